From an optimization exercise on the open Yosys and OpenROAD flow, aimed at small area, a short achievable clock period and few clock cycles; shortcuts taken in it are not production practice.
Only simulation tests tie the RTL to the original design; equivalence was not proved.
Runs are listed by start time; runs that overlapped did not see each other's results, and the first one shown may already differ from the original design.
Some runs may be left out. An edit can pass the tests and still lose a function that they never use.
No activity file was given, so power comes from the tool's default toggle rates.

[design/flow/constraint.sdc]
create_clock -name core_clock -period 10.0 [get_ports {clk}]
set_input_delay 2.0000 -clock core_clock [delete_from_list [all_inputs] [get_ports {clk}]]
set_output_delay 2.0000 -clock core_clock [all_outputs]
set_load 0.01 [all_outputs]
[design/flow/config.mk]
export PLATFORM = sky130hd
export DESIGN_NAME = femtorv_core
export DESIGN_NICKNAME = femtorv_core
export VERILOG_FILES = /design/flow/design.v
export SDC_FILE = /design/flow/constraint.sdc
export NUM_CORES = 4
export LEC_CHECK = 0
export CAP_MARGIN = 20
export CORE_MARGIN = 2
export CORE_UTILIZATION = 30
export SLEW_MARGIN = 20
[design/flow/design.v]
module dffr #(
    parameter int DATA_WIDTH = 1
) (
    input  logic                  clk_i,
    input  logic                  rst_n_i,
    input  logic [DATA_WIDTH-1:0] dat_i,
    output logic [DATA_WIDTH-1:0] dat_o
);
  always_ff @(posedge clk_i) begin
    if (!rst_n_i) dat_o <= '0;
    else dat_o <= dat_i;
  end
endmodule
module dffer #(
    parameter int DATA_WIDTH = 1
) (
    input  logic                  clk_i,
    input  logic                  rst_n_i,
    input  logic                  en_i,
    input  logic [DATA_WIDTH-1:0] dat_i,
    output logic [DATA_WIDTH-1:0] dat_o
);
  always_ff @(posedge clk_i) begin
    if (!rst_n_i) dat_o <= '0;
    else if (en_i) dat_o <= dat_i;
  end
endmodule
module edge_det_sync_re #(
    parameter int DATA_WIDTH = 1
) (
    input  logic                  clk_i,
    input  logic                  rst_n_i,
    input  logic [DATA_WIDTH-1:0] dat_i,
    output logic [DATA_WIDTH-1:0] re_o
);
  logic [DATA_WIDTH-1:0] s_dat_q;
  dffr #(DATA_WIDTH) u_dffr (
      clk_i,
      rst_n_i,
      dat_i,
      s_dat_q
  );
  assign re_o = dat_i & ~s_dat_q;
endmodule
module FemtoRV32(
   input          clk,
   output [31:0] mem_addr,   
   output [31:0] mem_wdata,  
   output [3:0]  mem_wmask,  
   input  [31:0] mem_rdata,  
   output        mem_rstrb,  
   input         mem_rbusy,  
   input         mem_wbusy,  
   input         reset       
);
   parameter RESET_ADDR       = 32'h00000000;
   parameter ADDR_WIDTH       = 24;
   localparam FETCH_INSTR_bit     = 0;
   localparam WAIT_INSTR_bit      = 1;
   localparam EXECUTE1_bit        = 2;
   localparam EXECUTE2_bit        = 3;
   localparam WAIT_ALU_OR_MEM_bit = 4;
   localparam NB_STATES           = 5;
   localparam FETCH_INSTR     = 1 << FETCH_INSTR_bit;
   localparam WAIT_INSTR      = 1 << WAIT_INSTR_bit;
   localparam EXECUTE1        = 1 << EXECUTE1_bit;
   localparam EXECUTE2        = 1 << EXECUTE2_bit;
   localparam WAIT_ALU_OR_MEM = 1 << WAIT_ALU_OR_MEM_bit;
   reg  [31:2] instr;         
   wire writeBack;
   wire [31:0] writeBackData;
   (* onehot *)
   reg [NB_STATES-1:0] state;
   reg [31:0]  cycles;
   wire [31:0] LOAD_data;
   wire  [7:0] LOAD_byte;
   wire [15:0] LOAD_halfword;
 wire [4:0] rdId = instr[11:7];
 (* onehot *)
 wire [7:0] funct3Is = 8'b00000001 << instr[14:12];
 wire [31:0] Uimm = {    instr[31],   instr[30:12], {12{1'b0}}};
 wire [31:0] Iimm = {{21{instr[31]}}, instr[30:20]};
 /*verilator lint_off UNUSED*/  
 wire [31:0] Simm = {{21{instr[31]}}, instr[30:25],instr[11:7]};
 wire [31:0] Bimm = {{20{instr[31]}}, instr[7],instr[30:25],instr[11:8],1'b0};
 wire [31:0] Jimm = {{12{instr[31]}}, instr[19:12],instr[20],instr[30:21],1'b0};
 /*verilator lint_on UNUSED*/
   wire isLoad    =  (instr[6:2] == 5'b00000);  
   wire isALUimm  =  (instr[6:2] == 5'b00100);  
   wire isAUIPC   =  (instr[6:2] == 5'b00101);  
   wire isStore   =  (instr[6:2] == 5'b01000);  
   wire isALUreg  =  (instr[6:2] == 5'b01100);  
   wire isLUI     =  (instr[6:2] == 5'b01101);  
   wire isBranch  =  (instr[6:2] == 5'b11000);  
   wire isJALR    =  (instr[6:2] == 5'b11001);  
   wire isJAL     =  (instr[6:2] == 5'b11011);  
   wire isSYSTEM  =  (instr[6:2] == 5'b11100);  
   wire isALU = isALUimm | isALUreg;
   reg [31:0] rs1;
   reg [31:0] rs2;
   reg [31:0] registerFile [31:0];
   always @(posedge clk) begin
      if (!reset) begin
         integer i;
         for(i = 0; i < 32; ++i) registerFile[i] <= 32'd0;
      end
     else if (writeBack)
       if (rdId != 0)
         registerFile[rdId] <= writeBackData;
   end
   wire [31:0] aluIn1 = rs1;
   wire [31:0] aluIn2 = isALUreg | isBranch ? rs2 : Iimm;
   reg  [31:0] aluReg;        
   reg  [4:0]  aluShamt;      
   wire aluBusy = |aluShamt;  
   wire aluWr;                
   wire [31:0] aluPlus = aluIn1 + aluIn2;
   wire [32:0] aluMinus = {1'b1, ~aluIn2} + {1'b0,aluIn1} + 33'b1;
   wire        LT  = (aluIn1[31] ^ aluIn2[31]) ? aluIn1[31] : aluMinus[32];
   wire        LTU = aluMinus[32];
   wire        EQ  = (aluMinus[31:0] == 0);
   wire [31:0] aluOut = aluReg;
   wire funct3IsShift = funct3Is[1] | funct3Is[5];
   always @(posedge clk) begin
      if(!reset) begin
         aluShamt <= 5'd0;
         aluReg <= 32'd0;
      end
      else begin
      if(aluWr) begin
	 aluShamt <= funct3IsShift ? aluIn2[4:0] : 5'b0;
	 aluReg <=
	 (funct3IsShift ? aluIn1 : 32'b0                                        ) |
	 (funct3Is[0]  ? instr[30] & instr[5] ? aluMinus[31:0] : aluPlus : 32'b0) |
	 (funct3Is[2]  ? {31'b0, LT}                                     : 32'b0) |
         (funct3Is[3]  ? {31'b0, LTU}                                    : 32'b0) |
         (funct3Is[4]  ? aluIn1 ^ aluIn2                                 : 32'b0) |
         (funct3Is[6]  ? aluIn1 | aluIn2                                 : 32'b0) |
	 (funct3Is[7]  ? aluIn1 & aluIn2                                 : 32'b0) ;
      end
      if (|aluShamt) begin
         aluShamt <= aluShamt - 1;
	 aluReg <= funct3Is[1] ? aluReg << 1 :               
		   {instr[30] & aluReg[31], aluReg[31:1]};   
      end
   end
   end
   wire predicate_ =
        funct3Is[0] &  EQ  |  
        funct3Is[1] & !EQ  |  
        funct3Is[4] &  LT  |  
        funct3Is[5] & !LT  |  
        funct3Is[6] &  LTU |  
        funct3Is[7] & !LTU ;  
   reg 	predicate;
   reg  [ADDR_WIDTH-1:0] PC;  
   wire [ADDR_WIDTH-1:0] PCplus4 = PC + 4;
   reg [ADDR_WIDTH-1:0]  PCplusImm;
   reg [ADDR_WIDTH-1:0]  loadstore_addr;
   /*verilator lint_off WIDTH*/
   assign mem_addr = state[WAIT_INSTR_bit] | state[FETCH_INSTR_bit] ?
		     PC : loadstore_addr ;
   assign writeBackData  =
      (isSYSTEM            ? cycles    : 32'b0) |   
      (isLUI               ? Uimm      : 32'b0) |   
      (isALU               ? aluOut    : 32'b0) |   
      (isAUIPC             ? PCplusImm : 32'b0) |   
      (isJALR   | isJAL    ? PCplus4   : 32'b0) |   
      (isLoad              ? LOAD_data : 32'b0) ;   
   /*verilator lint_on WIDTH*/
   wire mem_byteAccess     = instr[13:12] == 2'b00;  
   wire mem_halfwordAccess = instr[13:12] == 2'b01;  
   wire LOAD_sign =
	!instr[14] & (mem_byteAccess ? LOAD_byte[7] : LOAD_halfword[15]);
   assign LOAD_data =
         mem_byteAccess ? {{24{LOAD_sign}},     LOAD_byte} :
     mem_halfwordAccess ? {{16{LOAD_sign}}, LOAD_halfword} :
                          mem_rdata ;
   assign LOAD_halfword =
	       loadstore_addr[1] ? mem_rdata[31:16] : mem_rdata[15:0];
   assign LOAD_byte =
	       loadstore_addr[0] ? LOAD_halfword[15:8] : LOAD_halfword[7:0];
   assign mem_wdata[ 7: 0] = rs2[7:0];
   assign mem_wdata[15: 8] = loadstore_addr[0] ? rs2[7:0]  : rs2[15: 8];
   assign mem_wdata[23:16] = loadstore_addr[1] ? rs2[7:0]  : rs2[23:16];
   assign mem_wdata[31:24] = loadstore_addr[0] ? rs2[7:0]  :
			     loadstore_addr[1] ? rs2[15:8] : rs2[31:24];
   wire [3:0] STORE_wmask =
	      mem_byteAccess      ?
	            (loadstore_addr[1] ?
		          (loadstore_addr[0] ? 4'b1000 : 4'b0100) :
		          (loadstore_addr[0] ? 4'b0010 : 4'b0001)
                    ) :
	      mem_halfwordAccess ?
	            (loadstore_addr[1] ? 4'b1100 : 4'b0011) :
              4'b1111;
   assign writeBack = ~(isBranch | isStore ) &
	            (state[EXECUTE2_bit] | state[WAIT_ALU_OR_MEM_bit]);
   assign mem_rstrb = state[EXECUTE2_bit] & isLoad | state[FETCH_INSTR_bit];
   assign mem_wmask = {4{state[EXECUTE2_bit] & isStore}} & STORE_wmask;
   assign aluWr = state[EXECUTE1_bit] & isALU;
   wire jumpToPCplusImm = isJAL | (isBranch & predicate);
   wire needToWait = isLoad | isStore | aluBusy;
   always @(posedge clk) begin
      if(!reset) begin
         state      <= WAIT_ALU_OR_MEM;  
         PC         <= RESET_ADDR[ADDR_WIDTH-1:0];
      end else
      case(1'b1)
        state[WAIT_INSTR_bit]: begin
           if(!mem_rbusy) begin  
              rs1 <= registerFile[mem_rdata[19:15]];
              rs2 <= registerFile[mem_rdata[24:20]];
              instr <= mem_rdata[31:2];  
              state <= EXECUTE1;         
           end
        end
        state[EXECUTE1_bit]: begin
	   PCplusImm <= PC + ( instr[3] ? Jimm[ADDR_WIDTH-1:0] :
			       instr[4] ? Uimm[ADDR_WIDTH-1:0] :
			                  Bimm[ADDR_WIDTH-1:0] );
	   loadstore_addr <= rs1[ADDR_WIDTH-1:0] +
 		     (instr[5] ? Simm[ADDR_WIDTH-1:0] : Iimm[ADDR_WIDTH-1:0]);
	   predicate <= predicate_;
	   state <= EXECUTE2;
	end
        state[EXECUTE2_bit]: begin
           PC <= isJALR          ? {aluPlus[ADDR_WIDTH-1:1],1'b0} :
                 jumpToPCplusImm ? PCplusImm :
                 PCplus4;
	   state <= needToWait ? WAIT_ALU_OR_MEM : FETCH_INSTR;
        end
        state[WAIT_ALU_OR_MEM_bit]: begin
           if(!aluBusy & !mem_rbusy & !mem_wbusy) state <= FETCH_INSTR;
        end
        default: begin  
          state <= WAIT_INSTR;
        end
      endcase
   end
   always @(posedge clk) begin
      if(~reset) cycles <= 32'd0;
      else cycles <= cycles + 1;
   end
endmodule
module femtorv_core (
    input  logic        clk,
    input  logic        resetn,
    output logic        mem_valid,
    input  logic        mem_ready,
    output logic [ 3:0] mem_wstrb,
    output logic [31:0] mem_addr,
    output logic [31:0] mem_wdata,
    input  logic [31:0] mem_rdata
);
  logic s_mem_rstrb;
  logic s_mem_rstrb_re, s_mem_wmask_re;
  logic [31:0] s_mem_addr;
  logic [3:0] s_mem_wmask_d, s_mem_wmask_q;
  logic [3:0] s_mem_wmask;
  logic [31:0] s_mem_rdata_d, s_mem_rdata_q;
  logic [1:0] s_mem_req_d, s_mem_req_q;
  assign mem_valid = |s_mem_req_q;
  assign mem_addr  = {s_mem_addr[31:2], 2'b00};
  always_comb begin
    mem_wstrb = '0;
    if (s_mem_wmask_re) mem_wstrb = s_mem_wmask;
    else if (s_mem_req_q == 2'd2) mem_wstrb = s_mem_wmask_q;
  end
  edge_det_sync_re #(1) u_mem_rstrb_edge_det_sync_re (
      clk,
      resetn,
      s_mem_rstrb,
      s_mem_rstrb_re
  );
  edge_det_sync_re #(1) u_mem_wmask_edge_det_sync_re (
      clk,
      resetn,
      |s_mem_wmask,
      s_mem_wmask_re
  );
  always_comb begin
    s_mem_req_d = s_mem_req_q;
    if (s_mem_rstrb_re) s_mem_req_d = 2'd1;
    else if (s_mem_wmask_re) s_mem_req_d = 2'd2;
    else if ((|s_mem_req_q) && mem_ready) s_mem_req_d = 2'd0;
  end
  dffr #(2) u_mem_req_dffr (
      clk,
      resetn,
      s_mem_req_d,
      s_mem_req_q
  );
  assign s_mem_rdata_d = mem_rdata;
  dffer #(32) u_mem_rdata_dffer (
      clk,
      resetn,
      s_mem_req_q == 2'd1 && mem_ready,
      s_mem_rdata_d,
      s_mem_rdata_q
  );
  assign s_mem_wmask_d = s_mem_wmask;
  dffer #(4) u_mem_mask_dffer (
      clk,
      resetn,
      s_mem_wmask_re,
      s_mem_wmask_d,
      s_mem_wmask_q
  );
  FemtoRV32 #(
      .RESET_ADDR(32'h0000_0000),
      .ADDR_WIDTH(32)
  ) u_FemtoRV32 (
      .clk      (clk),
      .reset    (resetn),
      .mem_addr (s_mem_addr),
      .mem_wdata(mem_wdata),
      .mem_wmask(s_mem_wmask),
      .mem_rdata(s_mem_rdata_q),
      .mem_rstrb(s_mem_rstrb),
      .mem_rbusy(mem_valid),
      .mem_wbusy(mem_valid)
  );
endmodule
[design/flow/run.sh]
#!/bin/bash
# synth_recipe.tcl (not shown) runs the flow's synth.tcl, then flattens the netlist and writes it again
# the make line also repeats each setting of config.mk as NAME=value (left out here)
make -C /OpenROAD-flow-scripts/flow DESIGN_CONFIG=/design/flow/config.mk WORK_HOME=/design/flow/orfs CLKGATE_MAP_FILE= SYNTH_SCRIPT=/design/flow/synth_recipe.tcl finish
==> notes.md, run 1 <==
* Post-route ant nets at 0
* Kind of critical path: flip-flop to flip-flop
* Final WL at 277700 um
* Post-Syn Instances at 5962
* Synth Warn # at 6
* Nets@finish at 6052
* Cell Rows at 183
* DP Wirelength at 181700 um
* Crit-path max FO at 33
* DRT Pass-1 Iters at 9
* Hold path depth at 2
* Largest net degree at the start of global routing at 127
* Status: no timing/DRC/antenna violations
* Post-Syn Area at 0.07478 mm2
* #FFs+latches synth at between 1000 and 1500
* Count of different cell masters after synthesis at 100
* Worst setup SP type: flip-flop
* Main synth FF type: edfxtp_1
* Via density at 5.815
* RSZ-0062 raised after global routing: false
* DR top layer: met5
* FF-to-FF path depth at 20
* Tot GR Track Use at 21.49%
* Pwr/cell area at 188.6 mW/mm2
* Layout Skew at about 72 ps
* # port buffers at 101
* Worst setup EP type: flip-flop
* # hold bufs at CTS at 0
* Fin crit period at between 6000 and 7000 ps
* Final Hold Viols at 0
* Die Ht at 503.3 um
* Clk pin slew, worst setup/hold paths at about 70 ps
* Fmax at 162.0 MHz
* Max Slew Vio Count at 0
* Total die area at 0.2533 mm2
* Finished Cell Area at ~0.084 mm2
* Max IR drop VDD at 0.1432 mV
* Clock Tree Buf Depth at 3
* Top Ports at 104
* Core box area at 0.2482 mm2
* Number of global-route vias before repair at 52960
* Resize count post-CTS at 0
* Final setup fails at 0
* Clk root buf: clkbuf_16
* Setup Fix Bufs, Post-CTS at 0
* Post-DP Area at between 0.07 and 0.08 mm2
* Starting Density at 30.13%
* DRC viols at 0
* Total stage count of the critical path at 20
* WL met2 at 128300 um
* Slew HR at approximately a quarter
* Vias at 54080
* Clock sink count at 1329
* Largest delay share family, worst path: simple AND/OR/NAND/NOR gates
* Worst slew pin tran at 1124 ps
* Leakage at ~27 nW
* Setup TNS at 0 ps
* Crit-path max cell delay at 690 ps
* Detailed Route Iter0 Violations at just under 8000
* Routed len/inst at 29.86 um
* H-tree level count at 4
* Worst EP required at about 11000 ps
* CP Cell Sequence: nor2_1 -> nand2_1 -> nor2_4 -> buf_4 -> nor2b_1 -> buf_4 -> a21o_1 -> inv_1 -> ha_1 -> inv_1 -> nor2_1 -> a22oi_1 -> nand4_1 -> nor4b_1 -> nand4b_1 -> or4_1 -> nor4_1 -> and4_1 -> a31oi_1 -> nand3b_1
* Met3 routed wirelength at 30370 um
* Fillers at 24330
* Post-synth EDFFs at 1183
* Sequential-to-total area share from yosys stat at 51.42%
* Grt ovf at 0
* Num CTS Buffers at 139
* Crit path buf inv count at 4
* Maxcap violations at 0
* Avg Cell Area, Syn at 12.54 um2
* Clock latency on the worst-skew pair at 840 ps
* Antenna violations before repair at 29
* Global-route wire length before repair at 389900 um
* Die W at 503.3 um
* Ratio of cells with drive above 1 in the final layout at 21.34%
* Layout area overhead at 12.59%
* TritonCTS clock tree: yes
* Final period utilization at 61.74%
* Critical-path top delay cell: edfxtp_1
* M1 WL at 107700 um
* Routability cong. at 0.9547
* Arrival time worst endpoint at between 6000 and 7000 ps
* Worst hold-check path type: flip-flop to flip-flop
* Asr flop ratio synth at 0%
-- layout make-up --
| class | instances | area (um2) | area share [%] |
|---|---|---|---|
| diodes | 2 | 5.005 | 0.005945 |
| clock buffers | 175 | 3665 | 4.353 |
| clock inverters | 83 | 938.4 | 1.115 |
| inverters | 130 | 498.0 | 0.5915 |
| multi-input cells | 4003 | 34270 | 40.71 |
| flip-flops and latches | 1329 | 38480 | 45.70 |
| well taps | 3330 | 4167 | 4.949 |
| repair buffers | 249 | 2167 | 2.574 |
-- sequential cells by signal, summed over array words and instances (netlist names) --
signal	cells
u_FemtoRV32.registerFile	1024
u_FemtoRV32.PC	32
u_FemtoRV32.PCplusImm	32
u_FemtoRV32.aluReg	32
u_FemtoRV32.cycles	32
u_FemtoRV32.loadstore_addr	32
u_FemtoRV32.rs1	32
u_FemtoRV32.rs2	32
u_mem_rdata_dffer.dat_o	32
u_FemtoRV32.instr	30
u_FemtoRV32.aluShamt	5
u_FemtoRV32.state	5
u_mem_mask_dffer.dat_o	4
u_mem_req_dffr.dat_o	2
u_FemtoRV32.predicate	1
u_mem_rstrb_edge_det_sync_re.u_dffr.dat_o	1
u_mem_wmask_edge_det_sync_re.u_dffr.dat_o	1
-- power by group --
group          leakage (nW)  switching [mW]  internal [mW]  total [mW]
clock network          2.21            2.43           2.91        5.34
logic                  12.1            2.26           1.42        3.69
registers              13.2           0.425           6.43        6.85
total                  27.5            5.11           10.8        15.9
-- through the flow --
stage	instances	utilization (%)	setup WS, ps	total power, mW	hold slack (ps)
final	9301	33.92	3826	15.88	458.1
after global routing	9301	33.92	3576	16.35	476.2
after CTS	9299	33.92	3912	15.84	458.4
after detailed placement	9041	32.06	3715	10.56	449.7
after global placement	9041	32.06	3726	10.52	443.5
after floorplan	5995	-	2317	9.081	406.4
-- metal layers --
layer  GRT usage, %  vias up
met1          29.10    27810
li1               -    22260
met2          33.85     3397
met5              0        -
met4          8.032        6
met3          4.522      605
-- kinds of logic (layout without fill, tap and decap cells) --
| logic type | count (synthesis) | after routing | share of synthesized area (%) |
|---|---|---|---|
| compound gates | 812 | 812 | 7.317 |
| xor+xnor | 164 | 164 | 1.921 |
| fa+ha+maj | 165 | 165 | 2.801 |
| buf+inv | 663 | 637 | 3.402 |
| flops | 1329 | 1329 | 51.42 |
| mux | 829 | 829 | 22.04 |
| other cells | 1 | 36 | 0.005015 |
| simple gates | 1999 | 1999 | 11.09 |
-- cell usage after synthesis (29+ instances only) --
cell type  number  area (um2)
xnor2_1       107       937.2
nor2_1       1242        4662
buf_1          78       292.8
clkbuf_1      438        1644
o21ai_0       161       805.8
mux4_2        641       14440
a21oi_1       226        1131
mux2i_1        56       560.5
nor3_1         60       300.3
nor2b_1        29       181.4
nand3_1        72       360.4
and3_1         34       212.7
inv_1         125       469.2
a31oi_1        30       187.7
a222oi_1       36       360.4
xor2_1         57       499.2
mux2_2        132        1486
a21o_1         74       555.5
nand2_1       414        1554
nand2b_1       31       193.9
a211oi_1       49       367.9
edfxtp_1     1183       35520
dfxtp_1       146        2923
ha_1          161        2014
-- cells in the final DEF (no fill, tap or decap), drive strengths merged, types with 107 or more instances in the layout --
| cell | synthesis | routed |
|---|---|---|
| clkbuf | 438 | 175 |
| ha | 161 | 161 |
| dfxtp | 146 | 146 |
| buf | 95 | 149 |
| a21oi | 227 | 227 |
| edfxtp | 1183 | 1183 |
| nor2 | 1242 | 1242 |
| xnor2 | 107 | 107 |
| o21ai | 168 | 168 |
| mux4 | 641 | 641 |
| nand2 | 414 | 414 |
| mux2 | 132 | 132 |
| inv | 127 | 132 |
-- worst paths after layout --
check	start	endpoint	slack (ps)
setup / recovery	u_FemtoRV32.instr[3]$_DFFE_PP_	u_FemtoRV32.predicate$_DFFE_PP_	3830
hold / removal	u_mem_mask_dffer.dat_o[0]$_SDFFE_PN0P_	u_mem_mask_dffer.dat_o[0]$_SDFFE_PN0P_	460
setup reg to reg	u_FemtoRV32.instr[3]$_DFFE_PP_	u_FemtoRV32.predicate$_DFFE_PP_	3830
hold reg to reg	u_mem_mask_dffer.dat_o[0]$_SDFFE_PN0P_	u_mem_mask_dffer.dat_o[0]$_SDFFE_PN0P_	460
-- tightest hold or removal path, cell delays in order (launching register included) --
cell and delay (ps):
dfxtp_1 310, nand2_1 50, a21oi_1 50
Testbench counts, summed over its fixed seeds: cycles 235,629.
==> run 2: changes to the inputs <==
==> design/flow/design.v (replaced) <==
module femtorv_core (
    input  logic        clk,
    input  logic        resetn,
    output logic        mem_valid,
    input  logic        mem_ready,
    output logic [ 3:0] mem_wstrb,
    output logic [31:0] mem_addr,
    output logic [31:0] mem_wdata,
    input  logic [31:0] mem_rdata
);
  logic        valid_q;
  logic [31:2] addr_q;      
  logic [ 3:0] wstrb_q;
  logic [31:0] wdata_q;
  logic        is_data;     
  logic        iv;          
  logic [31:2] pc;          
  logic [31:2] instr;
  logic [ 2:0] ld_f3;
  logic [ 1:0] ld_off;
  logic [ 4:0] ld_rd_q;
  logic        ld_en_q;
  assign mem_valid = valid_q;
  assign mem_addr  = {addr_q, 2'b00};
  assign mem_wstrb = wstrb_q;
  assign mem_wdata = wdata_q;
  wire [4:0] opc = instr[6:2];
  wire isBr    =  opc[4] & ~opc[0];
  wire isJal   =  opc[4] &  opc[1];
  wire isJalr  =  opc[4] &  opc[0] & ~opc[1];
  wire isMem   = ~opc[4] & ~opc[2];
  wire isStore =  isMem  &  opc[3];
  wire isLoad  =  isMem  & ~opc[3];
  wire isALU   = ~opc[4] &  opc[2] & ~opc[0];
  wire isOp    =  isALU  &  opc[3];
  wire isU     = ~opc[4] &  opc[2] &  opc[0];
  wire isLui   =  isU    &  opc[3];
  wire isAuipc =  isU    & ~opc[3];
  wire [2:0] f3 = instr[14:12];
  wire [4:0] rd = instr[11:7];
  wire [31:0] Iimm = {{21{instr[31]}}, instr[30:20]};
  wire [31:0] Simm = {{21{instr[31]}}, instr[30:25], instr[11:7]};
  wire [31:0] Uimm = {instr[31:12], 12'b0};
  wire [31:0] Bimm = {{20{instr[31]}}, instr[7], instr[30:25], instr[11:8], 1'b0};
  wire [31:0] Jimm = {{12{instr[31]}}, instr[19:12], instr[20], instr[30:21], 1'b0};
  logic [31:1][31:0] rf;
  wire [4:0] ra1 = instr[19:15];
  wire [4:0] ra2 = instr[24:20];
  wire [31:0] r1 = (ra1 == 5'd0) ? 32'd0 : rf[ra1];
  wire [31:0] r2 = (ra2 == 5'd0) ? 32'd0 : rf[ra2];
  logic [31:0] a_q, bx_q;
  logic        sub_q, sra_q;
  logic        r_add, r_slt, r_sltu, r_xor, r_or, r_and, r_sll, r_sr, r_link;
  logic        br_q, jal_q, jalr_q, ld_q, st_q;
  logic [ 2:0] f3_q;
  logic [31:1] wbe_q;
  wire        aluF = isALU;
  wire        sub  = isBr | (isALU & (f3 == 3'b010 | f3 == 3'b011)) |
                     (isOp & f3 == 3'b000 & instr[30]);
  wire [31:0] b    = (isOp | isBr) ? r2 : isStore ? Simm : isU ? Uimm : Iimm;
  wire        writesRd = ~(isBr | isMem);
  wire [4:0]  widx = is_data ? ld_rd_q : rd;
  wire        wen  = is_data ? ld_en_q : (iv & writesRd);
  always_ff @(posedge clk) begin
    a_q    <= isAuipc ? {pc, 2'b00} : isLui ? 32'd0 : r1;
    bx_q   <= b ^ {32{sub}};
    sub_q  <= sub;
    sra_q  <= instr[30];
    r_add  <= aluF ? (f3 == 3'b000) : ~(isJal | isJalr);
    r_slt  <= aluF & (f3 == 3'b010);
    r_sltu <= aluF & (f3 == 3'b011);
    r_xor  <= aluF & (f3 == 3'b100);
    r_or   <= aluF & (f3 == 3'b110);
    r_and  <= aluF & (f3 == 3'b111);
    r_sll  <= aluF & (f3 == 3'b001);
    r_sr   <= aluF & (f3 == 3'b101);
    r_link <= isJal | isJalr;
    br_q   <= isBr;
    jal_q  <= isJal;
    jalr_q <= isJalr;
    ld_q   <= isLoad;
    st_q   <= isStore;
    f3_q   <= f3;
    for (int i = 1; i < 32; i++) wbe_q[i] <= wen & (widx == i[4:0]);
  end
  wire [32:0] sum33 = {1'b0, a_q} + {1'b0, bx_q} + {32'd0, sub_q};
  wire [31:0] sum   = sum33[31:0];
  wire        ltu   = ~sum33[32];
  wire        lt    = (a_q[31] ^ ~bx_q[31]) ? a_q[31] : ltu;
  wire        eq    = &(a_q ^ bx_q);     
  wire [31:0] sh_in;
  wire [31:0] sh_out;
  for (genvar k = 0; k < 32; k++) begin : g_rev
    assign sh_in[k]  = r_sll ? a_q[31-k] : a_q[k];
  end
  wire        sh_fill = sra_q & ~r_sll & a_q[31];
  wire [31:0] sh_s1 = bx_q[0] ? {{ 1{sh_fill}}, sh_in[31: 1]} : sh_in;
  wire [31:0] sh_s2 = bx_q[1] ? {{ 2{sh_fill}}, sh_s1[31: 2]} : sh_s1;
  wire [31:0] sh_s3 = bx_q[2] ? {{ 4{sh_fill}}, sh_s2[31: 4]} : sh_s2;
  wire [31:0] sh_s4 = bx_q[3] ? {{ 8{sh_fill}}, sh_s3[31: 8]} : sh_s3;
  wire [31:0] sh_res = bx_q[4] ? {{16{sh_fill}}, sh_s4[31:16]} : sh_s4;
  for (genvar k = 0; k < 32; k++) begin : g_rev2
    assign sh_out[k] = r_sll ? sh_res[31-k] : sh_res[k];
  end
  wire [31:0] res = ({32{r_add }} & sum) |
                    ({32{r_slt }} & {31'd0, lt}) |
                    ({32{r_sltu}} & {31'd0, ltu}) |
                    ({32{r_xor }} & (a_q ^ bx_q)) |
                    ({32{r_or  }} & (a_q | bx_q)) |
                    ({32{r_and }} & (a_q & bx_q)) |
                    ({32{r_sll | r_sr}} & sh_out) |
                    ({32{r_link}} & {addr_q, 2'b00});
  wire cond  = (f3_q[2] ? (f3_q[1] ? ltu : lt) : eq) ^ f3_q[0];
  wire taken = jal_q | jalr_q | (br_q & cond);
  wire [31:2] pcimm  = pc + (isJal ? Jimm[31:2] : Bimm[31:2]);
  wire [31:2] target = jalr_q ? sum[31:2] : pcimm;
  wire        exec   = iv & ~is_data;
  wire [15:0] ld_half = ld_off[1] ? mem_rdata[31:16] : mem_rdata[15:0];
  wire [ 7:0] ld_byte = ld_off[0] ? ld_half[15:8] : ld_half[7:0];
  wire        ld_sign = ~ld_f3[2] & (ld_f3[0] ? ld_half[15] : ld_byte[7]);
  wire [31:0] ldata   = ld_f3[1] ? mem_rdata :
                        ld_f3[0] ? {{16{ld_sign}}, ld_half} : {{24{ld_sign}}, ld_byte};
  wire [31:0] wb = is_data ? ldata : res;
  always_ff @(posedge clk)
    for (int i = 1; i < 32; i++)
      if (mem_ready & wbe_q[i]) rf[i] <= wb;
  wire [3:0] smask = f3_q[1] ? 4'b1111 :
                     f3_q[0] ? (sum[1] ? 4'b1100 : 4'b0011) :
                     (4'b0001 << sum[1:0]);
  always_ff @(posedge clk) begin
    if (!is_data)
      wdata_q <= f3[1] ? r2 : f3[0] ? {2{r2[15:0]}} : {4{r2[7:0]}};
    if (mem_ready & ~is_data) begin
      instr <= mem_rdata[31:2];
      pc    <= addr_q;
    end
    if (mem_ready & ~is_data & exec & (ld_q | st_q)) begin
      ld_rd_q <= rd;
      ld_en_q <= ld_q & (rd != 5'd0);
      ld_f3   <= f3_q;
      ld_off  <= sum[1:0];
    end
    if (!resetn) begin
      valid_q <= 1'b0;
      addr_q  <= 30'd0;
      wstrb_q <= 4'd0;
      is_data <= 1'b0;
      iv      <= 1'b0;
    end else begin
      valid_q <= 1'b1;
      if (mem_ready) begin
        if (is_data) begin
          is_data <= 1'b0;
          addr_q  <= pc + 30'd1;
          wstrb_q <= 4'd0;
        end else if (exec & (ld_q | st_q)) begin
          is_data <= 1'b1;
          addr_q  <= sum[31:2];
          wstrb_q <= st_q ? smask : 4'd0;
          iv      <= 1'b1;
        end else if (exec & taken) begin
          addr_q  <= target;
          iv      <= 1'b0;
        end else begin
          addr_q  <= addr_q + 30'd1;
          iv      <= 1'b1;
        end
      end
    end
  end
endmodule
==> run 2 against run 1 <==
Against the previous run: sequential share of layout area grew 2.3 points; via count down 12%; fmax up 17%; highest routed layer unchanged; global-route usage is 0.90 points higher; clock power increased by 1%; non-clock buffer count unchanged; worst setup slack better by 890 ps; total power grew 1.6%; cell count fell by 15%; sequential power fell by 2.9%; area after synthesis shrank 13%; largest power group unchanged; first-iteration DRC count decreased by 7.7%; critical endpoint is now rf[638]$_DFFE_PP_.
==> notes.md, run 2 <==
* Status: no timing/DRC/antenna violations
* Ranking of synthesized cells by area: edfxtp_1, mux4_2, dfxtp_1, nand2_1, a21oi_1
* Complex-gate fraction of the synthesized area at 10.73%
* Post-Synth XOR/XNOR Area at 2.054%
* CP startpoint: a_q[0]$_SDFF_PP0_
* Multi-input gate area at roughly 0.028 mm2
* Resize count post-CTS at 0
* #FFs+latches synth at 1246
* Clk pin slew, worst setup/hold paths at 60 ps
* Antenna violations before repair at 13
* Post-Synth Adder-Cell Area at 1.991%
* Num CTS Buffers at 140
* Grt ovf at 0
* Detailed Route Iter0 Violations at 7274
* Post-Syn Area at 0.06524 mm2
* Max Slew Vio Count at 0
* DP Wirelength at between 150000 and 200000 um
* Post-Synth Simple-Gate Area at 8.425%
* Min-delay src: instr[3]$_DFFE_PP_
* Clock sink count at around 1200
* Worst slew pin tran at 1242 ps
* Final period utilization at 52.82%
* Most frequent cells in the layout: edfxtp_1, nand2_1, mux4_2, nor2_1, a21oi_1
* Core box area at 0.2167 mm2
* Final setup fails at 0
* Cell Rows at about 170
* Post-synthesis mux area share at between 10% and 20%
* Crit-path max FO at 31
* Pwr/cell area at 215.6 mW/mm2
* Routability cong. at 1.032
* Worst setup EP type: flip-flop
* Vias at 47790
* Total die area at 0.2212 mm2
* Kind of critical path: flip-flop to flip-flop
* Starting Density at 30.10%
* RSZ-0062 raised after global routing: false
* Post-Syn Instances at 4922
* Post-synth EDFFs at 1095
* Via density at ~6
* Die W at 470.3 um
* Largest family of logic cells by synthesized area: multiplexers
* Main synth FF type: edfxtp_1
* Largest register FFs at 992
* Max IR drop VDD at ~0.13 mV
* Top Ports at around 100
* Nets@finish at 5066
* Setup Fix Bufs, Post-CTS at 0
* DRT Pass-1 Iters at 6
* Arrival time worst endpoint at 5690 ps
* Count leader, synth: edfxtp_1
* DRC viols at 0
* Sequential-to-total area share from yosys stat at 55.03%
* Fmax at 189.3 MHz
* Fin crit period at around 5300 ps
* Post-synth top area share at 50.40%
* Maxcap violations at 0
* Number of global-route vias before repair at 46040
* Worst hold-check path type: flip-flop to flip-flop
* FF+latch area at 0.03591 mm2
* Layout area overhead at 14.65%
* Clock Tree Buf Depth at 3
* Global-route wire length before repair at 355100 um
* TritonCTS clock tree: yes
* Die Ht at about 470 um
* # port buffers at 101
* Worst setup SP type: flip-flop
* Layout Skew at 59.22 ps
* Reg with most FFs: rf
* Finished Cell Area at around 0.075 mm2
* Routed len/inst at around 32 um
* Worst R2R Setup Slack at 4720 ps
* Most common cell after layout, fill and taps aside: edfxtp_1
* Final Hold Viols at 0
* Avg Cell Area, Syn at 13.26 um2
* H-tree level count at 4
* Synth Warn # at 1
* Clk root buf: clkbuf_16
* Slew HR at 17.19%
* Final WL at ~260000 um
* Fillers at 20810
* Post-DP Area at approximately 0.07 mm2
* Clock latency on the worst-skew pair at 820 ps
* Worst EP required at about 10000 ps
* Ratio of cells with drive above 1 in the final layout at about a fifth
* Largest net degree at the start of global routing at 123
* Post-route ant nets at 0
* Asr flop ratio synth at 0%
* Tot GR Track Use at between 20 and 25%
* Setup TNS at 0 ps
* Most frequent cells after synthesis: edfxtp_1, nand2_1, mux4_2
* FF-to-FF Start: a_q[0]$_SDFF_PP0_
* # hold bufs at CTS at 0
* Count of different cell masters after synthesis at 84
* Leading area contributor after synthesis: edfxtp_1
* Leakage at 24.73 nW
[run 2: kinds of logic after synthesis]
group                      Yosys count
adders and majority gates          102
buffers and inverters              498
DFF                               1246
xor gates and xnor gates           153
other                                1
AOI/OAI and AO/OA                 1051
and+or+nand+nor                   1258
muxes                              613
[run 2: worst paths after layout]
path / to / cells after the start
setup reg to reg: rf[638]$_DFFE_PP_ / 13
setup / recovery: rf[638]$_DFFE_PP_ / 13
hold reg to reg: jalr_q$_DFF_P_ / 1
hold / removal: jalr_q$_DFF_P_ / 1
[run 2: area by class of cell]
cell class	count	share of cell area, %
clock buffers	195	5.336
inverters	113	0.5671
clock inverters	60	1.089
well taps	2854	4.774
flip-flops and latches	1246	48.01
repair buffers	249	2.984
multi-input cells	3179	37.24
diodes	1	0.003345
[run 2: power by group]
group / switching, mW / internal, mW / total, mW
clock network: 2.20 / 3.22 / 5.42
logic: 2.80 / 1.25 / 4.05
registers: 0.229 / 6.42 / 6.65
total: 5.24 / 10.9 / 16.1
[run 2: metrics by stage]
step	power, mW	util (%)	setup slack, ps	hold slack [ps]	instances
global route	16.57	34.51	4559	493.1	7896
finish	16.13	34.51	4718	480.4	7897
floorplan	8.951	-	4719	346.2	4923
detailed placement	10.66	32.28	4662	469.6	7641
CTS	16.05	34.50	4683	477.9	7896
global placement	10.61	32.24	4675	447.7	7640
[run 2: routing by layer]
| metal | vias to the layer above | GRT usage (%) | part of all wire (%) | wire length (um) |
|---|---|---|---|---|
| li1 | 19370 | - | - | - |
| met1 | 24710 | 28.62 | 38 | 96000 |
| met2 | 2989 | 34.83 | 45 | 115700 |
| met3 | 700 | 5.627 | 11 | 27660 |
| met4 | 18 | 12.17 | 6.2 | 15720 |
| met5 | - | 0 | 0.046 | 118 |
[run 2: critical path, cell delays in order (launching register included)]
cell	delay, ps
dfxtp_1	890
fa_1	360
inv_1	70
fa_1	440
nand2b_1	200
a21oi_1	290
o21ai_0	170
o211a_1	280
o31a_1	350
o21ai_1	250
a21o_1	200
xnor2_1	230
a221oi_1	220
nor2_2	920
Testbench counts for the RTL of run 2, summed over its fixed seeds: cycles 83,774.
==> run 3: changes to the inputs <==
--- a/design/flow/design.v
+++ b/design/flow/design.v
@@ -17,8 +17,13 @@
   logic [31:2] pc;          
   logic [31:2] instr;
+  logic        pred_q;      
   logic [ 2:0] ld_f3;
   logic [ 1:0] ld_off;
   logic [ 4:0] ld_rd_q;
   logic        ld_en_q;
+  logic [31:0] res_q;
+  logic        wb_en_q;
+  logic        wb_ld_q;
+  logic [ 4:0] wb_idx_q;
   assign mem_valid = valid_q;
   assign mem_addr  = {addr_q, 2'b00};
@@ -42,11 +47,34 @@
   wire [31:0] Simm = {{21{instr[31]}}, instr[30:25], instr[11:7]};
   wire [31:0] Uimm = {instr[31:12], 12'b0};
-  wire [31:0] Bimm = {{20{instr[31]}}, instr[7], instr[30:25], instr[11:8], 1'b0};
-  wire [31:0] Jimm = {{12{instr[31]}}, instr[19:12], instr[20], instr[30:21], 1'b0};
+  wire [31:0] rdi = mem_rdata;
+  wire         t_s    = rdi[31];
+  wire         smallB = (rdi[7] == t_s) & (rdi[30] == t_s);
+  wire         smallJ = (rdi[19:12] == {8{t_s}}) & (rdi[20] == t_s) & (rdi[30] == t_s);
+  wire         p_new  = rdi[6] & (rdi[3] ? smallJ : (~rdi[2] & smallB));   
+  wire [9:2]   t_off  = {rdi[29:25], rdi[3] ? rdi[24:22] : rdi[11:9]};
+  wire [10:2]  t_lo   = {1'b0, addr_q[9:2]} + {1'b0, t_off};
+  wire [31:10] a_hp1  = addr_q[31:10] + 22'd1;
+  wire [31:10] a_hm1  = addr_q[31:10] - 22'd1;
+  wire [31:10] t_hi   = (t_lo[10] == t_s) ? addr_q[31:10] : t_lo[10] ? a_hp1 : a_hm1;
+  wire [31:2]  t_new  = {t_hi, t_lo[9:2]};
+  wire [31:2]  Bimm   = {{20{instr[31]}}, instr[7], instr[30:25], instr[11:9]};
+  wire [31:2]  Jimm   = {{12{instr[31]}}, instr[19:12], instr[20], instr[30:22]};
+  wire [15:0] ld_half = ld_off[1] ? res_q[31:16] : res_q[15:0];
+  wire [ 7:0] ld_byte = ld_off[0] ? ld_half[15:8] : ld_half[7:0];
+  wire        ld_sign = ~ld_f3[2] & (ld_f3[0] ? ld_half[15] : ld_byte[7]);
+  wire [31:0] wbdata  = ~wb_ld_q | ld_f3[1] ? res_q :
+                        ld_f3[0] ? {{16{ld_sign}}, ld_half} : {{24{ld_sign}}, ld_byte};
   logic [31:1][31:0] rf;
-  wire [4:0] ra1 = instr[19:15];
-  wire [4:0] ra2 = instr[24:20];
-  wire [31:0] r1 = (ra1 == 5'd0) ? 32'd0 : rf[ra1];
-  wire [31:0] r2 = (ra2 == 5'd0) ? 32'd0 : rf[ra2];
+  always_ff @(posedge clk)
+    for (int i = 1; i < 32; i++)
+      if (wb_en_q & (wb_idx_q == i[4:0])) rf[i] <= wbdata;
+  logic        is_a_q;      
+  logic [31:0] r2_q;
+  wire  [4:0]  ra1 = instr[19:15];
+  wire  [4:0]  ra2 = instr[24:20];
+  wire  [4:0]  pa  = is_a_q ? ra1 : mem_rdata[24:20];
+  wire  [31:0] pr  = (pa == 5'd0) ? 32'd0 : rf[pa];
+  wire  [31:0] r1  = (wb_en_q & (wb_idx_q == ra1)) ? wbdata : pr;
+  wire  [31:0] r2  = (wb_en_q & (wb_idx_q == ra2)) ? wbdata : r2_q;
   logic [31:0] a_q, bx_q;
   logic        sub_q, sra_q;
@@ -54,14 +82,12 @@
   logic        br_q, jal_q, jalr_q, ld_q, st_q;
   logic [ 2:0] f3_q;
-  logic [31:1] wbe_q;
   wire        aluF = isALU;
   wire        sub  = isBr | (isALU & (f3 == 3'b010 | f3 == 3'b011)) |
                      (isOp & f3 == 3'b000 & instr[30]);
   wire [31:0] b    = (isOp | isBr) ? r2 : isStore ? Simm : isU ? Uimm : Iimm;
-  wire        writesRd = ~(isBr | isMem);
-  wire [4:0]  widx = is_data ? ld_rd_q : rd;
-  wire        wen  = is_data ? ld_en_q : (iv & writesRd);
   always_ff @(posedge clk) begin
-    a_q    <= isAuipc ? {pc, 2'b00} : isLui ? 32'd0 : r1;
+    is_a_q <= mem_ready;
+    r2_q   <= (mem_ready & ~is_data) ? pr : r2;
+    if (is_a_q) a_q <= isAuipc ? {pc, 2'b00} : isLui ? 32'd0 : r1;
     bx_q   <= b ^ {32{sub}};
     sub_q  <= sub;
@@ -82,5 +108,4 @@
     st_q   <= isStore;
     f3_q   <= f3;
-    for (int i = 1; i < 32; i++) wbe_q[i] <= wen & (widx == i[4:0]);
   end
   wire [32:0] sum33 = {1'b0, a_q} + {1'b0, bx_q} + {32'd0, sub_q};
@@ -110,19 +135,12 @@
                     ({32{r_and }} & (a_q & bx_q)) |
                     ({32{r_sll | r_sr}} & sh_out) |
-                    ({32{r_link}} & {addr_q, 2'b00});
+                    ({32{r_link}} & {pc1, 2'b00});
   wire cond  = (f3_q[2] ? (f3_q[1] ? ltu : lt) : eq) ^ f3_q[0];
-  wire taken = jal_q | jalr_q | (br_q & cond);
-  wire [31:2] pcimm  = pc + (isJal ? Jimm[31:2] : Bimm[31:2]);
-  wire [31:2] target = jalr_q ? sum[31:2] : pcimm;
+  wire [31:2] pc1      = pc + 30'd1;
+  wire [31:2] pcimm    = pc + (jal_q ? Jimm : Bimm);
+  wire        redirect = jalr_q | ((jal_q | (br_q & cond)) ^ pred_q);
+  wire [31:2] target   = jalr_q ? sum[31:2] : pred_q ? pc1 : pcimm;
   wire        exec   = iv & ~is_data;
-  wire [15:0] ld_half = ld_off[1] ? mem_rdata[31:16] : mem_rdata[15:0];
-  wire [ 7:0] ld_byte = ld_off[0] ? ld_half[15:8] : ld_half[7:0];
-  wire        ld_sign = ~ld_f3[2] & (ld_f3[0] ? ld_half[15] : ld_byte[7]);
-  wire [31:0] ldata   = ld_f3[1] ? mem_rdata :
-                        ld_f3[0] ? {{16{ld_sign}}, ld_half} : {{24{ld_sign}}, ld_byte};
-  wire [31:0] wb = is_data ? ldata : res;
-  always_ff @(posedge clk)
-    for (int i = 1; i < 32; i++)
-      if (mem_ready & wbe_q[i]) rf[i] <= wb;
+  wire        writesRd = ~(br_q | ld_q | st_q);
   wire [3:0] smask = f3_q[1] ? 4'b1111 :
                      f3_q[0] ? (sum[1] ? 4'b1100 : 4'b0011) :
@@ -131,7 +149,13 @@
     if (!is_data)
       wdata_q <= f3[1] ? r2 : f3[0] ? {2{r2[15:0]}} : {4{r2[7:0]}};
+    if (mem_ready) begin
+      res_q    <= is_data ? mem_rdata : res;
+      wb_ld_q  <= is_data;
+      wb_idx_q <= is_data ? ld_rd_q : rd;
+    end
     if (mem_ready & ~is_data) begin
-      instr <= mem_rdata[31:2];
-      pc    <= addr_q;
+      instr  <= mem_rdata[31:2];
+      pc     <= addr_q;
+      pred_q <= p_new;
     end
     if (mem_ready & ~is_data & exec & (ld_q | st_q)) begin
@@ -147,10 +171,12 @@
       is_data <= 1'b0;
       iv      <= 1'b0;
+      wb_en_q <= 1'b0;
     end else begin
       valid_q <= 1'b1;
+      wb_en_q <= mem_ready & (is_data ? ld_en_q : exec & writesRd & (rd != 5'd0));
       if (mem_ready) begin
         if (is_data) begin
           is_data <= 1'b0;
-          addr_q  <= pc + 30'd1;
+          addr_q  <= pred_q ? pcimm : pc1;
           wstrb_q <= 4'd0;
         end else if (exec & (ld_q | st_q)) begin
@@ -159,9 +185,9 @@
           wstrb_q <= st_q ? smask : 4'd0;
           iv      <= 1'b1;
-        end else if (exec & taken) begin
+        end else if (exec & redirect) begin
           addr_q  <= target;
           iv      <= 1'b0;
         end else begin
-          addr_q  <= addr_q + 30'd1;
+          addr_q  <= p_new ? t_new : addr_q + 30'd1;
           iv      <= 1'b1;
         end
--- a/design/flow/config.mk
+++ b/design/flow/config.mk
@@ -8,4 +8,5 @@
 export CAP_MARGIN = 20
 export CORE_MARGIN = 2
-export CORE_UTILIZATION = 30
+export CORE_UTILIZATION = 50
+export SETUP_SLACK_MARGIN = 5
 export SLEW_MARGIN = 20
==> run 3 against run 2 <==
Against the previous run: still clean; die area shrank 43%; global-route usage grew 12 points; area after synthesis is 5.2% lower; register-to-register slack better by 290 ps; combinational power is 3% higher; critical path depth grew 9; total power down 1.7%; synthesized cell count shrank 4.4%; sequential cell count rose by 42; via count shrank 10%; largest cell class unchanged; largest power group unchanged.
==> notes.md, run 3 <==
* Status: no timing/DRC/antenna violations
* Worst setup SP type: input pin
* DP Wirelength at 139500 um
* FF+latch area at 0.03746 mm2
* Die W at 355.6 um
* Main synth FF type: edfxtp_1
* Synth Warn # at 1
* Critical-path top delay cell: or3_4
* P_int at roughly 11 mW
* Fin cells at 6567
* # port buffers at 101
* Layout Skew at 44.94 ps
* Die Ht at 355.6 um
* Clock sink count at 1288
* Core box area at between 0.1 and 0.15 mm2
* Clk root buf: clkbuf_16
* Leading area contributor after synthesis: edfxtp_1
* Clock Tree Buf Depth at 3
* Grt ovf at 0
* Maxcap violations at 0
* Worst R2R Setup Slack at approximately 5000 ps
* RSZ-0062 raised after global routing: true
* Kind of critical path: input pin to flip-flop
* DR top layer: met5
* Most frequent cells after synthesis: edfxtp_1, nand2_1, a21oi_1
* Max Slew Vio Count at 0
* Tot GR Track Use at 34.41%
* Fin crit period at around 5500 ps
* Reg with most FFs: rf
* Most common cell after layout, fill and taps aside: edfxtp_1
* Comb pwr share at 26.4%
* Crit-path max FO at 6
* Nets@finish at 4983
* Crit-path max cell delay at 420 ps
* Asr flop ratio synth at 0%
* Arrival time worst endpoint at 6140 ps
* Final Hold Viols at 0
* Switching Fraction at 33.10%
* Sequential power share at approximately two fifths
* Worst EP required at 10680 ps
* Num CTS Buffers at 134
* Largest net degree at the start of global routing at 90
* Ratio of cells with drive above 1 in the final layout at 17.13%
* Count leader, synth: edfxtp_1
* Via density at about 6.5
* Pwr/cell area at 223.6 mW/mm2
* TritonCTS clock tree: yes
* Post-Syn Instances at around 4700
* Worst hold-check path type: flip-flop to flip-flop
* Worst slew pin tran at around 1200 ps
* Final WL at 219500 um
* Total die area at 0.1265 mm2
* Placed insts at 6252
* Count of different cell masters after synthesis at 87
* Max IR drop VDD at ~0.19 mV
* DRT Pass-1 Iters at 6
* Post-synth top area share at 56.63%
* Sequential-to-total area share from yosys stat at between 60% and 70%
* Most frequent cells in the layout: edfxtp_1, nand2_1, a21oi_1, mux4_2, nor2_1
* Post-Syn Area at 0.06182 mm2
* Clock latency on the worst-skew pair at 790 ps
* Worst setup EP type: flip-flop
* Fillers at 9889
* Clk pin slew, worst setup/hold paths at 60 ps
* Met3 routed wirelength at ~19000 um
* Routed len/inst at ~33 um
* Slew HR at 19.50%
* Antenna violations before repair at 8
* DRC viols at 0
* CP Cell Sequence: buf_12 -> nand2_4 -> o21ai_2 -> ha_2 -> fa_2 -> a21o_1 -> a21oi_2 -> o21ai_2 -> o41a_1 -> clkinvlp_4 -> buf_12 -> ha_4 -> a211oi_4 -> o21bai_1 -> or3_1 -> or3_4 -> a31o_4 -> a21oi_2 -> xnor2_1 -> o211ai_1 -> a21o_1 -> a31oi_1
* Setup TNS at 0 ps
* Layout area overhead at 14.71%
* # hold bufs at CTS at 0
* M1 WL at 81840 um
* H-tree level count at 4
* Final period utilization at 54.56%
* Number of global-route vias before repair at 40980
* Multi-input gate area at 0.02357 mm2
* Final setup fails at 0
* Vias at 43010
* Cell Rows at 129
* Global-route wire length before repair at 307700 um
* Clock power frac at 31.6%
* Routability cong. at roughly 1.0
* WL met2 at 102300 um
* #FFs+latches synth at 1288
* Top Ports at 104
* P_sw at ~5.2 mW
* Post-synth EDFFs at 1166
* Leakage at 24.45 nW
* Post-route ant nets at 0
* Detailed Route Iter0 Violations at 5619
* Ranking of synthesized cells by area: edfxtp_1, mux4_2, dfxtp_1, nand2_1, a21oi_1
* Starting Density at 50.20%
* Fmax at about 180 MHz
* Largest register FFs at approximately 990
* Avg Cell Area, Syn at 13.15 um2
-- run 3: per-stage QoR --
| step | util [%] | hold WS [ps] | power (mW) | instance area (um2) | setup WS, ps |
|---|---|---|---|---|---|
| finish | 57.59 | 464.0 | 15.86 | 70920 | 4544 |
| global route | 57.58 | 486.9 | 16.33 | 70910 | 4382 |
| detailed placement | 52.94 | 450.4 | 10.58 | 65190 | 2232 |
| CTS | 57.24 | 458.7 | 15.71 | 70490 | 4608 |
| global placement | 52.93 | 453.7 | 10.58 | 65190 | 2288 |
| floorplan | - | 346.2 | 8.994 | 62350 | 3717 |
-- run 3: final timing paths --
| path | from | endpoint | cells past startpoint |
|---|---|---|---|
| max | mem_rdata[3] | addr_q[28]$_SDFFE_PN0P_ | 22 |
| min reg2reg | wstrb_q[1]$_SDFFE_PN0P_ | wstrb_q[1]$_SDFFE_PN0P_ | 2 |
| min | wstrb_q[1]$_SDFFE_PN0P_ | wstrb_q[1]$_SDFFE_PN0P_ | 2 |
| max reg2reg | bx_q[4]$_DFF_P_ | addr_q[10]$_SDFFE_PN0P_ | 14 |
-- run 3: worst max-delay path: cells and delay by family --
family | cells | cell delay [ps]
AOI/OAI and AO/OA | 12 | 2040
buffers and inverters | 3 | 390
xor gates and xnor gates | 1 | 150
adders and majority gates | 3 | 760
and+or+nand+nor | 3 | 790
-- run 3: what timing repair did --
item	CTS	global route
gates resized for setup	115	55
gates cloned	7	4
setup endpoints to repair	93	41
buffers inserted	44	10
pin swaps	41	21
-- run 3: power by group through the flow --
stage               registers, mW  logic, mW  clock network, mW
detailed placement           6.77       3.82                  0
floorplan                    6.63       2.36                  0
global placement             6.76       3.81                  0
finish                       6.66       4.18               5.02
global route                 6.66       4.39               5.29
CTS                          6.64       4.00               5.07
-- run 3: area by class of cell --
class | count | area share, %
inverters | 155 | 0.8874
flip-flops and latches | 1288 | 52.82
clock inverters | 82 | 1.329
well taps | 1637 | 2.888
clock buffers | 164 | 4.915
repair inverters | 3 | 0.03529
repair buffers | 277 | 3.880
multi-input cells | 2959 | 33.23
diodes | 2 | 0.007057
-- run 3: routing by layer --
metal	vias to the layer above	global-route usage (%)
met2	2211	54.22
met3	612	6.643
li1	18370	-
met5	-	0
met4	6	21.71
met1	21810	44.00
-- run 3: cells by family (layout without fill, tap and decap cells) --
kind of cell	after synthesis	after routing	share of synthesized area, %
buf+inv	458	681	2.969
other cells	1	4	0.006066
xor+xnor	178	179	2.534
compound gates	1159	1159	12.22
flops	1288	1288	60.58
simple gates	1125	1125	7.939
mux	364	364	11.06
fa+ha+maj	130	130	2.692
Testbench counts for the RTL of run 3, summed over its fixed seeds: cycles 79,072.
==> run 4: changes to the inputs <==
--- a/design/flow/design.v
+++ b/design/flow/design.v
@@ -48,16 +48,12 @@
   wire [31:0] Uimm = {instr[31:12], 12'b0};
   wire [31:0] rdi = mem_rdata;
-  wire         t_s    = rdi[31];
-  wire         smallB = (rdi[7] == t_s) & (rdi[30] == t_s);
-  wire         smallJ = (rdi[19:12] == {8{t_s}}) & (rdi[20] == t_s) & (rdi[30] == t_s);
-  wire         p_new  = rdi[6] & (rdi[3] ? smallJ : (~rdi[2] & smallB));   
+  wire         p_new  = rdi[6] & (rdi[3] | ~rdi[2]);           
   wire [9:2]   t_off  = {rdi[29:25], rdi[3] ? rdi[24:22] : rdi[11:9]};
-  wire [10:2]  t_lo   = {1'b0, addr_q[9:2]} + {1'b0, t_off};
-  wire [31:10] a_hp1  = addr_q[31:10] + 22'd1;
-  wire [31:10] a_hm1  = addr_q[31:10] - 22'd1;
-  wire [31:10] t_hi   = (t_lo[10] == t_s) ? addr_q[31:10] : t_lo[10] ? a_hp1 : a_hm1;
-  wire [31:2]  t_new  = {t_hi, t_lo[9:2]};
+  wire [9:2]   t_lo   = addr_q[9:2] + t_off;
+  wire [31:2]  a_inc  = addr_q + 30'd1;
+  wire [31:2]  t_next = ({30{p_new}} & {addr_q[31:10], t_lo}) | ({30{~p_new}} & a_inc);
   wire [31:2]  Bimm   = {{20{instr[31]}}, instr[7], instr[30:25], instr[11:9]};
   wire [31:2]  Jimm   = {{12{instr[31]}}, instr[19:12], instr[20], instr[30:22]};
+  wire [31:2]  pcimm  = pc + (isJal ? Jimm : Bimm);
   wire [15:0] ld_half = ld_off[1] ? res_q[31:16] : res_q[15:0];
   wire [ 7:0] ld_byte = ld_off[0] ? ld_half[15:8] : ld_half[7:0];
@@ -69,10 +65,10 @@
     for (int i = 1; i < 32; i++)
       if (wb_en_q & (wb_idx_q == i[4:0])) rf[i] <= wbdata;
-  logic        is_a_q;      
   logic [31:0] r2_q;
   wire  [4:0]  ra1 = instr[19:15];
   wire  [4:0]  ra2 = instr[24:20];
-  wire  [4:0]  pa  = is_a_q ? ra1 : mem_rdata[24:20];
-  wire  [31:0] pr  = (pa == 5'd0) ? 32'd0 : rf[pa];
+  wire  [4:0]  pa  = mem_ready ? mem_rdata[24:20] : ra1;
+  wire  [31:0][31:0] rfv = {rf, 32'd0};    
+  wire  [31:0] pr  = rfv[pa];
   wire  [31:0] r1  = (wb_en_q & (wb_idx_q == ra1)) ? wbdata : pr;
   wire  [31:0] r2  = (wb_en_q & (wb_idx_q == ra2)) ? wbdata : r2_q;
@@ -81,4 +77,5 @@
   logic        r_add, r_slt, r_sltu, r_xor, r_or, r_and, r_sll, r_sr, r_link;
   logic        br_q, jal_q, jalr_q, ld_q, st_q;
+  logic        tgt_ok_q;    
   logic [ 2:0] f3_q;
   wire        aluF = isALU;
@@ -87,7 +84,6 @@
   wire [31:0] b    = (isOp | isBr) ? r2 : isStore ? Simm : isU ? Uimm : Iimm;
   always_ff @(posedge clk) begin
-    is_a_q <= mem_ready;
     r2_q   <= (mem_ready & ~is_data) ? pr : r2;
-    if (is_a_q) a_q <= isAuipc ? {pc, 2'b00} : isLui ? 32'd0 : r1;
+    a_q    <= isAuipc ? {pc, 2'b00} : isLui ? 32'd0 : r1;    
     bx_q   <= b ^ {32{sub}};
     sub_q  <= sub;
@@ -108,4 +104,5 @@
     st_q   <= isStore;
     f3_q   <= f3;
+    tgt_ok_q <= (pcimm == addr_q);
   end
   wire [32:0] sum33 = {1'b0, a_q} + {1'b0, bx_q} + {32'd0, sub_q};
@@ -138,7 +135,8 @@
   wire cond  = (f3_q[2] ? (f3_q[1] ? ltu : lt) : eq) ^ f3_q[0];
   wire [31:2] pc1      = pc + 30'd1;
-  wire [31:2] pcimm    = pc + (jal_q ? Jimm : Bimm);
-  wire        redirect = jalr_q | ((jal_q | (br_q & cond)) ^ pred_q);
-  wire [31:2] target   = jalr_q ? sum[31:2] : pred_q ? pc1 : pcimm;
+  wire        taken    = jal_q | (br_q & cond);
+  wire        redirect = jalr_q | (taken ? ~(pred_q & tgt_ok_q) : pred_q);
+  wire [31:2] target   = jalr_q ? sum[31:2] :
+                         (({30{taken}} & pcimm) | ({30{~taken}} & pc1));
   wire        exec   = iv & ~is_data;
   wire        writesRd = ~(br_q | ld_q | st_q);
@@ -189,5 +187,5 @@
           iv      <= 1'b0;
         end else begin
-          addr_q  <= p_new ? t_new : addr_q + 30'd1;
+          addr_q  <= t_next;
           iv      <= 1'b1;
         end
==> design/flow/flow/run.sh (new file) <==
#!/bin/bash
export SETUP_SLACK_MARGIN=6.0
bash standard.sh > standard.log 2>&1
==> design/flow/standard.sh (new file) <==
#!/bin/bash
# synth_recipe.tcl (not shown) runs the flow's synth.tcl, then flattens the netlist and writes it again
# the make line also repeats each setting of config.mk as NAME=value (left out here)
make -C /OpenROAD-flow-scripts/flow DESIGN_CONFIG=/design/flow/config.mk WORK_HOME=/design/flow/orfs CLKGATE_MAP_FILE= SYNTH_SCRIPT=/design/flow/synth_recipe.tcl "${@:-finish}"
--- a/design/flow/config.mk
+++ b/design/flow/config.mk
@@ -9,4 +9,3 @@
 export CORE_MARGIN = 2
 export CORE_UTILIZATION = 50
-export SETUP_SLACK_MARGIN = 5
 export SLEW_MARGIN = 20
removed: design/flow/run.sh
==> run 4 against run 3 <==
Against the previous run: still clean on timing, DRC and antenna; combinational power fell by 16%; critical path depth shrank 5; routed wire length shrank 0.87%; cell area down 1.2%; worst setup slack improved by 1400 ps; non-clock buffer count is 3 higher; cell count decreased by 0.85%; sequential cell count did not move; register-to-register slack better by 890 ps; critical endpoint is now tgt_ok_q$_DFF_P_; largest cell class unchanged; largest power group unchanged; highest routed layer unchanged.
==> notes.md, run 4 <==
* DP Wirelength at 138200 um
* DR top layer: met5
* Antenna violations before repair at 10
* Tot GR Track Use at between 30% and 40%
* Die Ht at 352.6 um
* Placed insts at a little over 6000
* Worst EP required at 10700 ps
* Reg with most FFs: rf
* Ratio of cells with drive above 1 in the final layout at 18.15%
* Post-route ant nets at 0
* Detailed Route Iter0 Violations at 5928
* Post-DP Area at 0.06395 mm2
* Vias at between 40000 and 50000
* Worst hold-check path type: flip-flop to flip-flop
* Clk pin slew, worst setup/hold paths at 60 ps
* Top Ports at roughly 100
* Post-synth top area share at 56.06%
* Post-place setup slack at 3581 ps
* Post-Syn Area at 0.06074 mm2
* CP startpoint: instr[3]$_DFFE_PP_
* Max Slew Vio Count at 0
* Number of global-route vias before repair at around 40000
* Core box area at 0.1203 mm2
* Layout Skew at 39.38 ps
* Arrival time worst endpoint at around 4800 ps
* Post-synth EDFFs at 1134
* Grt ovf at 0
* Worst slew pin tran at about 1200 ps
* Final Hold Viols at 0
* DRT Pass-1 Iters at 6
* Avg Cell Area, Syn at 13.04 um2
* Die W at around 350 um
* Largest register FFs at 992
* Main synth FF type: edfxtp_1
* Clock Tree Buf Depth at 3
* # hold bufs at CTS at 0
* Layout area overhead at 15.37%
* Most frequent cells in the layout: edfxtp_1, nand2_1, a21oi_1, o21ai_0, mux4_2
* Crit-path max FO at 11
* Cell Rows at between 100 and 150
* Ranking of synthesized cells by area: edfxtp_1, mux4_2, dfxtp_1, nand2_1, a21oi_1
* Leading area contributor after synthesis: edfxtp_1
* Post-Syn Instances at 4657
* Synth Warn # at 1
* H-tree level count at 4
* PnR worst setup slack at ~5900 ps
* Clock latency on the worst-skew pair at roughly 800 ps
* Final WL at roughly 220000 um
* Worst setup EP type: flip-flop
* Fin crit period at 4102 ps
* Largest net degree at the start of global routing at 161
* RSZ-0062 raised after global routing: true
* Finished Cell Area at around 0.070 mm2
* Worst R2R Setup Slack at 5900 ps
* Asr flop ratio synth at 0%
* Leakage at 24.20 nW
* TritonCTS clock tree: yes
* Max IR drop VDD at about 0.19 mV
* Routed len/inst at 33.42 um
* Sequential-to-total area share from yosys stat at 61.13%
* Num CTS Buffers at 138
* Count of different cell masters after synthesis at 90
* Via density at approximately 6.5
* Routability cong. at 1.043
* Fin cells at 6511
* Most frequent cells after synthesis: edfxtp_1, nand2_1, a21oi_1
* M1 WL at 86270 um
* Total die area at 0.1243 mm2
* Most common cell after layout, fill and taps aside: edfxtp_1
* Global-route wire length before repair at 301900 um
* FF-to-FF Start: instr[3]$_DFFE_PP_
* WL met2 at 97780 um
* DRC viols at 0
* Starting Density at 50.50%
* Min-delay src: wstrb_q[2]$_SDFFE_PN0P_
* Status: no timing/DRC/antenna violations
* Count leader, synth: edfxtp_1
* Kind of critical path: flip-flop to flip-flop
* Slew HR at 19.23%
* Final period utilization at between 40% and 50%
* Met3 routed wirelength at 20890 um
* Clock sink count at 1288
* Clk root buf: clkbuf_16
* Maxcap violations at 0
* Fillers at roughly 9600
* #FFs+latches synth at 1288
* # port buffers at 101
* Final setup fails at 0
* Pwr/cell area at 215.8 mW/mm2
* Fmax at 243.8 MHz
* Nets@finish at 4930
* Setup TNS at 0 ps
* Worst setup SP type: flip-flop
==> run 4: metal layers <==
layer	up-vias	GRT usage, %
met2	2532	51.63
met1	21420	47.53
met4	12	17.39
met3	491	6.235
li1	18010	-
met5	-	0
==> run 4: worst paths after layout <==
kind,to,cells after the start
worst min-delay path,wstrb_q[2]$_SDFFE_PN0P_,2
worst max-delay path,tgt_ok_q$_DFF_P_,17
worst min register to register,wstrb_q[2]$_SDFFE_PN0P_,2
worst max register to register,tgt_ok_q$_DFF_P_,17
==> run 4: cell families after synthesis <==
family	share of synthesized area, %
xor+xnor	2.783
other cells	0.006173
fa+ha+maj	2.233
mux	11.60
flops	61.13
simple gates	8.925
buf+inv	2.908
compound gates	10.41
==> run 4: where the power goes <==
group | leakage, nW | internal [mW] | switching (mW)
clock | 2.15 | 2.84 | 2.19
sequential | 11.7 | 6.33 | 0.260
combinational | 10.4 | 1.18 | 2.33
total | 24.2 | 10.3 | 4.78
==> run 4: repair_timing <==
| action | in CTS | in global routing |
|---|---|---|
| setup endpoints to repair | 176 | 97 |
| resized for setup | 160 | 104 |
| pin swaps | 29 | 28 |
| buffers inserted | 34 | 26 |
| gates cloned | 8 | 7 |
| hold endpoints to repair | 0 | 0 |
==> run 4: final cells by class <==
cell class | count | area [um2] | share of cell area (%)
well taps | 1612 | 2017 | 2.878
diodes | 2 | 5.005 | 0.007142
clock inverters | 59 | 639.4 | 0.9123
inverters | 162 | 621.8 | 0.8873
flip-flops and latches | 1288 | 37180 | 53.05
clock buffers | 189 | 3789 | 5.406
repair buffers | 280 | 2780 | 3.967
multi-input cells | 2919 | 23050 | 32.89
==> run 4: stage by stage <==
step                      hold slack [ps]  total power, mW  util [%]
after detailed placement            459.3            9.836     53.16
final                               479.6            15.12     58.26
after global routing                512.8            15.54     58.26
after CTS                           494.4            14.94     57.66
after global placement              453.7            9.824     53.13
after floorplan                     416.6            8.482         -
==> run 4: critical path, cell delays in order (launching register included) <==
cell and delay [ps]:
edfxtp_1 430, nand2_4 140, clkinvlp_4 120, buf_8 150
nand2_2 70, nand2_2 90, ha_4 240, nor2b_1 140
o31a_1 330, o31a_1 370, a211o_1 350, buf_4 160
xor2_2 260, xnor2_1 170, o2111ai_1 150, nor4_2 300
nand4_1 220, nor4_2 340
Testbench counts for the RTL of run 4, summed over its fixed seeds: cycles 79,262.
==> run 5: changes to the inputs <==
==> design/flow/flow/run.sh (replaced) <==
#!/bin/bash
export SETUP_SLACK_MARGIN=6.0
export BUFFER_PORTS_ARGS="-buffer_cell sky130_fd_sc_hd__buf_4"
bash standard.sh > standard.log 2>&1
==> run 5 against run 4 <==
Against the previous run: still clean on timing, DRC and antenna; first-iteration DRC count is 1.1% lower; synthesized cell count stayed put; clock-buffer cell count is 17 lower; clock skew is 2.0 ps higher; clock power hardly changed; fmax is 1.2% higher; hold slack worse by 4.7 ps; total power is 0.15% lower; register-to-register slack better by 50 ps; die area stayed put; sequential cell count stayed put; largest cell class unchanged.
==> notes.md, run 5 <==
* Clk pin slew, worst setup/hold paths at approximately 60 ps
* DP Wirelength at approximately 140000 um
* Fin crit period at roughly 4100 ps
* # hold bufs at CTS at 0
* Die Ht at 352.6 um
* Fin util at 57.89%
* Nets@finish at just under 5000
* Slew HR at ~20%
* RSZ-0062 raised after global routing: true
* Most frequent cells in the layout: edfxtp_1, nand2_1, a21oi_1, o21ai_0, mux4_2
* Global-route wire length before repair at 298900 um
* Routability cong. at 1.040
* # port buffers at 101
* Maxcap violations at 0
* Total power draw at between 15 and 20 mW
* TritonCTS clock tree: yes
* Post-place setup slack at 3979 ps
* Worst slew pin tran at 1167 ps
* Worst setup SP type: flip-flop
* Vias at 42390
* Setup TNS at 0 ps
* Count of different cell masters after synthesis at 90
* Clk root buf: clkbuf_16
* Post-synth top area share at 56.06%
* Placed insts at 6179
* PnR worst setup slack at approximately 6000 ps
* Leakage at about 24 nW
* DRT Pass-1 Iters at 6
* Post-Syn Instances at 4657
* DRC viols at 0
* Kind of critical path: flip-flop to flip-flop
* H-tree level count at 4
* Ratio of cells with drive above 1 in the final layout at 19.47%
* Ranking of synthesized cells by area: edfxtp_1, mux4_2, dfxtp_1, nand2_1, a21oi_1
* Final Hold Viols at 0
* Max Slew Vio Count at 0
* Detailed Route Iter0 Violations at 5864
* Finished Cell Area at just under 0.07 mm2
* Final period utilization at 40.52%
* Worst hold-check path type: flip-flop to flip-flop
* Status: no timing/DRC/antenna violations
* Total die area at 0.1243 mm2
* Layout Skew at just over 40 ps
* Grt ovf at 0
* Count leader, synth: edfxtp_1
* Final WL at between 200000 and 250000 um
* Worst setup EP type: flip-flop
* Arrival time worst endpoint at 4770 ps
* Top Ports at roughly 100
* Leading area contributor after synthesis: edfxtp_1
* Largest net degree at the start of global routing at 81
* Worst EP required at 10720 ps
* Most common cell after layout, fill and taps aside: edfxtp_1
* Core box area at between 0.1 and 0.15 mm2
* Post-Syn Area at 0.06074 mm2
* Starting Density at 50.50%
* Largest register FFs at 992
* Clock sink count at 1288
* Avg Cell Area, Syn at 13.04 um2
* Main synth FF type: edfxtp_1
* Clock Tree Buf Depth at 3
* Sequential-to-total area share from yosys stat at roughly 61%
* Crit-path max FO at 10
* Num CTS Buffers at ~140
* Fmax at 246.8 MHz
* Post-route ant nets at 0
* Max IR drop VDD at 0.1879 mV
* Tot GR Track Use at 33.87%
* Via density at around 6.5
* Pwr/cell area at 216.8 mW/mm2
* Reg with most FFs: rf
* Number of global-route vias before repair at 39520
* Asr flop ratio synth at 0%
* Routed len/inst at roughly 33 um
* Post-DP Area at 0.06360 mm2
* Synth Warn # at 1
* Final setup fails at 0
* Most frequent cells after synthesis: edfxtp_1, nand2_1, a21oi_1
* Antenna violations before repair at 10
* Post-synth EDFFs at 1134
* Die W at between 300 and 400 um
* #FFs+latches synth at ~1300
* Layout area overhead at 14.64%
* WHS at 474.9 ps
* Cell Rows at 127
* Fin cells at 6487
* Clock latency on the worst-skew pair at 790 ps
==> run 5: changes by cell type in the layout (fill, tap and decap cells not counted), moves of 4 or more <==
cell and change:
buf_4 +74, clkbuf_16 -4, clkinv_2 +11, clkbuf_1 -12, o21ai_1 +6, clkdlybuf4s50_1 -91
a21oi_1 +4, clkinv_1 +11, clkinv_8 -5, dfxtp_2 -18, dfxtp_1 +17, inv_6 +5
==> run 5: what timing repair did <==
action / 4_1_cts / 5_1_grt
endpoints found under the setup margin: 146 / 85
gates resized for setup: 119 / 96
buffers inserted: 19 / 21
cloned: 10 / 3
pin swaps: 14 / 32
==> run 5: worst paths after layout <==
kind / startpoint / endpoint / slack [ps] / cells past startpoint
min: wstrb_q[1]$_SDFFE_PN0P_ / wstrb_q[1]$_SDFFE_PN0P_ / 470 / 2
min reg2reg: wstrb_q[1]$_SDFFE_PN0P_ / wstrb_q[1]$_SDFFE_PN0P_ / 470 / 2
max: a_q[18]$_DFF_P_ / flip-flop / 5950 / 11
max reg2reg: a_q[18]$_DFF_P_ / flip-flop / 5950 / 11
==> run 5: worst max-delay path, cell delays in order, from the launching register on <==
cell	delay [ps]
dfxtp_1	740
inv_1	240
ha_1	490
nand4_1	310
o21bai_1	300
a31o_4	280
a211o_1	310
and2_2	280
o31ai_4	610
a21oi_1	100
o221ai_1	100
o221a_1	200
==> run 5: cells by family after synthesis <==
group,count (synthesis),synth area share [%]
other,1,0.006173
XOR/XNOR,180,2.783
multiplexers,379,11.60
AND/OR/NAND/NOR,1221,8.925
AO/OA/AOI/OAI,1023,10.41
buffers and inverters,459,2.908
flip-flops,1288,61.13
adder cells (fa/ha/maj),106,2.233
==> run 5: power breakdown <==
group          internal [mW]  switching (mW)  leakage (nW)
logic                   1.15            2.33          10.4
registers               6.33           0.267          11.7
clock network           2.79            2.23          2.16
==> run 5: cell type report <==
| type | count | area [um2] |
|---|---|---|
| timing repair buffer | 255 | 2427 |
| sequential | 1288 | 37160 |
| clock buffer | 172 | 3652 |
| fill | 9658 | 50650 |
| tap | 1612 | 2017 |
| inverter | 162 | 621.8 |
| multi-input combinational | 2915 | 22990 |
| antenna | 1 | 2.502 |
| clock inverter | 82 | 768.2 |
==> run 5: layer usage <==
| layer | up-vias | track usage [%] | share of wire (%) |
|---|---|---|---|
| met2 | 2382 | 51.87 | 46 |
| met5 | - | 0 | 0.032 |
| met1 | 21510 | 45.78 | 39 |
| li1 | 17940 | - | - |
| met3 | 553 | 6.453 | 9.0 |
| met4 | 10 | 18.77 | 6.3 |
==> run 6: changes to the inputs <==
--- a/design/flow/config.mk
+++ b/design/flow/config.mk
@@ -9,3 +9,4 @@
 export CORE_MARGIN = 2
 export CORE_UTILIZATION = 50
+export CTS_BUF_LIST = sky130_fd_sc_hd__clkbuf_4 sky130_fd_sc_hd__clkbuf_8
 export SLEW_MARGIN = 20
==> run 6 against run 5 <==
Against the previous run: sequential power is essentially flat; synthesized cell count is the same; fmax is essentially flat; area after synthesis is the same; global-route usage grew 0.15 points; via count grew 1.6%; non-clock buffer count grew 5; routed wire length grew 0.30%; register-to-register slack is essentially flat; still clean on timing, DRC and antenna.
==> notes.md, run 6 <==
* Final setup fails at 0
* Die W at 352.6 um
* Max Slew Vio Count at 0
* Slew HR at just under 20%
* H-tree level count at 4
* Post-synth EDFFs at ~1100
* Cell Rows at 127
* Worst EP required at 10860 ps
* Routability cong. at 1.040
* Final Hold Viols at 0
* Grt ovf at 0
* Final WL at 215500 um
* Max IR drop VDD at 0.1506 mV
* #FFs+latches synth at 1288
* Ranking of synthesized cells by area: edfxtp_1, mux4_2, dfxtp_1, nand2_1, a21oi_1
* Crit-path max cell delay at 440 ps
* Hold path depth at 2
* Layout Skew at between 60 and 70 ps
* Avg Cell Area, Syn at 13.04 um2
* Count leader, synth: edfxtp_1
* Clk root buf: clkbuf_8
* Layout area overhead at 14.41%
* DP Wirelength at 135100 um
* Most frequent cells after synthesis: edfxtp_1, nand2_1, a21oi_1
* Nets@finish at 4978
* Post-synth top area share at about 56%
* Sequential-to-total area share from yosys stat at 61.13%
* Pwr/cell area at 213.0 mW/mm2
* WHS at 473.1 ps
* Fin crit period at 4052 ps
* Core box area at 0.1203 mm2
* Synth Warn # at 1
* Top Ports at 104
* Number of global-route vias before repair at 40090
* DRT Pass-1 Iters at 6
* Antenna violations before repair at 11
* Starting Density at 50.50%
* FF-to-FF path depth at 16
* Post-Syn Area at 0.06074 mm2
* Tot GR Track Use at 34.02%
* Status: no timing/DRC/antenna violations
* Clock sink count at 1288
* Global-route wire length before repair at 300700 um
* Total die area at 0.1243 mm2
* Worst setup EP type: flip-flop
* Worst hold-check path type: flip-flop to flip-flop
* Kind of critical path: flip-flop to flip-flop
* Post-Syn Instances at approximately 4700
* DRC viols at 0
* Most common cell after layout, fill and taps aside: edfxtp_1
* Arrival time worst endpoint at 4910 ps
* Clk pin slew, worst setup/hold paths at ~60 ps
* Total stage count of the critical path at 16
* Largest net degree at the start of global routing at 81
* Largest register FFs at 992
* Fmax at 246.8 MHz
* Clock Tree Buf Depth at 3
* Leakage at ~24 nW
* Main synth FF type: edfxtp_1
* Crit-path max FO at 5
* Detailed Route Iter0 Violations at 5721
* Fillers at between 9000 and 10000
* Maxcap violations at 0
* Worst slew pin tran at about 1200 ps
* Worst setup SP type: flip-flop
* Asr flop ratio synth at 0%
* Reg with most FFs: rf
* Count of different cell masters after synthesis at 90
* Post-route ant nets at 0
* # port buffers at 101
* Final period utilization at 40.52%
* Total power draw at around 15 mW
* TritonCTS clock tree: yes
* Routed len/inst at between 30 and 40 um
* Critical-path top delay cell: a221o_2
* Leading area contributor after synthesis: edfxtp_1
* RSZ-0062 raised after global routing: true
* Most frequent cells in the layout: edfxtp_1, nand2_1, a21oi_1, o21ai_0, mux4_2
* Largest delay share family, worst path: compound AO/OA/AOI/OAI gates
* Clock latency on the worst-skew pair at 970 ps
* Via density at ~6.5
* Setup TNS at 0 ps
* Crit path buf inv count at 3
* Die Ht at 352.6 um
* Num CTS Buffers at 210
* Ratio of cells with drive above 1 in the final layout at 22.04%
* CP Cell Sequence: nand2_4 -> inv_4 -> buf_4 -> nand2_2 -> nand2_2 -> ha_4 -> nor2b_4 -> o31a_1 -> o31a_1 -> a211o_4 -> a221o_2 -> o41ai_4 -> xnor2_2 -> buf_4 -> xor2_1 -> nor4_2
* Vias at 43070
-- run 6: cell types whose count changed in the layout (fill, tap and decap cells not counted), moves of 12 or more --
cell and change:
clkbuf_1 -28, clkbuf_16 -139, clkbuf_4 +87, clkbuf_8 +216
clkinv_1 +12
-- run 6: worst register-to-register path: cells and delay by family (launching register included) --
kind | cells | cell delay (ps)
flops | 1 | 430
fa+ha+maj | 1 | 270
simple gates | 5 | 650
buf+inv | 3 | 360
xor+xnor | 2 | 330
compound gates | 5 | 1940
-- run 6: cell families after synthesis --
group                      count (synthesis)  synth area share [%]
AOI/OAI and AO/OA                       1023                 10.41
buffers and inverters                    459                 2.908
other                                      1              0.006173
xor gates and xnor gates                 180                 2.783
DFF                                     1288                 61.13
and+or+nand+nor                         1221                 8.925
adders and majority gates                106                 2.233
muxes                                    379                 11.60
-- run 6: area by class of cell --
cell class | count | area, um2 | share of cell area, %
Inverter | 162 | 621.8 | 0.8948
Antenna cell | 8 | 20.02 | 0.02880
Timing Repair Buffer | 260 | 2410 | 3.467
Multi-Input combinational cell | 2915 | 22960 | 33.04
Clock buffer | 308 | 3695 | 5.316
Clock inverter | 86 | 619.3 | 0.8912
Tap cell | 1612 | 2017 | 2.902
Sequential cell | 1288 | 37160 | 53.46
-- run 6: per-stage QoR --
stage	worst slack [ps]	area (um2)	instances	utilization (%)
floorplan	5734	60900	4658	-
global placement	4010	63600	6179	52.87
detailed placement	3979	63600	6179	52.87
CTS	5955	68770	6601	57.17
global route	5809	69480	6633	57.76
finish	5948	69500	6639	57.78
-- run 6: power by group --
part	switching [mW]	total, mW	internal, mW
clock	2.21	4.73	2.52
sequential	0.269	6.60	6.33
combinational	2.33	3.47	1.14
total	4.81	14.8	9.99
-- run 6: metal layers --
| metal | wire length, um | part of all wire, % | global-route usage, % |
|---|---|---|---|
| met3 | 20260 | 9.4 | 7.125 |
| met2 | 97380 | 45 | 51.65 |
| met4 | 14140 | 6.6 | 19.48 |
| met1 | 83690 | 39 | 45.70 |
| met5 | 51 | 0.024 | 0 |
-- run 6: timing repair --
action / CTS / global route
resized for setup: 107 / 103
hold buffers: 0 / 0
setup endpoints to repair: 122 / 72
cloned: 9 / 3
setup buffers: 19 / 27
pin swaps: 14 / 29
-- run 6: final timing paths --
check | from | to | slack, ps
hold reg to reg | wstrb_q[1]$_SDFFE_PN0P_ | wstrb_q[1]$_SDFFE_PN0P_ | 470
hold / removal | wstrb_q[1]$_SDFFE_PN0P_ | wstrb_q[1]$_SDFFE_PN0P_ | 470
setup / recovery | instr[3]$_DFFE_PP_ | tgt_ok_q$_DFF_P_ | 5950
setup reg to reg | instr[3]$_DFFE_PP_ | tgt_ok_q$_DFF_P_ | 5950
==> run 7: changes to the inputs <==
==> design/flow/flow/run.sh (replaced) <==
#!/bin/bash
export SETUP_SLACK_MARGIN=6.3
export BUFFER_PORTS_ARGS="-buffer_cell sky130_fd_sc_hd__buf_4"
bash standard.sh > standard.log 2>&1
--- a/design/flow/config.mk
+++ b/design/flow/config.mk
@@ -9,4 +9,3 @@
 export CORE_MARGIN = 2
 export CORE_UTILIZATION = 50
-export CTS_BUF_LIST = sky130_fd_sc_hd__clkbuf_4 sky130_fd_sc_hd__clkbuf_8
 export SLEW_MARGIN = 20
==> run 7 against run 6 <==
Against the previous run: critical path depth shrank 4; routed wire length increased by 1.2%; still clean; first-iteration DRC count increased by 9.6%; clock-buffer cell count shrank 125; die area unchanged; total power up 3.8%; sequential share of layout area down 1.6 points.
==> notes.md, run 7 <==
* Status: no timing/DRC/antenna violations
* TritonCTS clock tree: yes
* Largest register FFs at 992
* Avg Cell Area, Syn at 13.04 um2
* Reg with most FFs: rf
* Multi-input gate area at around 0.024 mm2
* Global-route wire length before repair at 304000 um
* Asr flop ratio synth at 0%
* Clock sink count at 1288
* PnR worst setup slack at 5816 ps
* H-tree level count at 4
* Post-synth top area share at 56.06%
* Grt ovf at 0
* Routability cong. at 1.022
* Die Ht at 352.6 um
* Fin crit period at 4184 ps
* Crit-path max FO at 8
* Post-route ant nets at 0
* Antenna violations before repair at 10
* Setup TNS at 0 ps
* Post-place setup slack at ~4000 ps
* Final Hold Viols at 0
* Layout area overhead at 18.06%
* Max Slew Vio Count at 0
* Routed len/inst at approximately 33 um
* Most frequent cells after synthesis: edfxtp_1, nand2_1, a21oi_1
* # port buffers at 101
* Number of global-route vias before repair at 40220
* Largest net degree at the start of global routing at approximately 90
* Post-Syn Instances at about 4700
* Detailed Route Iter0 Violations at 6273
* Slew HR at 20.44%
* Core box area at 0.1203 mm2
* Sequential-to-total area share from yosys stat at about three fifths
* Comb pwr share at 24.4%
* # hold bufs at CTS at 0
* DP Wirelength at around 130000 um
* Most common cell after layout, fill and taps aside: edfxtp_1
* Clock latency on the worst-skew pair at between 800 and 900 ps
* Max IR drop VDD at approximately 0.2 mV
* Worst setup EP type: flip-flop
* Leakage at 25.02 nW
* Main synth FF type: edfxtp_1
* DRT Pass-1 Iters at 6
* Via density at around 6.6
* Fmax at 239.0 MHz
* Total power draw at 15.36 mW
* Num CTS Buffers at 136
* Sequential power share at 43.1%
* Die W at 352.6 um
* FF+latch area at 0.03721 mm2
* Cell Rows at 127
* Vias at 43030
* Clk pin slew, worst setup/hold paths at 60 ps
* Arrival time worst endpoint at roughly 4900 ps
* Ratio of cells with drive above 1 in the final layout at 23.45%
* Fillers at ~9500
* Total die area at approximately 0.12 mm2
* Pwr/cell area at ~210 mW/mm2
* Nets@finish at 4978
* Count of different cell masters after synthesis at 90
* Ranking of synthesized cells by area: edfxtp_1, mux4_2, dfxtp_1, nand2_1, a21oi_1
* Leading area contributor after synthesis: edfxtp_1
* Switching Fraction at approximately a third
* Top Ports at around 100
* Post-Syn Area at 0.06074 mm2
* Layout Skew at ~60 ps
* Most frequent cells in the layout: edfxtp_1, nand2_1, a21oi_1, mux4_2, buf_4
* P_sw at 4.914 mW
* Worst EP required at between 10000 and 15000 ps
* Synth Warn # at 1
* Maxcap violations at 0
* Clock Tree Buf Depth at 3
* Count leader, synth: edfxtp_1
* DRC viols at 0
* Clock power frac at 32.5%
* Worst slew pin tran at 1193 ps
* Worst setup SP type: flip-flop
* #FFs+latches synth at 1288
* Final period utilization at 41.84%
* Clk root buf: clkbuf_16
* RSZ-0062 raised after global routing: true
* Worst hold-check path type: flip-flop to flip-flop
* Post-synth EDFFs at 1134
* Fin util at 59.62%
* Final setup fails at 0
* Starting Density at between 50% and 60%
* P_int at 10.44 mW
* Final WL at 218100 um
* Kind of critical path: flip-flop to flip-flop
* Tot GR Track Use at 34.37%
run 7: area by class of cell:
type                    count  area share, %
multi-input cells        2919          33.21
diodes                      5        0.01745
clock buffers             183          5.075
repair buffers            329          5.025
clock inverters            69          1.106
repair inverters            1       0.006979
flip-flops and latches   1288          51.89
inverters                 162         0.8602
well taps                1612          2.813
run 7: worst max-delay path: stages, from the launching register on:
cell and delay, ps:
edfxtp_1 920, a21o_1 360, ha_4 280, xnor2_1 260
or3_1 170, o2111ai_1 230, nor4_2 270, nand4_1 190
nor4b_4 350, nand4_1 210, nor4_2 180, nand4_1 270
nor4_2 370
run 7: stage by stage:
step / std cells / hold slack [ps] / area [um2]
2_1_floorplan: 4658 / 416.6 / 61260
3_3_place_gp: 6167 / 447.7 / 63530
3_5_place_dp: 6167 / 452.4 / 63540
4_1_cts: 6501 / 460.3 / 70230
5_1_grt: 6563 / 474.8 / 71700
6_report: 6568 / 462.5 / 71710
run 7: worst paths after layout:
path | depth (start not counted) | end | slack (ps) | start
setup / recovery | 12 | tgt_ok_q$_DFF_P_ | 5820 | instr[15]$_DFFE_PP_
hold / removal | 2 | wstrb_q[1]$_SDFFE_PN0P_ | 460 | wstrb_q[1]$_SDFFE_PN0P_
setup reg to reg | 12 | tgt_ok_q$_DFF_P_ | 5820 | instr[15]$_DFFE_PP_
hold reg to reg | 2 | wstrb_q[1]$_SDFFE_PN0P_ | 460 | wstrb_q[1]$_SDFFE_PN0P_
run 7: cells by family after synthesis:
logic type	share of synthesized area, %
compound gates	10.41
xor+xnor	2.783
fa+ha+maj	2.233
buf+inv	2.908
flops	61.13
mux	11.60
other cells	0.006173
simple gates	8.925
run 7: what timing repair did:
item                                    in CTS  in global routing
gates cloned                                26                 10
gates resized for setup                    241                188
endpoints found under the setup margin     125                134
setup buffers                               56                 51
pin swaps                                   51                 91
run 7: per-layer routing:
metal / global-route usage, % / wire length [um]
met2: 53.46 / 100600
met4: 21.18 / 15980
met5: 0 / 27
met3: 6.649 / 19730
met1: 44.80 / 81830
run 7: power groups by stage:
stage	combinational, mW	clock (mW)	sequential, mW
after CTS	3.44	5.04	6.59
after floorplan	1.96	0	6.56
final	3.75	4.99	6.61
after global placement	3.11	0	6.71
after global routing	3.92	5.27	6.61
after detailed placement	3.12	0	6.70
==> run 8: changes to the inputs <==
==> design/flow/flow/run.sh (replaced) <==
#!/bin/bash
export SETUP_SLACK_MARGIN=5.6
export BUFFER_PORTS_ARGS="-buffer_cell sky130_fd_sc_hd__buf_4"
bash standard.sh > standard.log 2>&1
--- a/design/flow/config.mk
+++ b/design/flow/config.mk
@@ -9,3 +9,4 @@
 export CORE_MARGIN = 2
 export CORE_UTILIZATION = 50
+export CTS_BUF_LIST = sky130_fd_sc_hd__clkbuf_4 sky130_fd_sc_hd__clkbuf_8
 export SLEW_MARGIN = 20
==> run 8 against run 7 <==
Against the previous run: critical endpoint is now a_q[20]$_DFF_P_; die area unchanged; register-to-register slack worse by 220 ps; fmax down 6.0%; highest routed layer unchanged; hold slack improved by 11 ps; sequential share of layout area up 2.4 points; non-clock buffer count fell by 115; largest cell class unchanged; clock power is 7.6% lower; clock skew up 27 ps; routed wire length rose by 0.20%.
==> notes.md, run 8 <==
* Via density at 6.444
* Post-synth top area share at a little under three fifths
* Clk root buf: clkbuf_8
* Grt ovf at 0
* Largest register FFs at 992
* Vias at 42390
* # hold bufs at CTS at 0
* Tot GR Track Use at 34.73%
* Die Ht at 352.6 um
* Crit-path max FO at 58
* Main synth FF type: edfxtp_1
* Final Hold Viols at 0
* P_sw at 4.742 mW
* Arrival time worst endpoint at roughly 5200 ps
* DRC viols at 0
* Top Ports at 104
* TritonCTS clock tree: yes
* Ratio of cells with drive above 1 in the final layout at 19.88%
* DP Wirelength at 138200 um
* Leading area contributor after synthesis: edfxtp_1
* H-tree level count at 4
* Clock Tree Buf Depth at 3
* Max IR drop VDD at 0.1783 mV
* Count leader, synth: edfxtp_1
* Largest net degree at the start of global routing at 161
* Detailed Route Iter0 Violations at 5555
* Max Slew Vio Count at 0
* Maxcap violations at 0
* DRT Pass-1 Iters at 6
* Antenna violations before repair at 12
* Layout area overhead at 12.64%
* Clock latency on the worst-skew pair at between 900 and 1000 ps
* Sequential-to-total area share from yosys stat at 61.13%
* Clock sink count at 1288
* Worst slew pin tran at 1215 ps
* #FFs+latches synth at 1288
* Post-route ant nets at 0
* Total die area at 0.1243 mm2
* Reg with most FFs: rf
* Post-synth EDFFs at 1134
* # port buffers at 101
* Status: no timing/DRC/antenna violations
* Count of different cell masters after synthesis at 90
* Nets@finish at 4930
* Fillers at 9790
* Num CTS Buffers at 207
* Die W at between 300 and 400 um
* Slew HR at ~18%
* Leakage at 23.88 nW
* Routability cong. at 1.023
* Asr flop ratio synth at 0%
* Post-Syn Instances at 4657
* Ranking of synthesized cells by area: edfxtp_1, mux4_2, dfxtp_1, nand2_1, a21oi_1
* Final setup fails at 0
* Global-route wire length before repair at 305000 um
* Cell Rows at 127
* Synth Warn # at 1
* Avg Cell Area, Syn at 13.04 um2
* Number of global-route vias before repair at just over 40000
* Worst hold-check path type: flip-flop to flip-flop
* Final WL at 218600 um
* P_int at between 9 and 10 mW
* Total power draw at 14.52 mW
* Most frequent cells after synthesis: edfxtp_1, nand2_1, a21oi_1
* Core box area at 0.1203 mm2
* Worst setup SP type: input pin
* Switching Fraction at 32.65%
* Sequential power share at 45.4%
* Kind of critical path: input pin to flip-flop
* RSZ-0062 raised after global routing: true
* Worst setup EP type: flip-flop
* Worst EP required at approximately 11000 ps
* Final period utilization at about 45%
* Post-Syn Area at approximately 0.061 mm2
* Comb pwr share at 22.8%
* Setup TNS at 0 ps
* Pwr/cell area at between 200 and 250 mW/mm2
* Clock power frac at 31.8%
* Fmax at 224.6 MHz
* Most common cell after layout, fill and taps aside: edfxtp_1
* Clk pin slew, worst setup/hold paths at around 60 ps
* Layout Skew at 87.04 ps
* Routed len/inst at around 33 um
* Fin crit period at 4453 ps
* Most frequent cells in the layout: edfxtp_1, nand2_1, a21oi_1, o21ai_0, mux4_2
* Starting Density at between 50% and 60%
-- run 8: final cells by class --
cell class | count | area [um2] | share of cell area [%]
antenna | 7 | 17.52 | 0.02560
sequential | 1288 | 37150 | 54.30
clock inverter | 89 | 651.9 | 0.9527
multi-input combinational | 2915 | 22570 | 32.98
clock buffer | 290 | 3541 | 5.175
timing repair buffer | 214 | 1857 | 2.714
timing repair inverter | 1 | 5.005 | 0.007314
inverter | 162 | 615.6 | 0.8996
tap | 1612 | 2017 | 2.948
-- run 8: what timing repair did --
item	4_1_cts	5_1_grt
cloned	8	1
gates resized for setup	46	48
buffers inserted	10	0
pin swaps	2	2
setup endpoints to repair	109	64
-- run 8: cell families after synthesis --
group / share of synthesized area [%]
flops: 61.13
simple gates: 8.925
compound gates: 10.41
buf+inv: 2.908
mux: 11.60
xor+xnor: 2.783
fa+ha+maj: 2.233
other cells: 0.006173
-- run 8: final timing paths --
| kind | from | cells after the start | to | slack (ps) |
|---|---|---|---|---|
| worst max-delay path | mem_ready | 11 | a_q[20]$_DFF_P_ | 5550 |
| worst min-delay path | wstrb_q[3]$_SDFFE_PN0P_ | 2 | wstrb_q[3]$_SDFFE_PN0P_ | 470 |
| worst max register to register | bx_q[2]$_DFF_P_ | 14 | res_q[26]$_DFFE_PP_ | 5600 |
| worst min register to register | wstrb_q[3]$_SDFFE_PN0P_ | 2 | wstrb_q[3]$_SDFFE_PN0P_ | 470 |
-- run 8: power by group through the flow --
stage	clock (mW)	combinational [mW]	sequential (mW)
floorplan	0	1.91	6.56
global placement	0	3.12	6.69
detailed placement	0	3.12	6.69
CTS	4.67	3.19	6.58
global route	4.90	3.50	6.60
finish	4.61	3.31	6.60
-- run 8: through the flow --
step	cells	setup slack (ps)	utilization (%)	instance area [um2]	hold WS (ps)
5_1_grt	6573	5373	56.87	68410	505.0
3_3_place_gp	6172	3455	52.84	63570	453.4
4_1_cts	6569	5567	56.69	68190	485.3
3_5_place_dp	6172	3408	52.85	63570	458.5
2_1_floorplan	4658	5608	-	60770	416.6
6_report	6578	5547	56.88	68430	473.8
-- run 8: critical path, stage by stage --
cell and delay [ps]:
clkbuf_8 320, buf_16 290, mux2_8 520, buf_16 260
mux4_2 350, nand2_1 80, nand3_1 110, nand3_1 230
o21ai_1 230, o211ai_1 470, o31ai_1 130
-- run 8: routing by layer --
metal	share of wire (%)	global-route usage, %
met3	10	8.093
met4	5.3	17.33
met2	45	52.88
met5	0.019	0
met1	39	46.99
==> run 9: changes to the inputs <==
--- a/design/flow/design.v
+++ b/design/flow/design.v
@@ -55,5 +55,5 @@
   wire [31:2]  Bimm   = {{20{instr[31]}}, instr[7], instr[30:25], instr[11:9]};
   wire [31:2]  Jimm   = {{12{instr[31]}}, instr[19:12], instr[20], instr[30:22]};
-  wire [31:2]  pcimm  = pc + (isJal ? Jimm : Bimm);
+  wire [31:2]  pcimm  = pc + (isJal ? Jimm : isU ? Uimm[31:2] : Bimm);    
   wire [15:0] ld_half = ld_off[1] ? res_q[31:16] : res_q[15:0];
   wire [ 7:0] ld_byte = ld_off[0] ? ld_half[15:8] : ld_half[7:0];
@@ -75,5 +75,5 @@
   logic [31:0] a_q, bx_q;
   logic        sub_q, sra_q;
-  logic        r_add, r_slt, r_sltu, r_xor, r_or, r_and, r_sll, r_sr, r_link;
+  logic        r_add, r_slt, r_sltu, r_xor, r_or, r_and, r_sll, r_sr, r_link, r_lui, r_auipc;
   logic        br_q, jal_q, jalr_q, ld_q, st_q;
   logic        tgt_ok_q;    
@@ -82,12 +82,14 @@
   wire        sub  = isBr | (isALU & (f3 == 3'b010 | f3 == 3'b011)) |
                      (isOp & f3 == 3'b000 & instr[30]);
-  wire [31:0] b    = (isOp | isBr) ? r2 : isStore ? Simm : isU ? Uimm : Iimm;
+  wire [31:0] b    = (isOp | isBr) ? r2 : isStore ? Simm : Iimm;
   always_ff @(posedge clk) begin
     r2_q   <= (mem_ready & ~is_data) ? pr : r2;
-    a_q    <= isAuipc ? {pc, 2'b00} : isLui ? 32'd0 : r1;    
+    a_q    <= r1;    
     bx_q   <= b ^ {32{sub}};
     sub_q  <= sub;
     sra_q  <= instr[30];
-    r_add  <= aluF ? (f3 == 3'b000) : ~(isJal | isJalr);
+    r_add  <= aluF ? (f3 == 3'b000) : ~(isJal | isJalr | isU);
+    r_lui  <= isLui;
+    r_auipc <= isAuipc;
     r_slt  <= aluF & (f3 == 3'b010);
     r_sltu <= aluF & (f3 == 3'b011);
@@ -132,5 +134,7 @@
                     ({32{r_and }} & (a_q & bx_q)) |
                     ({32{r_sll | r_sr}} & sh_out) |
-                    ({32{r_link}} & {pc1, 2'b00});
+                    ({32{r_link}} & {pc1, 2'b00}) |
+                    ({32{r_lui }} & Uimm) |
+                    ({32{r_auipc}} & {pcimm, 2'b00});
   wire cond  = (f3_q[2] ? (f3_q[1] ? ltu : lt) : eq) ^ f3_q[0];
   wire [31:2] pc1      = pc + 30'd1;
==> design/flow/flow/run.sh (replaced) <==
#!/bin/bash
export SETUP_SLACK_MARGIN=6.0
export BUFFER_PORTS_ARGS="-buffer_cell sky130_fd_sc_hd__buf_4"
bash standard.sh > standard.log 2>&1
==> run 9 against run 8 <==
Against the previous run: routed wire length grew 0.38%; sequential cell count grew 2; still clean; area after synthesis shrank 0.73%; via count grew 0.65%; sequential share of layout area shrank 1.3 points; total power grew 1.9%; critical path type is now flip-flop to flip-flop; largest power group unchanged.
==> notes.md, run 9 <==
* Maxcap violations at 0
* # port buffers at 101
* Ranking of synthesized cells by area: edfxtp_1, mux4_2, dfxtp_1, nand2_1, a21oi_1
* Post-route ant nets at 0
* Count leader, synth: edfxtp_1
* Hold path depth at 2
* Clock latency on the worst-skew pair at 960 ps
* Detailed Route Iter0 Violations at 5766
* Max IR drop VDD at 0.1899 mV
* H-tree level count at 4
* Worst setup EP type: flip-flop
* Num CTS Buffers at 208
* RSZ-0062 raised after global routing: true
* Fillers at 9711
* Crit-path max FO at 6
* Setup TNS at 0 ps
* Synth Warn # at 1
* Most common cell after layout, fill and taps aside: edfxtp_1
* Max Slew Vio Count at 0
* Die Ht at 351.3 um
* Post-synth EDFFs at 1134
* Number of global-route vias before repair at around 40000
* Most frequent cells after synthesis: edfxtp_1, nand2_1, a21oi_1
* Largest net degree at the start of global routing at 81
* Arrival time worst endpoint at 4870 ps
* Clk root buf: clkbuf_8
* Status: no timing/DRC/antenna violations
* DRT Pass-1 Iters at 9
* Clk pin slew, worst setup/hold paths at 60 ps
* Antenna violations before repair at 16
* Kind of critical path: flip-flop to flip-flop
* Via density at 6.392
* Layout Skew at between 60 and 70 ps
* Clock sink count at 1290
* Fin crit period at 4219 ps
* TritonCTS clock tree: yes
* Met3 Use GR at 8.318%
* Grt ovf at 0
* Count of different cell masters after synthesis at 98
* GRT met1 Usage at 44.26%
* Routed len/inst at 32.87 um
* DRC viols at 0
* Die W at 351.3 um
* Global-route wire length before repair at 304500 um
* Tot GR Track Use at 35.31%
* Final Hold Viols at 0
* # hold bufs at CTS at 0
* Vias at 42660
* Final setup fails at 0
* Fin util at 58.66%
* Post-Syn Area at just over 0.06 mm2
* Leading area contributor after synthesis: edfxtp_1
* Post-DP Area at 0.06323 mm2
* Main synth FF type: edfxtp_1
* PnR worst setup slack at 5781 ps
* Slew HR at about a tenth
* FF-to-FF path depth at 18
* Post-Syn Instances at 4632
* Cell Rows at 127
* Largest register FFs at ~1000
* Fmax at 237.0 MHz
* Clock Tree Buf Depth at 3
* DP Wirelength at 133300 um
* Asr flop ratio synth at 0%
* #FFs+latches synth at 1290
* Post-place setup slack at 4194 ps
* WHS at 450.3 ps
* Post-synth top area share at 56.47%
* M2 GR Usage at 55.31%
* Sequential-to-total area share from yosys stat at 61.65%
* Ratio of cells with drive above 1 in the final layout at between 20% and 30%
* Starting Density at 50.33%
* Worst EP required at 10650 ps
* Layout area overhead at 16.55%
* Worst slew pin tran at about 1400 ps
* Final period utilization at 42.19%
* Finished Cell Area at 0.07028 mm2
* Avg Cell Area, Syn at approximately 13 um2
* Nets@finish at 5014
* Worst setup SP type: flip-flop
* Core box area at 0.1198 mm2
* Worst hold-check path type: flip-flop to flip-flop
* Pwr/cell area at 210.6 mW/mm2
* Routability cong. at 1.047
* Final WL at 219400 um
* Total die area at 0.1234 mm2
* Most frequent cells in the layout: edfxtp_1, nand2_1, a21oi_1, o21ai_0, buf_4
* Reg with most FFs: rf
* Top Ports at 104
* Leakage at between 20 and 25 nW
* GRT busiest layer: met2
-- run 9: power breakdown --
| group | total [mW] | internal, mW | switching (mW) |
|---|---|---|---|
| clock network | 4.77 | 2.53 | 2.24 |
| registers | 6.55 | 6.28 | 0.262 |
| logic | 3.48 | 1.18 | 2.30 |
-- run 9: critical path, stage by stage, from the launching register on --
cell	delay [ps]
edfxtp_1	380
buf_6	150
nor2b_4	180
and2_4	190
buf_12	120
buf_4	190
o21ai_0	140
nand2_2	130
ha_4	230
a21oi_1	130
o211ai_1	110
a31o_2	270
a22o_1	220
a311oi_2	250
o31ai_1	130
a21oi_1	260
xnor2_2	150
a22o_1	290
o32a_1	390
-- run 9: per-stage QoR --
step                      power [mW]  instances
after detailed placement       9.613       6164
after CTS                      14.55       6614
after floorplan                8.323       4633
final                          14.80       6674
after global routing           15.22       6667
after global placement         9.609       6164
-- run 9: what timing repair did --
item	4_1_cts	5_1_grt
setup buffers	48	49
pin swaps	46	58
endpoints found under the setup margin	184	167
cloned	12	2
gates resized for setup	209	139
-- run 9: final timing paths --
path,end,slack (ps),start
setup / recovery,res_q[30]$_DFFE_PP_,5780,instr[6]$_DFFE_PP_
hold / removal,wstrb_q[2]$_SDFFE_PN0P_,450,wstrb_q[2]$_SDFFE_PN0P_
setup reg to reg,res_q[30]$_DFFE_PP_,5780,instr[6]$_DFFE_PP_
hold reg to reg,wstrb_q[2]$_SDFFE_PN0P_,450,wstrb_q[2]$_SDFFE_PN0P_
-- run 9: area by class of cell --
type,instances,area (um2),area share [%]
sequential,1290,37250,53.00
multi-input combinational,2912,23310,33.17
clock buffer,324,3834,5.455
timing repair buffer,305,2636,3.751
tap,1612,2017,2.870
inverter,156,640.6,0.9115
clock inverter,66,571.8,0.8136
antenna,9,22.52,0.03205
-- run 9: metal layers --
metal	share of wire [%]	wire, um
met5	0.011	24
met4	7.4	16280
met3	9.8	21490
met2	46	101100
met1	37	80550
-- run 9: logic make-up (layout without fill, tap and decap cells) --
group | Yosys count | in the layout | synth area share (%)
AOI/OAI and AO/OA | 1019 | 1022 | 10.43
DFF | 1290 | 1290 | 61.65
and+or+nand+nor | 1231 | 1233 | 8.837
muxes | 375 | 380 | 11.44
xor gates and xnor gates | 169 | 169 | 2.527
buffers and inverters | 441 | 851 | 2.861
other | 1 | 11 | 0.006219
adders and majority gates | 106 | 106 | 2.249
Testbench counts for the RTL of run 9, summed over its fixed seeds: cycles 79,262.
==> run 10: changes to the inputs <==
--- a/design/flow/config.mk
+++ b/design/flow/config.mk
@@ -8,5 +8,5 @@
 export CAP_MARGIN = 20
 export CORE_MARGIN = 2
-export CORE_UTILIZATION = 50
+export CORE_UTILIZATION = 65
 export CTS_BUF_LIST = sky130_fd_sc_hd__clkbuf_4 sky130_fd_sc_hd__clkbuf_8
 export SLEW_MARGIN = 20
==> run 10 against run 9 <==
Against the previous run: routed wire length decreased by 5.1%; sequential power about the same; cell count decreased by 6.1%; largest cell class unchanged; highest routed layer unchanged.
==> notes.md, run 10 <==
* Worst slew pin tran at ~1300 ps
* Fmax at 228.8 MHz
* WHS at 457.9 ps
* Vias at 44480
* Post-route ant nets at 0
* Ranking of synthesized cells by area: edfxtp_1, mux4_2, dfxtp_1, nand2_1, a21oi_1
* Die W at between 300 and 400 um
* Post-synth top area share at 56.47%
* Antenna violations before repair at 13
* Worst R2R Setup Slack at 5630 ps
* DRC viols at 0
* Maxcap violations at 0
* Fillers at 5696
* Slew HR at 14.24%
* Leakage at 24.35 nW
* Layout Skew at 45.17 ps
* Clk pin slew, worst setup/hold paths at 70 ps
* Asr flop ratio synth at 0%
* Setup TNS at 0 ps
* Clk root buf: clkbuf_8
* Starting Density at 65.69%
* Fin crit period at 4371 ps
* RSZ-0062 raised after global routing: true
* Clock latency on the worst-skew pair at around 900 ps
* DP Wirelength at 127100 um
* Global-route wire length before repair at 292700 um
* Routability cong. at 1.094
* Cell Rows at 111
* Most frequent cells after synthesis: edfxtp_1, nand2_1, a21oi_1
* Arrival time worst endpoint at 5140 ps
* Final period utilization at a little over two fifths
* Layout area overhead at 14.84%
* Most frequent cells in the layout: edfxtp_1, nand2_1, a21oi_1, o21ai_0, buf_4
* Routed len/inst at 33.21 um
* H-tree level count at 4
* Count of different cell masters after synthesis at just under 100
* Final setup fails at 0
* Total power draw at 14.42 mW
* Reg with most FFs: rf
* Pwr/cell area at 208.2 mW/mm2
* TritonCTS clock tree: yes
* Detailed Route Iter0 Violations at 6910
* Worst setup SP type: flip-flop
* Avg Cell Area, Syn at about 13 um2
* Number of global-route vias before repair at 41570
* Num CTS Buffers at 198
* Total die area at around 0.095 mm2
* # port buffers at 101
* Largest register FFs at 992
* Main synth FF type: edfxtp_1
* Core box area at 0.09180 mm2
* Max Slew Vio Count at 0
* Crit-path max FO at 5
* Worst EP required at 10770 ps
* DRT Pass-1 Iters at 14
* Final Hold Viols at 0
* Largest net degree at the start of global routing at 161
* Synth Warn # at 1
* Worst hold-check path type: flip-flop to flip-flop
* Die Ht at 308.6 um
* Post-DP Area at 0.06277 mm2
* Kind of critical path: flip-flop to flip-flop
* Grt ovf at 0
* Clock sink count at 1290
* Nets@finish at 4991
* Post-Syn Instances at 4632
* Leading area contributor after synthesis: edfxtp_1
* Tot GR Track Use at 43.62%
* Status: no timing/DRC/antenna violations
* Count leader, synth: edfxtp_1
* #FFs+latches synth at 1290
* Post-synth EDFFs at 1134
* Max IR drop VDD at between 0.2 and 0.25 mV
* Sequential-to-total area share from yosys stat at 61.65%
* Finished Cell Area at 0.06925 mm2
* Worst setup EP type: flip-flop
* Most common cell after layout, fill and taps aside: edfxtp_1
* Via density at 7.098
* Ratio of cells with drive above 1 in the final layout at around a quarter
* Clock Tree Buf Depth at 3
* Final WL at approximately 210000 um
* Post-Syn Area at 0.06030 mm2
* # hold bufs at CTS at 0
* Top Ports at 104
-- run 10: cell type report --
type,instances,area (um2),share of cell area [%]
flip-flops and latches,1290,37270,53.83
multi-input cells,2912,23280,33.61
clock buffers,286,3517,5.079
repair buffers,292,2511,3.626
well taps,1243,1555,2.246
inverters,156,614.3,0.8872
clock inverters,80,481.7,0.6956
diodes,7,17.52,0.02530
-- run 10: through the flow --
step | worst slack (ps) | cells | util, %
after floorplan | 6003 | 4633 | -
after global placement | 4026 | 5792 | 68.35
after detailed placement | 3910 | 5793 | 68.37
after CTS | 5796 | 6209 | 74.23
after global routing | 5635 | 6260 | 75.42
final | 5629 | 6266 | 75.43
-- run 10: timing repair --
item | CTS | global route
setup buffers | 40 | 44
gates resized for setup | 203 | 151
pin swaps | 49 | 54
gates cloned | 10 | 5
setup endpoints to repair | 169 | 155
-- run 10: routing by layer --
| metal | global-route usage (%) | share of wire, % | vias up | wire, um |
|---|---|---|---|---|
| met4 | 29.38 | 8.3 | 14 | 17230 |
| met2 | 65.38 | 45 | 3730 | 93320 |
| met3 | 11.78 | 13 | 897 | 26590 |
| met1 | 56.34 | 34 | 21780 | 70850 |
| li1 | - | - | 18060 | - |
| met5 | 0 | 0.049 | - | 103 |
-- run 10: critical path, stage by stage, from the launching register on --
cell	delay [ps]
edfxtp_1	850
nand2_1	140
o21ai_2	100
ha_2	200
inv_2	50
fa_2	360
nor2b_2	130
o31a_1	160
o31a_1	230
a31o_4	230
a41oi_2	150
xnor2_1	150
buf_4	170
mux2_2	280
a222oi_1	730
a21boi_2	270
a21oi_1	70
-- run 10: cell families after synthesis --
logic type / share of synthesized area, %
compound gates: 10.43
xor+xnor: 2.527
fa+ha+maj: 2.249
buf+inv: 2.861
flops: 61.65
mux: 11.44
other cells: 0.006219
simple gates: 8.837
-- run 10: final timing paths --
check	to	cells after the start	start
worst max-delay path	flip-flop	16	instr[22]$_DFFE_PP_
worst min-delay path	wstrb_q[3]$_SDFFE_PN0P_	2	wstrb_q[3]$_SDFFE_PN0P_
worst max register to register	flip-flop	16	instr[22]$_DFFE_PP_
worst min register to register	wstrb_q[3]$_SDFFE_PN0P_	2	wstrb_q[3]$_SDFFE_PN0P_
-- run 10: where the power goes --
| group | switching [mW] | total [mW] | internal (mW) |
|---|---|---|---|
| logic | 2.28 | 3.45 | 1.17 |
| registers | 0.257 | 6.54 | 6.29 |
| clock network | 2.12 | 4.43 | 2.31 |
==> run 11: changes to the inputs <==
--- a/design/flow/design.v
+++ b/design/flow/design.v
@@ -55,5 +55,5 @@
   wire [31:2]  Bimm   = {{20{instr[31]}}, instr[7], instr[30:25], instr[11:9]};
   wire [31:2]  Jimm   = {{12{instr[31]}}, instr[19:12], instr[20], instr[30:22]};
-  wire [31:2]  pcimm  = pc + (isJal ? Jimm : isU ? Uimm[31:2] : Bimm);    
+  wire [31:2]  pcimm  = pc + (isJal ? Jimm : Bimm);
   wire [15:0] ld_half = ld_off[1] ? res_q[31:16] : res_q[15:0];
   wire [ 7:0] ld_byte = ld_off[0] ? ld_half[15:8] : ld_half[7:0];
@@ -75,5 +75,5 @@
   logic [31:0] a_q, bx_q;
   logic        sub_q, sra_q;
-  logic        r_add, r_slt, r_sltu, r_xor, r_or, r_and, r_sll, r_sr, r_link, r_lui, r_auipc;
+  logic        r_add, r_slt, r_sltu, r_xor, r_or, r_and, r_sll, r_sr, r_link;
   logic        br_q, jal_q, jalr_q, ld_q, st_q;
   logic        tgt_ok_q;    
@@ -82,14 +82,12 @@
   wire        sub  = isBr | (isALU & (f3 == 3'b010 | f3 == 3'b011)) |
                      (isOp & f3 == 3'b000 & instr[30]);
-  wire [31:0] b    = (isOp | isBr) ? r2 : isStore ? Simm : Iimm;
+  wire [31:0] b    = (isOp | isBr) ? r2 : isStore ? Simm : isU ? Uimm : Iimm;
   always_ff @(posedge clk) begin
     r2_q   <= (mem_ready & ~is_data) ? pr : r2;
-    a_q    <= r1;    
+    a_q    <= isAuipc ? {pc, 2'b00} : isLui ? 32'd0 : r1;    
     bx_q   <= b ^ {32{sub}};
     sub_q  <= sub;
     sra_q  <= instr[30];
-    r_add  <= aluF ? (f3 == 3'b000) : ~(isJal | isJalr | isU);
-    r_lui  <= isLui;
-    r_auipc <= isAuipc;
+    r_add  <= aluF ? (f3 == 3'b000) : ~(isJal | isJalr);
     r_slt  <= aluF & (f3 == 3'b010);
     r_sltu <= aluF & (f3 == 3'b011);
@@ -134,7 +132,5 @@
                     ({32{r_and }} & (a_q & bx_q)) |
                     ({32{r_sll | r_sr}} & sh_out) |
-                    ({32{r_link}} & {pc1, 2'b00}) |
-                    ({32{r_lui }} & Uimm) |
-                    ({32{r_auipc}} & {pcimm, 2'b00});
+                    ({32{r_link}} & {pc1, 2'b00});
   wire cond  = (f3_q[2] ? (f3_q[1] ? ltu : lt) : eq) ^ f3_q[0];
   wire [31:2] pc1      = pc + 30'd1;
==> run 11 against run 10 <==
Against the previous run: sequential power rose by 1%; the layout now fails its checks (capacitance limit, slew limit); worst setup slack improved by 240 ps; sequential cell count fell by 2; clock power rose by 2%; hold slack barely moved; register-to-register slack improved by 240 ps; clock-buffer cell count rose by 6; non-clock buffer count fell by 54; highest routed layer unchanged; cell area fell by 0.91%; cell count fell by 0.61%; fmax rose by 5.9%; critical path depth fell by 4; largest power group unchanged.
==> notes.md, run 11 <==
* Status: finished with violations
* Layout Check Fail Reasons: capacitance limit, slew limit
* Max IR drop VDD at between 0.15 and 0.2 mV
* Worst setup EP type: flip-flop
* Layout area overhead at 12.96%
* Largest net degree at the start of global routing at 91
* R2R Path End: res_q[30]$_DFFE_PP_
* Clk pin slew, worst setup/hold paths at 60 ps
* Main synth FF type: edfxtp_1
* Cell Rows at 112
* Post-Syn Area at 0.06074 mm2
* Maxcap violations at 1
* Post-route ant nets at 0
* Most common cell after layout, fill and taps aside: edfxtp_1
* Sequential-to-total area share from yosys stat at between 60 and 70%
* Crit-path max cell delay at 570 ps
* Post-place setup slack at 4129 ps
* Most frequent cells in the layout: edfxtp_1, nand2_1, a21oi_1, o21ai_0, mux4_2
* Crit-path max FO at 6
* Total die area at 0.09591 mm2
* Starting Density at 65.38%
* Asr flop ratio synth at 0%
* Final setup fails at 0
* Core box area at between 0.09 and 0.1 mm2
* DRC viols at 0
* Post-synth top area share at 56.06%
* # hold bufs at CTS at 0
* Worst setup SP type: flip-flop
* CP Cell Sequence: inv_1 -> ha_1 -> and3_1 -> and4b_1 -> a211oi_2 -> a31oi_1 -> o311ai_1 -> nand3b_1 -> a21oi_1 -> xnor2_2 -> nand2_1 -> a2bb2oi_2
* Clk root buf: clkbuf_8
* PnR worst setup slack at 5872 ps
* Pwr/cell area at 212.3 mW/mm2
* Layout Skew at 58.00 ps
* Final period utilization at 41.28%
* Fin crit period at ~4100 ps
* GRT busiest layer: met2
* Count of different cell masters after synthesis at 90
* Routability cong. at 1.047
* Fmax at 242.3 MHz
* Largest register FFs at about 990
* Slew HR at -8.800%
* Total stage count of the critical path at 12
* Die Ht at 309.7 um
* TritonCTS clock tree: yes
* #FFs+latches synth at 1288
* Clock latency on the worst-skew pair at ~920 ps
* Synth Warn # at 1
* Worst R2R Setup Slack at around 5900 ps
* Arrival time worst endpoint at 4800 ps
* # port buffers at between 100 and 150
* RSZ-0062 raised after global routing: true
* GRT met1 Usage at 57.51%
* Final Hold Viols at 0
* Detailed Route Iter0 Violations at 7237
* Worst hold-check path type: flip-flop to flip-flop
* Global-route wire length before repair at 294200 um
* Fillers at about 6000
* Via density at just over 7
* Met3 Use GR at 11.42%
* Largest delay share family, worst path: compound AO/OA/AOI/OAI gates
* Top Ports at roughly 100
* Clock sink count at about 1300
* Ratio of cells with drive above 1 in the final layout at 21.43%
* Number of global-route vias before repair at 41040
* Ranking of synthesized cells by area: edfxtp_1, mux4_2, dfxtp_1, nand2_1, a21oi_1
* Num CTS Buffers at 198
* Die W at just over 300 um
* Hold worst-path end: wstrb_q[2]$_SDFFE_PN0P_
* Leading area contributor after synthesis: edfxtp_1
* Most frequent cells after synthesis: edfxtp_1, nand2_1, a21oi_1
* Post-synth EDFFs at 1134
* FF+latch area at 0.03717 mm2
* Grt ovf at 0
* Min-delay src: wstrb_q[2]$_SDFFE_PN0P_
* Worst slew pin tran at 1629 ps
* Tot GR Track Use at 43.97%
* Avg Cell Area, Syn at 13.04 um2
* Leakage at 24.07 nW
* Fin util at 73.85%
* Count leader, synth: edfxtp_1
* FF-to-FF path depth at 12
* Crit path buf inv count at 1
* Reg with most FFs: rf
* Kind of critical path: flip-flop to flip-flop
* M2 GR Usage at between 60% and 70%
* DRT Pass-1 Iters at 8
* Clock Tree Buf Depth at 3
* Nets@finish at 4947
* Max Slew Vio Count at 9
* FF-to-FF Start: a_q[14]$_DFF_P_
* Antenna violations before repair at 11
* Routed len/inst at roughly 34 um
* Final WL at 212200 um
* Vias at between 40000 and 50000
* Worst EP required at 10670 ps
* DP Wirelength at 130700 um
* Multi-input gate area at 0.02299 mm2
* Setup TNS at 0 ps
* Hold path depth at 2
* H-tree level count at 4
* Post-Syn Instances at 4657
* Critical-path top delay cell: dfxtp_1
## run 11: final cells by class
| class | count | share of cell area [%] |
|---|---|---|
| Clock buffer | 292 | 5.100 |
| Antenna cell | 4 | 0.01459 |
| Multi-Input combinational cell | 2917 | 33.50 |
| Timing Repair Buffer | 238 | 3.229 |
| Tap cell | 1254 | 2.287 |
| Inverter | 162 | 0.9081 |
| Timing Repair inverter | 1 | 0.007294 |
| Clock inverter | 72 | 0.7859 |
| Sequential cell | 1288 | 54.17 |
## run 11: tightest hold or removal path, delay by kind of cell (launching register included)
family           cells  cell delay, ps
AO/OA/AOI/OAI        1              50
flip-flops           1             310
AND/OR/NAND/NOR      1              50
## run 11: what timing repair did
item,CTS,global route
pin swaps,22,22
cloned,9,4
setup buffers,16,19
gates resized for setup,126,101
setup endpoints to repair,156,76
## run 11: per-layer routing
layer  routed length, um  part of all wire (%)  vias up
met1               72140                    34    21390
met5                  48                 0.023        -
met2               92610                    44     3726
met4               19300                   9.1        8
li1                    -                     -    18060
met3               28090                    13      803
## run 11: where the power goes
group	switching [mW]	total (mW)	internal, mW
logic	2.32	3.45	1.13
registers	0.292	6.62	6.33
clock network	2.11	4.50	2.39
## run 11: how the worst max path moves through the flow
| stage | start | endpoint |
|---|---|---|
| after detailed placement | mem_ready | a_q[9]$_DFF_P_ |
| after CTS | bx_q[0]$_DFF_P_ | flip-flop |
| after global routing | bx_q[2]$_DFF_P_ | res_q[30]$_DFFE_PP_ |
| after floorplan | mem_rdata[3] | addr_q[9]$_SDFFE_PN0P_ |
| final | a_q[14]$_DFF_P_ | res_q[30]$_DFFE_PP_ |
| after global placement | mem_ready | a_q[9]$_DFF_P_ |
## run 11: logic make-up after synthesis
family,after synthesis,synth area share [%]
flip-flops,1288,61.13
AND/OR/NAND/NOR,1221,8.925
AO/OA/AOI/OAI,1023,10.41
buffers and inverters,459,2.908
multiplexers,379,11.60
XOR/XNOR,180,2.783
adder cells (fa/ha/maj),106,2.233
other,1,0.006173
## run 11: stage by stage
stage / power [mW] / instance area (um2) / instances / hold slack (ps)
6_report: 14.57 / 68620 / 6228 / 458.4
5_1_grt: 14.92 / 68610 / 6227 / 479.7
4_1_cts: 14.30 / 67940 / 6200 / 459.8
3_5_place_dp: 9.774 / 63090 / 5811 / 453.9
3_3_place_gp: 9.752 / 63080 / 5811 / 442.2
2_1_floorplan: 8.482 / 60900 / 4658 / 416.6
Testbench counts for the RTL of run 11, summed over its fixed seeds: cycles 79,262.

==> separate check: timing with driven ports <==
Ports are ideal in the flow. The routed layouts listed here were re-timed in OpenROAD. Step 1: set_driving_cell puts a clkbuf_16 on clk and a buf_2 on each other input, an assumption about the parent block. Step 2 times the ports against the registers' clock, not the clock port: input delays grow and output delays shrink by t, the midpoint of the rising clock arrivals with the driver on. a / b / c = ideal / step 1 / step 2; a / b = the first two.
| run | t (ns) | slack for setup (ns) | worst data-port slew with drivers (ns) |
|---|---|---|---|
| run 1 | 0.905 | 3.826 / 3.826 / 3.593 | 0.13 |
| run 2 | 0.877 | 4.718 / 4.718 / 4.718 | 0.04 |
| run 3 | 0.840 | 4.544 / 4.532 / 3.692 | 0.15 |
| run 4 | 0.859 | 5.898 / 5.898 / 5.171 | 0.12 |
| run 5 | 0.844 | 5.948 / 5.948 / 5.164 | 0.17 |
| run 6 | 1.007 | 5.948 / 5.948 / 5.022 | 0.18 |
| run 7 | 0.849 | 5.816 / 5.816 / 5.205 | 0.20 |
| run 8 | 1.006 | 5.547 / 5.582 / 4.576 | 0.13 |
| run 9 | 1.000 | 5.781 / 5.781 / 4.829 | 0.16 |
| run 10 | 0.952 | 5.629 / 5.629 / 5.035 | 0.13 |
| run 11 | 0.961 | 5.872 / 5.855 / 4.895 | 0.14 |
The setup slack of run 11, which loses most, moves by -0.017 ns with the drivers and by -0.977 ns with both steps.
